What follows belongs to an exercise in optimizing a design on an open flow for small area; a production flow would make more cautious choices.
Where RTL was checked, it was by simulation tests only, not by an equivalence proof against the original.
Order is by start time. A run may have started before the one above it ended, and the first run may already hold edits.
The series may have gaps, and a smaller design here may also do less where the tests do not look.
Function not checked in runs 1 and 2: the RTL went through the layout flow alone.
No activity file was given, so power comes from the tool's default toggle rates.

File: config.mk
export PLATFORM = sky130hd
export DESIGN_NAME = vec_alu
export DESIGN_NICKNAME = vec_alu
export VERILOG_FILES = /design/flow/design.v
export SDC_FILE = /design/flow/constraint.sdc
export NUM_CORES = 4
export LEC_CHECK = 0
export CAP_MARGIN = 20
export CORE_MARGIN = 2
export CORE_UTILIZATION = 30
export SLEW_MARGIN = 20
File: constraint.sdc
create_clock -name core_clock -period 10.0 [get_ports {clk}]
set_input_delay 2.0000 -clock core_clock [delete_from_list [all_inputs] [get_ports {clk}]]
set_output_delay 2.0000 -clock core_clock [all_outputs]
set_load 0.01 [all_outputs]
File: design.v
module register #(
        parameter BITS = 8
    )(
        input logic [BITS-1:0] in,
        input logic set,
        input logic en,
        input logic clk,
        output logic [BITS-1:0] out
    );
    logic [BITS-1:0] mem;
    always_ff @(posedge clk) begin
        if(set) mem <= in;
    end
    assign out = en ? mem : '0;
endmodule
module vector_element_alu #(
        parameter BITS = 8,
        parameter N = 64,
        parameter MULT_SHIFT = 0
    )(
        input logic [N-1:0][BITS-1:0] A,
        input logic [BITS-1:0] A_len,
        input logic [N-1:0][BITS-1:0] B,
        input logic [BITS-1:0] B_len,
        input logic [BITS-1:0] scalar,
        input logic [2:0] op_sel,
        input logic scalar_sel,
        input logic set,
        input logic en,
        input logic clk,
        output logic [N-1:0][BITS-1:0] S,
        output logic [BITS-1:0] S_len
    );
    logic [N-1:0][BITS-1:0] B_inter;
    logic [7:0] S_len_inter;
    assign S_len_inter = (scalar_sel) ? A_len : ((A_len > B_len) ? A_len : B_len);
    register #(
        .BITS(8)
    ) len (
        .in(S_len_inter),
        .set(set),
        .en(en),
        .clk(clk),
        .out(S_len)
    );
    genvar i;
    generate
        for (i=0; i<N; i++) begin
            assign B_inter[i] = scalar_sel ? scalar : B[i];
            single_element_alu #(
                .BITS(BITS),
                .MULT_SHIFT(MULT_SHIFT)
            ) alu (
                .A(A[i]),
                .B(B_inter[i]),
                .sel(op_sel),
                .set(set),
                .S(S[i]),
                .en(en),
                .clk(clk)
            );
        end
    endgenerate
endmodule
module single_element_alu #(
        parameter BITS = 8,
        parameter MULT_SHIFT = 0
    )(
        input logic [BITS-1:0] A,
        input logic [BITS-1:0] B,
        input logic [2:0] sel,
        input logic set,
        input logic en,
        input logic clk,
        output logic [BITS-1:0] S
    );
    logic [BITS-1:0] S_int;
    logic [BITS-1:0] add_sub_out;
    logic [BITS-1:0] mult_out;
    logic [BITS-1:0] cmp_out;
    always_comb begin
        if (sel[2]) begin  
            case (sel[1:0])
                2'b00: S_int = A & B;
                2'b01: S_int = A | B;
                2'b10: S_int = A ^ B;
                2'b11: S_int = ~A;
            endcase
        end else begin  
            if (sel[1]) begin  
                if (sel[0]) begin
                    S_int = cmp_out;
                end else begin
                    S_int = mult_out;
                end
            end else begin  
                S_int = add_sub_out;
            end
        end
    end
    assign cmp_out[BITS-1:1] = { (BITS-1) {add_sub_out[BITS-1]} };
    assign cmp_out[0] = |add_sub_out;
    single_add_sub #(
        .BITS(BITS)
    ) adder (
        .A(A),
        .B(B),
        .sub(sel[0]),
        .S(add_sub_out)
    );
    single_multiplier #(
        .BITS(BITS),
        .OUT_SHIFT(MULT_SHIFT)
    ) mult (
        .A(A),
        .B(B),
        .P(mult_out)
    ); 
    register #(
        .BITS(BITS)
    ) r (
        .in(S_int),
        .set(set),
        .en(en),
        .clk(clk),
        .out(S)
    );
endmodule
module single_add_sub #(
        parameter BITS = 8
    )(
        input logic [BITS-1:0] A,
        input logic [BITS-1:0] B,
        input logic sub,
        output logic [BITS-1:0] S
    );
    logic[BITS-1:0] B_int;
    assign B_int = B ^ {BITS{sub}};
    assign S = A + B_int + sub;
endmodule
module single_multiplier #(
        parameter BITS = 8,
        parameter OUT_SHIFT = 0
    )(
        input logic signed [BITS-1:0] A,
        input logic signed [BITS-1:0] B,
        output logic signed [BITS-1:0] P
    );
    logic [2*BITS-1:0] temp_P;
    assign temp_P = A * B;
    always_comb begin
        for (int i=0; i<BITS; i++) begin
            P[i] = temp_P[i+OUT_SHIFT];
        end
    end
endmodule
module vec_alu (
        input  logic         clk,
        input  logic         set,
        input  logic         en,
        input  logic [2:0]   op_sel,
        input  logic         scalar_sel,
        input  logic [7:0]   scalar,
        input  logic [511:0] A,
        input  logic [7:0]   A_len,
        input  logic [511:0] B,
        input  logic [7:0]   B_len,
        output logic [511:0] S,
        output logic [7:0]   S_len
    );
    vector_element_alu #(
        .BITS(8),
        .N(64),
        .MULT_SHIFT(0)
    ) alu (
        .A(A),
        .A_len(A_len),
        .B(B),
        .B_len(B_len),
        .scalar(scalar),
        .op_sel(op_sel),
        .scalar_sel(scalar_sel),
        .set(set),
        .en(en),
        .clk(clk),
        .S(S),
        .S_len(S_len)
    );
endmodule
File: run.sh
#!/bin/bash
# synth_recipe.tcl (not shown) runs the flow's synth.tcl, then flattens the netlist and writes it again
# the make line also repeats each setting of config.mk as NAME=value (left out here)
make -C /OpenROAD-flow-scripts/flow DESIGN_CONFIG=/design/flow/config.mk WORK_HOME=/design/flow/orfs CLKGATE_MAP_FILE= SYNTH_SCRIPT=/design/flow/synth_recipe.tcl finish
==> results of run 1 <==
cell families after synthesis:
family	after synthesis
compound gates	2546
simple gates	4036
xor+xnor	1846
buf+inv	3854
flops	520
mux	691
fa+ha+maj	3464
layer usage:
| metal | track usage, % | vias up | share of wire, % |
|---|---|---|---|
| met2 | 39.2 | 5356 | 44 |
| met5 | 0 | - | 0.094 |
| met3 | 5.08 | 1274 | 7.7 |
| met4 | 15.9 | 98 | 7.1 |
| li1 | - | 58692 | - |
| met1 | 32.0 | 63290 | 41 |
state kept, by name, indices dropped and copies added, names as in the netlist:
signal,cells
alu.len.mem,8
alu.genblk1.alu.r.mem,512
power groups by stage:
stage / Combinational [mW] / Sequential (mW) / Clock [mW]
final: 13.9 / 3.09 / 3.53
after floorplan: 9.37 / 2.96 / 0
after global routing: 15.4 / 3.12 / 3.67
after detailed placement: 13.8 / 3.14 / 0
after CTS: 13.9 / 3.10 / 3.64
after global placement: 13.6 / 3.14 / 0
worst max path at each step:
stage	start	slack, ns	to	cells after the start
floorplan	scalar_sel	2.74	alu.genblk1[23].alu.r.mem[7]	23
global placement	scalar_sel	1.77	alu.genblk1[49].alu.r.mem[7]	20
detailed placement	scalar_sel	1.79	alu.genblk1[49].alu.r.mem[7]	20
CTS	scalar_sel	2.74	alu.genblk1[49].alu.r.mem[7]	20
global route	scalar_sel	2.44	alu.genblk1[49].alu.r.mem[7]	20
finish	scalar_sel	2.69	alu.genblk1[49].alu.r.mem[7]	20
area by class of cell:
cell class / instances / area share [%]
Antenna cell: 147 / 0.214
Clock buffer: 103 / 1.36
Clock inverter: 54 / 0.387
Inverter: 3157 / 6.91
Multi-Input combinational cell: 12583 / 66.8
Sequential cell: 520 / 9.09
Tap cell: 6425 / 4.68
Timing Repair Buffer: 1821 / 10.5
layout by cell type, fill, tap and decap left out, types with 83 or more instances in the layout:
cell	instances
fa_1	832
clkdlybuf4s50_1	1561
nand2_1	787
edfxtp_1	520
a21oi_1	800
mux2i_1	156
nor2_1	2080
a2bb2oi_1	275
buf_4	213
inv_1	3116
mux4_2	441
clkbuf_16	92
nand3_1	133
and3_1	83
o21ai_0	341
ha_1	2632
and2_1	530
a21o_1	121
o21a_1	112
a21boi_0	113
xnor2_1	1243
diode_2	147
a22oi_1	117
xor2_1	566
a21oi_2	108
o211ai_1	86
through the flow:
step | utilization, % | hold WS, ns | instance area (sq um) | power, mW | setup slack, ns
2_1_floorplan | - | 2.11 | 145000 | 12.3 | 2.74
3_3_place_gp | 34.9 | 2.55 | 168000 | 16.7 | 1.77
3_5_place_dp | 34.9 | 2.56 | 168000 | 16.9 | 1.79
4_1_cts | 35.5 | 1.56 | 171000 | 20.6 | 2.74
5_1_grt | 35.6 | 1.57 | 172000 | 22.2 | 2.44
6_report | 35.6 | 1.61 | 172000 | 20.5 | 2.69
==> notes.md, run 1 <==
* Outcome: timing/DRC/antenna clean
* Clock root cell: clkbuf_16
* Initial antenna violation count at 226
* Post-route ant nets at 0
* FFs w/ async S/R, synth at 0%
* Synth Area in XOR/XNOR at 11.5%
* Top cells by count, synth: inv_1 (3117), ha_1 (2632), nor2_1 (2083)
* Largest family of logic cells by synthesized area: adder cells
* PortBufs at 1574
* Synth Area in Compound Gates at 11.9%
* Comb power frac at 67.7%
* Resized cells post-CTS at 0
* WP data required at 10.59 ns
* Area grow syn2layout at 18.2%
* Postcts setup bufs at 0
* Count leader, synth: inv_1
* GRT Util Overall at 25.2%
* Max Fclk at 137 MHz
* Post-Syn Area per Cell at 8.57 sq um
* CP Data Arrival Time at 7.90 ns
* Setup TNS at 0 ns
* GP Congestion at 0.968
* # DRC at 0
* Synth Cell Area at 0.145 sq mm
* Area of the multi-input gates at 0.115 sq mm
* Max Root-Sink Buffers at 4
* Largest cells by area after synthesis: ha_1 (23%), fa_1 (11%), edfxtp_1 (11%)
* Clock-pin slew on the worst setup and hold paths at 0.06 ns
* Critical Path Sink Type: register
* Worst path cell trace: buf_8 > and2_4 > buf_4 > a21oi_1 > inv_1 > nand2_1 > fa_1 > inv_1 > fa_1 > fa_1 > inv_1 > fa_1 > inv_1 > ha_1 > a21oi_1 > xnor2_1 > xnor2_1 > xnor3_1 > mux2i_1 > mux2_2
* Cts bufs inserted at 92
* FILL cells at 49611
* Endpoints failing hold at 0
* Seq. cell area at 0.0156 sq mm
* Worst slew pin tran at 1.10 ns
* Max VDD drop at 0.149 mV
* Power Density at 120 mW/mm^2
* Simple-Gate Fraction of Synth Area at 12.5%
* Slowest-stage cell, CP: and2_4
* GRT overflow at 0
* Clock sinks at 520
* Synth Area in Adders at 34.1%
* Synth Warn # at 3
* Cell count after synthesis at 16957
* Bufs and invs on worst path at 6
* Inst Count DP at 24506
* Synth top area share at 22.7%
* Fin crit share at 73.1%
* Hold Crit Endpoint: alu.genblk1[16].alu.r.mem[3]
* HP Start: set
* Hold Path Class: input port to register
* Leakage at 79.8 nW
* CTS tree: done
* Clock H-tree levels at 3
* Max Transition Viols Final at 0
* Initial core utilization at 30.1%
* Sequential share of power at 15.1%
* DRT iter0 DRCs at 11876
* Critical setup path kind: input port to register
* Hold-fix buffers, CTS at 0
* Vias/cell at 5.19
* Synth area leader: ha_1
* Site Rows at 255
* Post-synth cell types at 81
* Nets at 22694
* Clk pwr share at 17.2%
* Core area at 0.482 sq mm
* Power Internal at 11.1 mW
* Chip width at 700 um
* Die area at 0.490 sq mm
* Ys flop type: edfxtp_1
* Switch Pwr at 9.45 mW
* Switching share of power at 46.0%
* First-pass GRT wire length at 910000 um
* Slew HR at 26.4%
* Crit-path max FO at 23
* Vias at 128710
* Seq/Total Area, Yosys at 10.7%
* Max-cap check violation count at 0
* Synth Register Bits at 520
* Largest net degree at the start of global routing at 130
* Min Tclk post-route at 7.31 ns
* Mux cell area share after synthesis at 8.95%
* Routed wire per std cell at 25.7 um
* Final setup fails at 0
* Worst hold stages at 1
* First-pass detailed-route iteration total at 8
* Unrepaired setup endpoints after global routing: no
* Non-Filler Instances at 24810
* I/O Pins at 1575
* Number of flops mapped to enable cells by yosys at 520
* Critical path's top delay family: adder cells
* Critical path launch point type: input port
* Routed WL at 638000 um
* Die Ht at 700 um
* Share of layout cells above drive strength 1 at 6.08%
* CP peak stage delay at 0.77 ns
* Net count after synthesis at 21476
* Number of global-route vias before repair at 127616
* Final HPWL DP at 506000 um
==> run 2: changes to the inputs <==
==> design.v (replaced) <==
module register #(
        parameter BITS = 8
    )(
        input logic [BITS-1:0] r,
        input logic set,
        input logic en,
        input logic clk,
        output logic [BITS-1:0] out
    );
    logic [BITS-1:0] mem_n;
    always_ff @(posedge clk) begin
        mem_n <= ~r & (mem_n | {BITS{set}});
    end
    assign out = ~mem_n & {BITS{en}};
endmodule
module vector_element_alu #(
        parameter BITS = 8,
        parameter N = 64
    )(
        input logic [N-1:0][BITS-1:0] A,
        input logic [BITS-1:0] A_len,
        input logic [N-1:0][BITS-1:0] B,
        input logic [BITS-1:0] B_len,
        input logic [BITS-1:0] scalar,
        input logic [2:0] op_sel,
        input logic scalar_sel,
        input logic set,
        input logic en,
        input logic clk,
        output logic [N-1:0][BITS-1:0] S,
        output logic [BITS-1:0] S_len
    );
    logic is_not, is_mul, use_b, inv, cin, kill, sel_s, sel_c, sel_cmp;
    logic [BITS-1:0] b_scalar;
    assign is_not  = (op_sel == 3'd7);
    assign is_mul  = (op_sel == 3'd2);
    assign use_b   = ~scalar_sel & ~is_not;
    assign b_scalar = scalar & {BITS{scalar_sel & ~is_not}};
    assign inv     = (op_sel == 3'd1) | (op_sel == 3'd3) | is_not;
    assign cin     = (op_sel == 3'd1) | (op_sel == 3'd3);
    assign kill    = op_sel[2];
    assign sel_s   = set & (op_sel != 3'd3) & (op_sel != 3'd4);
    assign sel_c   = set & ((op_sel == 3'd4) | (op_sel == 3'd5));
    assign sel_cmp = set & (op_sel == 3'd3);
    logic a_gt;
    logic [BITS-1:0] len;
    always_comb begin
        a_gt = 1'b0;
        for (int i = 0; i < BITS; i++)
            a_gt = (A_len[i] & ~B_len[i]) | (~(A_len[i] ^ B_len[i]) & a_gt);
    end
    assign len = (scalar_sel | a_gt) ? A_len : B_len;
    register #(.BITS(BITS)) len_reg (
        .r(len & {BITS{set}}),
        .set(set),
        .en(en),
        .clk(clk),
        .out(S_len)
    );
    genvar i;
    generate
        for (i = 0; i < N; i++) begin : lane
            logic [BITS-1:0] r;
            alu_lane l (
                .a(A[i]),
                .bv(B[i]),
                .b_scalar(b_scalar),
                .use_b(use_b),
                .inv(inv),
                .m(is_mul),
                .cin(cin),
                .kill(kill),
                .sel_s(sel_s),
                .sel_c(sel_c),
                .sel_cmp(sel_cmp),
                .r(r)
            );
            register #(.BITS(BITS)) res_reg (
                .r(r),
                .set(set),
                .en(en),
                .clk(clk),
                .out(S[i])
            );
        end
    endgenerate
endmodule
module alu_lane (
        input  logic [7:0] a,
        input  logic [7:0] bv,
        input  logic [7:0] b_scalar,
        input  logic       use_b,
        input  logic       inv,
        input  logic       m,
        input  logic       cin,
        input  logic       kill,
        input  logic       sel_s,
        input  logic       sel_c,
        input  logic       sel_cmp,
        output logic [7:0] r
    );
    logic [7:0] y;
    assign y = ((bv & {8{use_b}}) | b_scalar) ^ {8{inv}};
    logic x0, y0;
    logic [7:0][7:0] ppn;
    assign x0 = a[0] | ~m;
    assign y0 = y[0] | ~m;
    always_comb begin
        ppn = '1;
        for (int k = 0; k < 8; k++) ppn[k][0] = ~(a[k] & y0);
        for (int k = 1; k < 8; k++) ppn[0][k] = ~(x0 & y[k]);
        for (int p = 1; p < 8; p++)
            for (int q = 1; p + q < 8; q++)
                ppn[p][q] = ~(a[p] & y[q] & m);
    end
    logic fc3_0, fc4_0, fc4_1, fc5_0, fc5_1, fc5_2, fc6_0, fc6_1, fc6_2, fc6_3, fs3_0, fs4_0, fs4_1, fs5_0, fs5_1, fs5_2, fs6_0, fs6_1, fs6_2, fs6_3, hc2_0, hc3_1, hc4_2, hc5_3, hc6_4, hs2_0, hs3_1, hs4_2, hs5_3, hs6_4;
    assign hs2_0 = ~(ppn[2][0] ^ ppn[1][1]);
    assign hc2_0 = ppn[2][0] | ppn[1][1];
    assign fs3_0 = ppn[3][0] ^ ppn[1][2] ^ ppn[2][1];
    assign fc3_0 = (ppn[3][0] & ppn[1][2]) | (ppn[3][0] & ppn[2][1]) | (ppn[1][2] & ppn[2][1]);
    assign hs3_1 = ~(fs3_0 ^ hc2_0);
    assign hc3_1 = fs3_0 | hc2_0;
    assign fs4_0 = ppn[4][0] ^ ppn[1][3] ^ ppn[2][2];
    assign fc4_0 = (ppn[4][0] & ppn[1][3]) | (ppn[4][0] & ppn[2][2]) | (ppn[1][3] & ppn[2][2]);
    assign fs4_1 = fs4_0 ^ ppn[3][1] ^ fc3_0;
    assign fc4_1 = (fs4_0 & ppn[3][1]) | (fs4_0 & fc3_0) | (ppn[3][1] & fc3_0);
    assign hs4_2 = ~(fs4_1 ^ hc3_1);
    assign hc4_2 = fs4_1 | hc3_1;
    assign fs5_0 = ppn[5][0] ^ ppn[1][4] ^ ppn[2][3];
    assign fc5_0 = (ppn[5][0] & ppn[1][4]) | (ppn[5][0] & ppn[2][3]) | (ppn[1][4] & ppn[2][3]);
    assign fs5_1 = fs5_0 ^ ppn[3][2] ^ ppn[4][1];
    assign fc5_1 = (fs5_0 & ppn[3][2]) | (fs5_0 & ppn[4][1]) | (ppn[3][2] & ppn[4][1]);
    assign fs5_2 = fs5_1 ^ fc4_0 ^ fc4_1;
    assign fc5_2 = (fs5_1 & fc4_0) | (fs5_1 & fc4_1) | (fc4_0 & fc4_1);
    assign hs5_3 = ~(fs5_2 ^ hc4_2);
    assign hc5_3 = fs5_2 | hc4_2;
    assign fs6_0 = ppn[6][0] ^ ppn[1][5] ^ ppn[2][4];
    assign fc6_0 = (ppn[6][0] & ppn[1][5]) | (ppn[6][0] & ppn[2][4]) | (ppn[1][5] & ppn[2][4]);
    assign fs6_1 = fs6_0 ^ ppn[3][3] ^ ppn[4][2];
    assign fc6_1 = (fs6_0 & ppn[3][3]) | (fs6_0 & ppn[4][2]) | (ppn[3][3] & ppn[4][2]);
    assign fs6_2 = fs6_1 ^ ppn[5][1] ^ fc5_0;
    assign fc6_2 = (fs6_1 & ppn[5][1]) | (fs6_1 & fc5_0) | (ppn[5][1] & fc5_0);
    assign fs6_3 = fs6_2 ^ fc5_1 ^ fc5_2;
    assign fc6_3 = (fs6_2 & fc5_1) | (fs6_2 & fc5_2) | (fc5_1 & fc5_2);
    assign hs6_4 = ~(fs6_3 ^ hc5_3);
    assign hc6_4 = fs6_3 | hc5_3;
    logic [7:0] xn, yn;
    assign xn[0] = ppn[0][0];
    assign yn[0] = ~(y[0] & ~m);
    assign xn[1] = ppn[1][0];
    assign xn[2] = hs2_0;
    assign xn[3] = hs3_1;
    assign xn[4] = hs4_2;
    assign xn[5] = hs5_3;
    assign xn[6] = hs6_4;
    assign xn[7] = ~(ppn[7][0] ^ ppn[1][6] ^ ppn[2][5] ^ ppn[3][4] ^ ppn[4][3] ^ ppn[5][2] ^ ppn[6][1] ^ fc6_0 ^ fc6_1 ^ fc6_2 ^ fc6_3 ^ hc6_4);
    always_comb for (int k = 1; k < 8; k++) yn[k] = ppn[0][k];
    logic [8:0] cn;
    logic [7:0] sn, con, s, co;
    assign cn[0] = ~cin;
    always_comb begin
        for (int k = 0; k < 8; k++) begin
            sn[k]  = xn[k] ^ yn[k] ^ cn[k];
            con[k] = (xn[k] & yn[k]) | (xn[k] & cn[k]) | (yn[k] & cn[k]);
            cn[k+1] = con[k] | kill;
        end
    end
    assign s  = ~sn;
    assign co = ~con;
    logic nz;
    assign nz = |s;
    always_comb begin
        r[0] = (s[0] & sel_s) | (co[0] & sel_c) | (nz & sel_cmp);
        for (int k = 1; k < 8; k++)
            r[k] = (s[k] & sel_s) | (co[k] & sel_c) | (s[7] & sel_cmp);
    end
endmodule
module vec_alu (
        input  logic         clk,
        input  logic         set,
        input  logic         en,
        input  logic [2:0]   op_sel,
        input  logic         scalar_sel,
        input  logic [7:0]   scalar,
        input  logic [511:0] A,
        input  logic [7:0]   A_len,
        input  logic [511:0] B,
        input  logic [7:0]   B_len,
        output logic [511:0] S,
        output logic [7:0]   S_len
    );
    vector_element_alu #(
        .BITS(8),
        .N(64)
    ) alu (
        .A(A),
        .A_len(A_len),
        .B(B),
        .B_len(B_len),
        .scalar(scalar),
        .op_sel(op_sel),
        .scalar_sel(scalar_sel),
        .set(set),
        .en(en),
        .clk(clk),
        .S(S),
        .S_len(S_len)
    );
endmodule
--- a/config.mk
+++ b/config.mk
@@ -7,5 +7,5 @@
 export LEC_CHECK = 0
 export CAP_MARGIN = 20
 export CORE_MARGIN = 2
-export CORE_UTILIZATION = 30
+export CORE_UTILIZATION = 60
 export SLEW_MARGIN = 20
==> notes.md, run 2 <==
* Outcome: did not finish (was timing/DRC/antenna clean)
* Stopped at: I/O pin placement
* Err: [ERROR PPL-0024] Number of IO pins (1575) exceeds maximum number of available positions (1402). Increase the die perimeter from 1550.50um to 2142.00um.
* Synth area leader: fa_1 (was ha_1)
* Post-Syn Area per Cell at 8.33 sq um (was 8.57 sq um)
* Count leader, synth: fa_1 (was inv_1)
* Die Ht at 388 um (was 700 um)
* Synth Warn # at 3 (unchanged)
* Chip width at 388 um (was 700 um)
* Initial core utilization at 60.5% (was 30.1%)
* Top cells by count, synth: fa_1 (1152), nor2_1 (1140), nor2b_1 (994) (was inv_1 (3117), ha_1 (2632), nor2_1 (2083))
* Largest cells by area after synthesis: fa_1 (26%), dfxtp_1 (12%), xnor2_1 (7.1%) (was ha_1 (23%), fa_1 (11%), edfxtp_1 (11%))
* Post-synth cell types at 75 (was 81)
* Seq/Total Area, Yosys at 11.9% (was 10.7%)
* Ys flop type: dfxtp_1 (was edfxtp_1)
* Cell count after synthesis at 10599 (was 16957)
* Net count after synthesis at 13133 (was 21476)
* Synth Register Bits at 520 (unchanged)
* FFs w/ async S/R, synth at 0% (unchanged)
* Synth top area share at 26.1% (was 22.7%)
* Synth Cell Area at 0.0883 sq mm (was 0.145 sq mm)
* Site Rows at 140 (was 255)
* Number of flops mapped to enable cells by yosys at 8 (was 520)
[run 2: cells by family after synthesis]
group,Yosys count,synth area share [%]
mux,302,3.73
compound gates,1977,14.6
simple gates,4334,24.7
buf+inv,1152,5.59
fa+ha+maj,1479,30.8
xor+xnor,835,8.70
flops,520,11.9
==> run 3: changes to the inputs <==
--- a/design.v
+++ b/design.v
@@ -35,7 +35,7 @@
     assign is_not  = (op_sel == 3'd7);
     assign is_mul  = (op_sel == 3'd2);
     assign use_b   = ~scalar_sel & ~is_not;
-    assign b_scalar = scalar & {BITS{scalar_sel & ~is_not}};
+    assign b_scalar = (scalar & {BITS{~is_not}}) ^ {BITS{inv}};
     assign inv     = (op_sel == 3'd1) | (op_sel == 3'd3) | is_not;
     assign cin     = (op_sel == 3'd1) | (op_sel == 3'd3);
     assign kill    = op_sel[2];
@@ -65,7 +65,8 @@
                 .a(A[i]),
                 .bv(B[i]),
                 .b_scalar(b_scalar),
-                .use_b(use_b),
+                .use_s(scalar_sel),
+                .is_not(is_not),
                 .inv(inv),
                 .m(is_mul),
                 .cin(cin),
@@ -89,7 +90,8 @@
         input  logic [7:0] a,
         input  logic [7:0] bv,
         input  logic [7:0] b_scalar,
-        input  logic       use_b,
+        input  logic       use_s,
+        input  logic       is_not,
         input  logic       inv,
         input  logic       m,
         input  logic       cin,
@@ -100,7 +102,7 @@
         output logic [7:0] r
     );
     logic [7:0] y;
-    assign y = ((bv & {8{use_b}}) | b_scalar) ^ {8{inv}};
+    assign y = use_s ? b_scalar : (bv & {8{~is_not}}) ^ {8{inv}};
     logic x0, y0;
     logic [7:0][7:0] ppn;
     assign x0 = a[0] | ~m;
==> flow/run.sh (new file) <==
#!/bin/bash
# The standard layout, with the port buffers made from the smallest buffer
# cell (sky130_fd_sc_hd__buf_1) instead of the flow's default choice.
export BUFFER_PORTS_ARGS="-buffer_cell sky130_fd_sc_hd__buf_1"
bash standard.sh > standard.log 2>&1
==> standard.sh (new file) <==
#!/bin/bash
# synth_recipe.tcl (not shown) runs the flow's synth.tcl, then flattens the netlist and writes it again
# the make line also repeats each setting of config.mk as NAME=value (left out here)
make -C /OpenROAD-flow-scripts/flow DESIGN_CONFIG=/design/flow/config.mk WORK_HOME=/design/flow/orfs CLKGATE_MAP_FILE= SYNTH_SCRIPT=/design/flow/synth_recipe.tcl "${@:-finish}"
--- a/config.mk
+++ b/config.mk
@@ -7,5 +7,5 @@
 export LEC_CHECK = 0
 export CAP_MARGIN = 20
 export CORE_MARGIN = 2
-export CORE_UTILIZATION = 60
+export CORE_UTILIZATION = 30
 export SLEW_MARGIN = 20
removed: run.sh
==> notes.md, run 3 <==
* Outcome: timing/DRC/antenna clean (was did not finish)
* Max VDD drop at 0.122 mV
* Routed WL at 480000 um
* First-pass detailed-route iteration total at 6
* Leakage at 40.8 nW
* Initial antenna violation count at 223
* Clock sinks at 520
* Worst path cell trace: clkbuf_4 > and2_4 > buf_4 > buf_4 > a21oi_2 > nand2_1 > and2_1 > fa_1 > fa_1 > fa_1 > fa_1 > ha_1 > xnor2_1 > xnor2_1 > xnor2_1 > xnor2_1 > xnor2_1 > xnor2_1 > fa_1 > nor4b_1 > a21oi_1 > a211oi_1
* Switch Pwr at 6.40 mW
* Cell count after synthesis at 10464 (was 10599)
* Post-route ant nets at 0
* Resized cells post-CTS at 0
* Sequential share of power at 24.4%
* Pwr Total at 13.8 mW
* GRT Util Overall at 31.8%
* Largest net degree at the start of global routing at 164
* Seq/Total Area, Yosys at 12.1% (was 11.9%)
* Fin crit share at 87.4%
* I/O Pins at 1575
* Initial core utilization at 30.1% (was 60.5%)
* Postcts setup bufs at 0
* Most common cell after layout, fill and taps aside: buf_1
* Endpoints failing hold at 0
* Final setup fails at 0
* Routed wire per std cell at 30.6 um
* Synth top area share at 26.5% (was 26.1%)
* Clock H-tree levels at 3
* Die area at 0.294 sq mm
* Number of flops mapped to enable cells by yosys at 8 (unchanged)
* Vias/cell at 5.65
* Net count after synthesis at 12998 (was 13133)
* Post-Syn Area per Cell at 8.30 sq um (was 8.33 sq um)
* Clk pwr share at 22.5%
* Max reg flops at 512
* CTS tree: done
* CP Data Arrival Time at 9.45 ns
* Count leader, synth: nor2_1 (was fa_1)
* Critical setup path kind: input port to register
* Post-route core utilization at 34.8%
* Slowest-stage cell, CP: and2_4
* Most frequent cells in the layout: buf_1 (1561), nor2_1 (1259), fa_1 (1152)
* DRT iter0 DRCs at 10038
* CP peak stage delay at 0.90 ns
* Switching share of power at 46.5%
* Nets at 14204
* GRT overflow at 0
* Hold-fix buffers, CTS at 0
* Chip width at 542 um (was 388 um)
* Synth Register Bits at 520 (unchanged)
* Final Cell Area at 0.100 sq mm
* Die Ht at 542 um (was 388 um)
* Comb power frac at 53.1%
* Biggest regs: alu.lane.res_reg.mem_n x512
* Synth area leader: fa_1 (unchanged)
* Slew HR at 19.0%
* Unrepaired setup endpoints after global routing: no
* Post-synth cell types at 65 (was 75)
* Number of global-route vias before repair at 86602
* Hold Path Class: register to register
* Max Transition Viols Final at 0
* Worst Skew at 0 ns
* Crit-path max FO at 24
* Critical path launch point type: input port
* # DRC at 0
* Ys flop type: dfxtp_1 (unchanged)
* Synth Warn # at 3 (unchanged)
* Max Root-Sink Buffers at 4
* Cts bufs inserted at 80
* Min Tclk post-route at 8.74 ns
* GP Congestion at 1.03
* Setup TNS at 0 ns
* Bufs and invs on worst path at 3
* Placed cell area at 0.0971 sq mm
* Area grow syn2layout at 15.3%
* First-pass GRT wire length at 669000 um
* Clock-pin slew on the worst setup and hold paths at 0.06 ns
* Clock root cell: clkbuf_16
* Core area at 0.288 sq mm
* Power Internal at 7.37 mW
* PortBufs at 1574
* Worst path most repeated cell: xnor2_1
* Clk Latency, worst-skew pair at 0.80 ns
* Critical path's top delay family: adder cells
* WP data required at 10.71 ns
* Max Fclk at 114 MHz
* FFs w/ async S/R, synth at 0% (unchanged)
* Share of layout cells above drive strength 1 at 4.83%
* Top cells by count, synth: nor2_1 (1261), fa_1 (1152), nor2b_1 (1042) (was fa_1 (1152), nor2_1 (1140), nor2b_1 (994))
* Synth Cell Area at 0.0869 sq mm (was 0.0883 sq mm)
* Worst slew pin tran at 1.22 ns
* Max-cap check violation count at 0
* Final HPWL DP at 384000 um
* Power Density at 137 mW/mm^2
* Vias at 88549
* Largest cells by area after synthesis: fa_1 (27%), dfxtp_1 (12%), nor2b_1 (7.5%) (was fa_1 (26%), dfxtp_1 (12%), xnor2_1 (7.1%))
* Critical Path Sink Type: register
* Site Rows at 197 (was 140)
* Register with the most flip-flops: alu.lane.res_reg.mem_n
-- run 3: cell count changes after synthesis, moves of 62 or more --
cell and change:
xnor2_1 -183, mux2i_1 +164, and3_1 -134, nor2_1 +121, and2_1 +114, inv_1 +92, nand2b_1 -87, nor3_1 -85
o22ai_1 -70, nand3_1 +66, or2_2 -62
-- run 3: metal layers --
| metal | global-route usage, % | wire length, um | vias up |
|---|---|---|---|
| met5 | 0 | 736 | - |
| met4 | 22.6 | 38000 | 110 |
| met3 | 11.5 | 57500 | 1208 |
| met2 | 45.6 | 200000 | 5346 |
| met1 | 39.2 | 184000 | 43890 |
| li1 | - | - | 37995 |
-- run 3: metrics by stage --
step | std cells | setup slack (ns) | hold slack, ns
after detailed placement | 15369 | 0.625 | 0.497
after CTS | 15510 | 1.50 | 0.511
after global placement | 15369 | 0.717 | 0.486
after floorplan | 10464 | 1.60 | 0.461
final | 15665 | 1.26 | 0.510
after global routing | 15621 | 1.06 | 0.527
-- run 3: power groups by stage --
stage	combinational [mW]	clock, mW	sequential (mW)
3_3_place_gp	7.16	0	3.38
5_1_grt	7.94	3.20	3.40
2_1_floorplan	4.65	0	3.02
3_5_place_dp	7.14	0	3.38
4_1_cts	7.20	3.13	3.34
6_report	7.31	3.10	3.36
-- run 3: path summary, 6_finish.rpt --
kind	from	to	slack, ns	depth (start not counted)
min	alu.lane[56].res_reg.mem_n[7]	alu.lane[56].res_reg.mem_n[7]	0.51	2
max reg2reg	alu.lane[10].res_reg.mem_n[0]	alu.lane[10].res_reg.mem_n[0]	8.90	2
min reg2reg	alu.lane[56].res_reg.mem_n[7]	alu.lane[56].res_reg.mem_n[7]	0.51	2
max	scalar_sel	alu.lane[22].res_reg.mem_n[0]	1.26	22
-- run 3: logic make-up after synthesis --
logic type,after synthesis,synth area share [%]
adders and majority gates,1479,31.3
DFF,520,12.1
and+or+nand+nor,4324,24.6
xor gates and xnor gates,629,6.90
buffers and inverters,1207,6.01
AOI/OAI and AO/OA,1865,14.0
muxes,440,5.15
-- run 3: layout make-up --
class / count / area, sq um
flip-flops and latches: 520 / 10500
clock buffers: 105 / 2260
clock inverters: 36 / 458
inverters: 461 / 1760
multi-input cells: 8737 / 71300
diodes: 155 / 388
well taps: 3781 / 4730
repair buffers: 1870 / 8860
fillers: 30931 / 188000
-- run 3: tightest hold or removal path, delay by kind of cell (launching register included) --
| kind | cells | cell delay, ns |
|---|---|---|
| AOI/OAI and AO/OA | 1 | 0.07 |
| and+or+nand+nor | 1 | 0.07 |
| DFF | 1 | 0.33 |
==> run 4: changes to the inputs <==
==> run.sh (new file) <==
#!/bin/bash
# synth_recipe.tcl (not shown) runs the flow's synth.tcl, then flattens the netlist and writes it again
# the make line also repeats each setting of config.mk as NAME=value (left out here)
make -C /OpenROAD-flow-scripts/flow DESIGN_CONFIG=/design/flow/config.mk WORK_HOME=/design/flow/orfs CLKGATE_MAP_FILE= SYNTH_SCRIPT=/design/flow/synth_recipe.tcl finish
removed: flow/run.sh
removed: standard.sh
==> notes.md, run 4 <==
* Slowest-stage cell, CP: and2_4 (unchanged)
* FILL cells at 29883 (was 30931)
* Critical setup path kind: input port to register (unchanged)
* Vias at 88109 (was 88549)
* Initial core utilization at 30.1% (unchanged)
* Worst reg-to-reg path cell count at 2 (unchanged)
* I/O Pins at 1575 (unchanged)
* Crit-path max FO at 22 (was 24)
* Most frequent cells in the layout: clkdlybuf4s50_1 (1564), nor2_1 (1259), fa_1 (1152) (was buf_1 (1561), nor2_1 (1259), fa_1 (1152))
* Post-Syn Area per Cell at 8.30 sq um (unchanged)
* Cts bufs inserted at 84 (was 80)
* Share of layout cells above drive strength 1 at 4.42% (was 4.83%)
* FFs w/ async S/R, synth at 0% (unchanged)
* Reg-to-reg slack, setup at 8.83 ns (was 8.90 ns)
* Clock root cell: clkbuf_16 (unchanged)
* Biggest regs: alu.lane.res_reg.mem_n x512 (unchanged)
* Min Tclk post-route at 8.57 ns (was 8.74 ns)
* Routed WL at 485000 um (was 480000 um)
* Number of global-route vias before repair at 87526 (was 86602)
* Unrepaired setup endpoints after global routing: no (unchanged)
* Number of flops mapped to enable cells by yosys at 8 (unchanged)
* Synth area leader: fa_1 (unchanged)
* Die Ht at 542 um (unchanged)
* Largest family of logic cells by synthesized area: adder cells (unchanged)
* Site Rows at 197 (unchanged)
* Seq. cell area at 0.0105 sq mm (unchanged)
* Final setup fails at 0 (unchanged)
* Hold-fix buffers, CTS at 0 (unchanged)
* Clock H-tree levels at 3 (unchanged)
* First-pass GRT wire length at 677000 um (was 669000 um)
* Synth Warn # at 3 (unchanged)
* Worst path most repeated cell: fa_1 (was xnor2_1)
* Chip width at 542 um (unchanged)
* Post-route core utilization at 38.0% (was 34.8%)
* Most common cell after layout, fill and taps aside: clkdlybuf4s50_1 (was buf_1)
* Synth top area share at 26.5% (unchanged)
* Hold Path Class: register to register (unchanged)
* GRT Util Overall at 32.1% (was 31.8%)
* First-pass detailed-route iteration total at 8 (was 6)
* DRT iter0 DRCs at 9847 (was 10038)
* Max VDD drop at 0.131 mV (was 0.122 mV)
* Ys flop type: dfxtp_1 (unchanged)
* Clock sinks at 520 (unchanged)
* Largest cells by area after synthesis: fa_1 (27%), dfxtp_1 (12%), nor2b_1 (7.5%) (unchanged)
* Clk Latency, worst-skew pair at 0.83 ns (was 0.80 ns)
* Max-cap check violation count at 0 (unchanged)
* CP Data Arrival Time at 9.29 ns (was 9.45 ns)
* Leakage at 44.7 nW (was 40.8 nW)
* PortBufs at 1574 (unchanged)
* GRT overflow at 0 (unchanged)
* Synth Cell Area at 0.0869 sq mm (unchanged)
* CP peak stage delay at 0.75 ns (was 0.90 ns)
* Synth Register Bits at 520 (unchanged)
* HP Start: alu.lane[31].res_reg.mem_n[7] (was alu.lane[56].res_reg.mem_n[7])
* Slew HR at 17.8% (was 19.0%)
* Post-synth cell types at 65 (unchanged)
* Top cells by count, synth: nor2_1 (1261), fa_1 (1152), nor2b_1 (1042) (unchanged)
* Count leader, synth: nor2_1 (unchanged)
* Outcome: timing/DRC/antenna clean (unchanged)
* Core area at 0.288 sq mm (unchanged)
* Register with the most flip-flops: alu.lane.res_reg.mem_n (unchanged)
* Max Root-Sink Buffers at 4 (unchanged)
* Vias/cell at 5.65 (about the same)
* Net count after synthesis at 12998 (unchanged)
* Seq/Total Area, Yosys at 12.1% (unchanged)
* Final HPWL DP at 385000 um (was 384000 um)
* WP data required at 10.72 ns (was 10.71 ns)
* Fin crit share at 85.7% (was 87.4%)
* Power Density at 133 mW/mm^2 (was 137 mW/mm^2)
* Postcts setup bufs at 0 (unchanged)
* # DRC at 0 (unchanged)
* Simple-Gate Fraction of Synth Area at 24.6% (unchanged)
* Routed wire per std cell at 31.1 um (was 30.6 um)
* Resized cells post-CTS at 0 (unchanged)
* Worst hold stages at 2 (unchanged)
* Cell count after synthesis at 10464 (unchanged)
* Max Transition Viols Final at 0 (unchanged)
* Post-route ant nets at 0 (unchanged)
* Worst path cell trace: clkbuf_8 > and2_4 > buf_12 > buf_4 > a21oi_1 > mux2i_1 > nor2_1 > fa_1 > fa_1 > fa_1 > fa_1 > ha_1 > xor2_1 > xnor2_1 > xnor2_1 > xnor2_1 > xnor2_1 > fa_1 > nor4b_1 > a21oi_1 > a211oi_1 (was clkbuf_4 > and2_4 > buf_4 > buf_4 > a21oi_2 > nand2_1 > and2_1 > fa_1 > fa_1 > fa_1 > fa_1 > ha_1 > xnor2_1 > xnor2_1 > xnor2_1 > xnor2_1 > xnor2_1 > xnor2_1 > fa_1 > nor4b_1 > a21oi_1 > a211oi_1)
* Setup TNS at 0 ns (unchanged)
* DP Worst Slack at 0.727 ns (was 0.625 ns)
* Synth Area in Adders at 31.3% (unchanged)
* CTS tree: done (unchanged)
* Synth Area in Compound Gates at 14.0% (unchanged)
* Hold Crit Endpoint: alu.lane[31].res_reg.mem_n[7] (was alu.lane[56].res_reg.mem_n[7])
* Largest net degree at the start of global routing at 152 (was 164)
* Worst r2r dst: alu.lane[15].res_reg.mem_n[1] (was alu.lane[10].res_reg.mem_n[0])
* Nets at 14156 (was 14204)
* Mux cell area share after synthesis at 5.15% (unchanged)
* Critical Path Sink Type: register (unchanged)
* GP Congestion at 1.01 (was 1.03)
* Max reg flops at 512 (unchanged)
* Worst Skew at 0 ns (unchanged)
* Worst reg2reg path startpoint: alu.lane[15].res_reg.mem_n[1] (was alu.lane[10].res_reg.mem_n[0])
* Clock-pin slew on the worst setup and hold paths at 0.06 ns (about the same)
* WHS at 0.506 ns (was 0.510 ns)
* Worst slew pin tran at 1.23 ns (was 1.22 ns)
* Synth Area in XOR/XNOR at 6.90% (unchanged)
* Initial antenna violation count at 187 (was 223)
* Endpoints failing hold at 0 (unchanged)
* Max Fclk at 117 MHz (was 114 MHz)
* Area grow syn2layout at 26.2% (was 15.3%)
* Critical path launch point type: input port (unchanged)
* Final setup margin at 1.43 ns (was 1.26 ns)
* Die area at 0.294 sq mm (unchanged)
* Area of the multi-input gates at 0.0713 sq mm (about the same)
-- run 4: kinds of logic (layout without fill, tap and decap cells) --
kind of cell / Yosys count / count (layout)
other: 0 / 121
flip-flops: 520 / 520
XOR/XNOR: 629 / 629
adder cells (fa/ha/maj): 1479 / 1479
buffers and inverters: 1207 / 2425
AND/OR/NAND/NOR: 4324 / 4324
AO/OA/AOI/OAI: 1865 / 1865
multiplexers: 440 / 440
-- run 4: power breakdown --
group	internal [mW]	total (mW)	switching, mW	leakage [nW]
sequential	2.75	3.35	0.599	4.39
combinational	3.52	8.03	4.51	38.9
clock	1.91	3.23	1.32	1.38
total	8.17	14.6	6.43	44.7
-- run 4: per-stage QoR --
step | std cells | area, sq um | total power, mW
global route | 15546 | 109000 | 15.4
finish | 15584 | 110000 | 14.6
detailed placement | 15317 | 106000 | 11.2
global placement | 15316 | 106000 | 11.2
CTS | 15463 | 109000 | 14.5
floorplan | 10464 | 86900 | 7.67
-- run 4: worst max-delay path by stage --
| stage | from | endpoint | slack (ns) | cells past startpoint |
|---|---|---|---|---|
| final | scalar_sel | alu.lane[38].res_reg.mem_n[0] | 1.43 | 21 |
| after global routing | op_sel[1] | alu.lane[28].res_reg.mem_n[0] | 1.09 | 21 |
| after CTS | scalar_sel | alu.lane[38].res_reg.mem_n[0] | 1.58 | 21 |
| after global placement | scalar_sel | alu.lane[38].res_reg.mem_n[0] | 0.82 | 21 |
| after floorplan | op_sel[0] | alu.lane[16].res_reg.mem_n[0] | 1.60 | 26 |
| after detailed placement | scalar_sel | alu.lane[38].res_reg.mem_n[0] | 0.73 | 21 |
-- run 4: metal layers --
layer,wire (um),GRT usage (%)
met1,189000,40.3
met2,206000,47.0
met5,629,0
met4,34600,21.0
met3,55200,10.2
-- run 4: final cells by class --
type	instances	share of cell area (%)
multi-input cells	8737	65.0
flip-flops and latches	520	9.57
repair buffers	1818	16.6
clock buffers	112	2.18
well taps	3781	4.32
clock inverters	34	0.411
inverters	461	1.61
diodes	121	0.276
-- run 4: critical path, delay by kind of cell --
kind	cells	cell delay [ns]
AO/OA/AOI/OAI	3	0.51
adder cells (fa/ha/maj)	6	3.00
XOR/XNOR	5	0.76
AND/OR/NAND/NOR	3	1.27
buffers and inverters	3	1.02
multiplexers	1	0.55
==> run 5: changes to the inputs <==
--- a/design.v
+++ b/design.v
@@ -31,11 +31,11 @@
         output logic [BITS-1:0] S_len
     );
     logic is_not, is_mul, use_b, inv, cin, kill, sel_s, sel_c, sel_cmp;
-    logic [BITS-1:0] b_scalar;
+    logic [BITS-1:0] b_xor;
     assign is_not  = (op_sel == 3'd7);
     assign is_mul  = (op_sel == 3'd2);
     assign use_b   = ~scalar_sel & ~is_not;
-    assign b_scalar = (scalar & {BITS{~is_not}}) ^ {BITS{inv}};
+    assign b_xor = is_not ? '1 : (scalar_sel ? scalar ^ {BITS{inv}} : {BITS{inv}});
     assign inv     = (op_sel == 3'd1) | (op_sel == 3'd3) | is_not;
     assign cin     = (op_sel == 3'd1) | (op_sel == 3'd3);
     assign kill    = op_sel[2];
@@ -43,15 +43,16 @@
     assign sel_c   = set & ((op_sel == 3'd4) | (op_sel == 3'd5));
     assign sel_cmp = set & (op_sel == 3'd3);
     logic a_gt;
-    logic [BITS-1:0] len;
     always_comb begin
         a_gt = 1'b0;
         for (int i = 0; i < BITS; i++)
             a_gt = (A_len[i] & ~B_len[i]) | (~(A_len[i] ^ B_len[i]) & a_gt);
     end
-    assign len = (scalar_sel | a_gt) ? A_len : B_len;
+    logic sel_a, sel_b;
+    assign sel_a = set & (scalar_sel | a_gt);
+    assign sel_b = set & ~(scalar_sel | a_gt);
     register #(.BITS(BITS)) len_reg (
-        .r(len & {BITS{set}}),
+        .r((A_len & {BITS{sel_a}}) | (B_len & {BITS{sel_b}})),
         .set(set),
         .en(en),
         .clk(clk),
@@ -64,9 +65,8 @@
             alu_lane l (
                 .a(A[i]),
                 .bv(B[i]),
-                .b_scalar(b_scalar),
-                .use_s(scalar_sel),
-                .is_not(is_not),
+                .b_xor(b_xor),
+                .use_b(use_b),
                 .inv(inv),
                 .m(is_mul),
                 .cin(cin),
@@ -89,9 +89,8 @@
 module alu_lane (
         input  logic [7:0] a,
         input  logic [7:0] bv,
-        input  logic [7:0] b_scalar,
-        input  logic       use_s,
-        input  logic       is_not,
+        input  logic [7:0] b_xor,
+        input  logic       use_b,
         input  logic       inv,
         input  logic       m,
         input  logic       cin,
@@ -102,7 +101,7 @@
         output logic [7:0] r
     );
     logic [7:0] y;
-    assign y = use_s ? b_scalar : (bv & {8{~is_not}}) ^ {8{inv}};
+    assign y = (bv & {8{use_b}}) ^ b_xor;
     logic x0, y0;
     logic [7:0][7:0] ppn;
     assign x0 = a[0] | ~m;
==> flow/run.sh (new file) <==
#!/bin/bash
# The standard layout with these changes:
#  - synthesis is the standard one (synth_recipe.tcl and ORFS's synth.tcl,
#    unchanged otherwise) but ABC maps with flow/area.abc, an area-oriented
#    script, instead of ORFS's delay-oriented abc_speed.script;
#  - flow/en_nor.py then rewrites the output gates that invert en inside
#    each gate to share one inverter (same function, smaller cells);
#  - the port buffers are the smallest buffer cell (sky130_fd_sc_hd__buf_1);
#  - floorplan skips its timing repair, which sizes up gates on nets that
#    are not yet buffered (REMOVE_ABC_BUFFERS=1; synthesis leaves no buffers
#    to remove); placement's repair_design buffers those nets;
#  - clock tree synthesis builds the tree from clkbuf_4 cells and adds no
#    dummy loads (the default builds it from clkbuf_16 cells).
# Every tool's output goes to the ORFS logs under orfs/logs and to
# standard.log; the netlist rewrite reports to en_nor.log.
set -euo pipefail
W=$PWD
# ORFS's synth.tcl with only the abc call's script replaced
sed 's|log_cmd abc {\*}$abc_args|log_cmd abc {*}[lreplace $abc_args 1 1 $::env(MY_ABC_SCRIPT)]|' \
    "$FLOW_HOME/scripts/synth.tcl" > "$W/synth_area.tcl"
grep -q 'MY_ABC_SCRIPT' "$W/synth_area.tcl"
# The standard flow's synthesis wrapper, sourcing that copy
sed "s|source \$::env(SCRIPTS_DIR)/synth.tcl|source $W/synth_area.tcl|" \
    "$W/synth_recipe.tcl" > "$W/synth_recipe_area.tcl"
grep -q "synth_area.tcl" "$W/synth_recipe_area.tcl"
sed "s|SYNTH_SCRIPT=[^ ]*|SYNTH_SCRIPT=$W/synth_recipe_area.tcl|" "$W/standard.sh" > "$W/standard_area.sh"
grep -q "synth_recipe_area.tcl" "$W/standard_area.sh"
WH=$(grep -o 'WORK_HOME=[^ ]*' "$W/standard.sh" | head -1 | cut -d= -f2)
RES="$WH/results/$FLOW_PLATFORM/vec_alu/base"
export MY_ABC_SCRIPT="$W/flow/area.abc"
export BUFFER_PORTS_ARGS="-buffer_cell sky130_fd_sc_hd__buf_1"
export REMOVE_ABC_BUFFERS=1
export CTS_ARGS="-sink_clustering_enable -repair_clock_nets -dont_use_dummy_load -buf_list sky130_fd_sc_hd__clkbuf_4"
bash "$W/standard_area.sh" "$RES/1_2_yosys.v" > "$W/standard_synth.log" 2>&1
python3 "$W/flow/en_nor.py" "$RES/1_2_yosys.v" > "$W/en_nor.log" 2>&1
bash "$W/standard_area.sh" > "$W/standard.log" 2>&1
==> flow/area.abc (new file) <==
strash
&get -n
&st
&synch2
&dch
&nf -R 1000 -p -F 8 -A 4
&put
==> flow/en_nor.py (new file) <==
#!/usr/bin/env python3
# Netlist clean-up after synthesis: ABC maps each output gate
# S = en & ~mem_n to nor2b(A=mem_n, B_N=en), inverting en inside every gate.
# This rewrites them as nor2(A=mem_n, B=en_n) with one shared inverter
# for en_n. The function is unchanged.
import re, sys
path = sys.argv[1]
src = open(path).read()
pat = re.compile(r'sky130_fd_sc_hd__nor2b_1(\s+\S+\s*\(\s*\.A\(([^()]*)\),\s*\.B_N\(en\),\s*\.Y\(([^()]*)\)\s*\);)')
n = 0
def rep(m):
    global n
    n += 1
    return 'sky130_fd_sc_hd__nor2_1' + m.group(1).replace('.B_N(en)', '.B(en_n_shared)')
out = pat.sub(rep, src)
if n:
    mod = re.search(r'module\s+vec_alu\s*\(.*?\);', out, re.S)
    ins = ('\n  wire en_n_shared;\n  sky130_fd_sc_hd__inv_1 en_n_shared_inv (\n    .A(en),\n    .Y(en_n_shared)\n  );\n')
    out = out[:mod.end()] + ins + out[mod.end():]
open(path, 'w').write(out)
print(f"en_nor.py: rewrote {n} nor2b gates on en")
==> standard.sh (new file) <==
#!/bin/bash
# synth_recipe.tcl (not shown) runs the flow's synth.tcl, then flattens the netlist and writes it again
# the make line also repeats each setting of config.mk as NAME=value (left out here)
make -C /OpenROAD-flow-scripts/flow DESIGN_CONFIG=/design/flow/config.mk WORK_HOME=/design/flow/orfs CLKGATE_MAP_FILE= SYNTH_SCRIPT=/design/flow/synth_recipe.tcl "${@:-finish}"
--- a/config.mk
+++ b/config.mk
@@ -6,6 +6,6 @@
 export NUM_CORES = 4
 export LEC_CHECK = 0
 export CAP_MARGIN = 20
-export CORE_MARGIN = 2
-export CORE_UTILIZATION = 30
+export CORE_AREA = 5 5 555 555
+export DIE_AREA = 0 0 560 560
 export SLEW_MARGIN = 20
removed: run.sh
==> notes.md, run 5 <==
* Outcome: timing/DRC/antenna clean (unchanged)
* Resized cells post-CTS at 0 (unchanged)
* Max reg flops at 512 (unchanged)
* DP Worst Slack at 0.429 ns (was 0.727 ns)
* Final setup fails at 0 (unchanged)
* Routed WL at 392000 um (was 485000 um)
* Clock sinks at 520 (unchanged)
* Post-Syn Area per Cell at 8.22 sq um (was 8.30 sq um)
* Hold-fix buffers, CTS at 0 (unchanged)
* Worst Skew at 0 ns (unchanged)
* Most common cell after layout, fill and taps aside: buf_1 (was clkdlybuf4s50_1)
* Biggest regs: alu.lane.res_reg.mem_n x512, alu.len_reg.mem_n x8 (was alu.lane.res_reg.mem_n x512)
* HP Start: alu.len_reg.mem_n[7] (was alu.lane[31].res_reg.mem_n[7])
* Slew HR at 22.2% (was 17.8%)
* Most frequent cells in the layout: buf_1 (1571), nor2_1 (1532), fa_1 (1152) (was clkdlybuf4s50_1 (1564), nor2_1 (1259), fa_1 (1152))
* PortBufs at 1574 (unchanged)
* Max-cap check violation count at 0 (unchanged)
* Comb power frac at 56.6% (was 55.0%)
* Routed wire per std cell at 25.3 um (was 31.1 um)
* Area grow syn2layout at 18.3% (was 26.2%)
* Power Density at 133 mW/mm^2 (about the same)
* Critical path launch point type: input port (unchanged)
* Chip width at 560 um (was 542 um)
* GRT overflow at 0 (unchanged)
* Worst r2r dst: alu.lane[47].res_reg.mem_n[4] (was alu.lane[15].res_reg.mem_n[1])
* Min Tclk post-route at 8.56 ns (was 8.57 ns)
* Clk Latency, worst-skew pair at 1.17 ns (was 0.83 ns)
* Max Fclk at 117 MHz (about the same)
* First-pass detailed-route iteration total at 7 (was 8)
* Leakage at 35.9 nW (was 44.7 nW)
* Bufs and invs on worst path at 2 (was 3)
* Cts bufs inserted at 178 (was 84)
* Clock-pin slew on the worst setup and hold paths at 0.05 ns (was 0.06 ns)
* Reg-to-reg slack, setup at 8.87 ns (was 8.83 ns)
* Site Rows at 202 (was 197)
* Power Internal at 6.24 mW (was 8.17 mW)
* Die area at 0.314 sq mm (was 0.294 sq mm)
* Endpoints failing hold at 0 (unchanged)
* I/O Pins at 1575 (unchanged)
* Cell count after synthesis at 9535 (was 10464)
* CP peak stage delay at 0.48 ns (was 0.75 ns)
* GP Congestion at 0.990 (was 1.01)
* Share of layout cells above drive strength 1 at 2.96% (was 4.42%)
* Crit-path max FO at 31 (was 22)
* Switching share of power at 49.5% (was 44.0%)
* Worst reg2reg path startpoint: alu.lane[47].res_reg.mem_n[4] (was alu.lane[15].res_reg.mem_n[1])
* GRT Util Overall at 24.0% (was 32.1%)
* Max Root-Sink Buffers at 4 (unchanged)
* Max Transition Viols Final at 0 (unchanged)
* Register with the most flip-flops: alu.lane.res_reg.mem_n (unchanged)
* Clk pwr share at 15.3% (was 22.1%)
* Worst slew pin tran at 1.16 ns (was 1.23 ns)
* Clock root cell: clkbuf_4 (was clkbuf_16)
* Final HPWL DP at 315000 um (was 385000 um)
* CTS tree: done (unchanged)
* Max VDD drop at 0.0843 mV (was 0.131 mV)
* WHS at 0.448 ns (was 0.506 ns)
* Worst hold stages at 2 (unchanged)
* Hold Crit Endpoint: alu.len_reg.mem_n[7] (was alu.lane[31].res_reg.mem_n[7])
* Critical path's top delay family: adder cells (unchanged)
* Clock H-tree levels at 4 (was 3)
* Hold Path Class: register to register (unchanged)
* Synth Warn # at 3 (unchanged)
* Pwr Total at 12.4 mW (was 14.6 mW)
* Critical Path Sink Type: register (unchanged)
* Slowest-stage cell, CP: fa_1 (was and2_4)
* CP Data Arrival Time at 9.50 ns (was 9.29 ns)
* Setup TNS at 0 ns (unchanged)
* Largest net degree at the start of global routing at 165 (was 152)
* Post-route ant nets at 0 (unchanged)
* # DRC at 0 (unchanged)
* Worst path most repeated cell: fa_1 (unchanged)
* Critical setup path kind: input port to register (unchanged)
* Final Cell Area at 0.0927 sq mm (was 0.110 sq mm)
* DRT iter0 DRCs at 8477 (was 9847)
* Initial core utilization at 26.0% (was 30.1%)
* Core area at 0.302 sq mm (was 0.288 sq mm)
* Initial antenna violation count at 127 (was 187)
* Placed cell area at 0.0912 sq mm (was 0.106 sq mm)
* Sequential share of power at 28.1% (was 22.9%)
* Die Ht at 560 um (was 542 um)
* Synth Cell Area at 0.0784 sq mm (was 0.0869 sq mm)
* Nets at 13958 (was 14156)
* WP data required at 10.94 ns (was 10.72 ns)
* First-pass GRT wire length at 564000 um (was 677000 um)
* Number of global-route vias before repair at 80886 (was 87526)
* Vias/cell at 5.21 (was 5.65)
* Postcts setup bufs at 0 (unchanged)
* Vias at 80656 (was 88109)
* Switch Pwr at 6.13 mW (was 6.43 mW)
* Unrepaired setup endpoints after global routing: no (unchanged)
* Worst reg-to-reg path cell count at 2 (unchanged)
* Final setup margin at 1.44 ns (was 1.43 ns)
* Fin crit share at 85.6% (was 85.7%)
## run 5: metal layers
metal  global-route usage, %  vias up  share of wire, %
met4                    12.8       96               6.1
li1                        -    35500                 -
met5                       0        -              0.17
met2                    37.4     4530                44
met3                    6.57      966                10
met1                    30.1    39564                39
## run 5: final cells by class
class,count,area (sq um)
Antenna cell,79,198
Tap cell,3978,4980
Timing Repair Buffer,1709,7580
Multi-Input combinational cell,8743,67200
Sequential cell,520,10400
Clock buffer,178,1340
Fill cell,32840,209000
Inverter,272,1030
## run 5: worst max-delay path by stage
stage          startpoint                             to  cells after the start
6_report        op_sel[1]   alu.lane[5].res_reg.mem_n[6]                     28
3_3_place_gp    op_sel[2]   alu.lane[2].res_reg.mem_n[5]                     29
4_1_cts         op_sel[2]   alu.lane[5].res_reg.mem_n[6]                     28
3_5_place_dp    op_sel[2]   alu.lane[2].res_reg.mem_n[2]                     29
2_1_floorplan   op_sel[0]  alu.lane[18].res_reg.mem_n[2]                     22
5_1_grt         op_sel[1]   alu.lane[2].res_reg.mem_n[2]                     29
## run 5: through the flow
step | cells | util [%]
after global placement | 15222 | 30.2
after floorplan | 9535 | -
after CTS | 15400 | 30.6
after detailed placement | 15222 | 30.2
after global routing | 15469 | 30.7
final | 15479 | 30.7
## run 5: worst reg2reg max path, stage by stage, from the launching register on
cell,delay [ns]
dfxtp_1,0.68
o21ai_0,0.19
a21oi_1,0.18
## run 5: power by group through the flow
stage,Clock [mW],Sequential [mW],Combinational [mW]
after global placement,0,3.51,6.86
after detailed placement,0,3.50,6.89
final,1.89,3.48,7.00
after global routing,2.06,3.54,7.68
after floorplan,0,3.11,4.68
after CTS,1.98,3.47,6.94
==> run 6: changes to the inputs <==
--- a/flow/run.sh
+++ b/flow/run.sh
@@ -9,7 +9,8 @@
 #  - floorplan skips its timing repair, which sizes up gates on nets that
 #    are not yet buffered (REMOVE_ABC_BUFFERS=1; synthesis leaves no buffers
 #    to remove); placement's repair_design buffers those nets;
-#  - clock tree synthesis builds the tree from clkbuf_4 cells and adds no
+#  - clock tree synthesis builds the tree from clkbuf_4 cells, in clusters
+#    of up to 14 sinks within 40 um, and adds no
 #    dummy loads (the default builds it from clkbuf_16 cells).
 # Every tool's output goes to the ORFS logs under orfs/logs and to
 # standard.log; the netlist rewrite reports to en_nor.log.
@@ -30,7 +31,7 @@
 export MY_ABC_SCRIPT="$W/flow/area.abc"
 export BUFFER_PORTS_ARGS="-buffer_cell sky130_fd_sc_hd__buf_1"
 export REMOVE_ABC_BUFFERS=1
-export CTS_ARGS="-sink_clustering_enable -repair_clock_nets -dont_use_dummy_load -buf_list sky130_fd_sc_hd__clkbuf_4"
+export CTS_ARGS="-sink_clustering_enable -repair_clock_nets -dont_use_dummy_load -buf_list sky130_fd_sc_hd__clkbuf_4 -sink_clustering_size 14 -sink_clustering_max_diameter 40"
 bash "$W/standard_area.sh" "$RES/1_2_yosys.v" > "$W/standard_synth.log" 2>&1
 python3 "$W/flow/en_nor.py" "$RES/1_2_yosys.v" > "$W/en_nor.log" 2>&1
 bash "$W/standard_area.sh" > "$W/standard.log" 2>&1
--- a/config.mk
+++ b/config.mk
@@ -5,7 +5,7 @@
 export SDC_FILE = /design/flow/constraint.sdc
 export NUM_CORES = 4
 export LEC_CHECK = 0
-export CAP_MARGIN = 20
+export CAP_MARGIN = 10
 export CORE_AREA = 5 5 555 555
 export DIE_AREA = 0 0 560 560
-export SLEW_MARGIN = 20
+export SLEW_MARGIN = 10
==> notes.md, run 6 <==
* Endpoints failing hold at 0 (unchanged)
* Nets at 13933 (was 13958)
* GRT overflow at 0 (unchanged)
* Reg-to-reg slack, setup at 8.87 ns (about the same)
* Outcome: timing/DRC/antenna clean (unchanged)
* Max Fclk at 117 MHz (about the same)
* Clk Latency, worst-skew pair at 1.17 ns (about the same)
* Slew HR at 16.8% (was 22.2%)
* Vias at 80421 (was 80656)
* Unrepaired setup endpoints after global routing: no (unchanged)
* Crit-path max FO at 31 (unchanged)
* Max Transition Viols Final at 0 (unchanged)
* Clock H-tree levels at 4 (unchanged)
* Register with the most flip-flops: alu.lane.res_reg.mem_n (unchanged)
* Hold-fix buffers, CTS at 0 (unchanged)
* Cts bufs inserted at 153 (was 178)
* Worst slew pin tran at 1.24 ns (was 1.16 ns)
* Critical setup path kind: input port to register (unchanged)
* I/O Pins at 1575 (unchanged)
* Synth Cell Area at 0.0784 sq mm (unchanged)
* GRT Util Overall at 23.9% (was 24.0%)
* Placed cell area at 0.0912 sq mm (unchanged)
* Number of global-route vias before repair at 80689 (was 80886)
* Min Tclk post-route at 8.54 ns (was 8.56 ns)
* Core area at 0.302 sq mm (unchanged)
* Final setup margin at 1.46 ns (was 1.44 ns)
* Site Rows at 202 (unchanged)
* Initial core utilization at 26.0% (unchanged)
* Max VDD drop at 0.0837 mV (was 0.0843 mV)
* Final HPWL DP at 315000 um (unchanged)
* Most common cell after layout, fill and taps aside: buf_1 (unchanged)
* Routed WL at 392000 um (about the same)
* Critical path's top delay family: adder cells (unchanged)
* Chip width at 560 um (unchanged)
* Clock sinks at 520 (unchanged)
* Clock-pin slew on the worst setup and hold paths at 0.06 ns (was 0.05 ns)
* Die area at 0.314 sq mm (unchanged)
* Setup TNS at 0 ns (unchanged)
* Vias/cell at 5.20 (was 5.21)
* Post-route core utilization at 30.6% (was 30.7%)
* Worst Skew at 0 ns (unchanged)
* Biggest regs: alu.lane.res_reg.mem_n x512, alu.len_reg.mem_n x8 (unchanged)
* CTS tree: done (unchanged)
* Hold Path Class: register to register (unchanged)
* Initial antenna violation count at 126 (was 127)
* Post-route ant nets at 0 (unchanged)
* PortBufs at 1574 (unchanged)
* Bufs and invs on worst path at 2 (unchanged)
* CP Data Arrival Time at 9.46 ns (was 9.50 ns)
* Post-Syn Area per Cell at 8.22 sq um (unchanged)
* Cell count after synthesis at 9535 (unchanged)
* Critical path launch point type: input port (unchanged)
* First-pass detailed-route iteration total at 7 (unchanged)
* Routed wire per std cell at 25.3 um (about the same)
* Max Root-Sink Buffers at 4 (unchanged)
* Fin crit share at 85.4% (was 85.6%)
* Final Cell Area at 0.0926 sq mm (was 0.0927 sq mm)
* Slowest-stage cell, CP: fa_1 (unchanged)
* Share of layout cells above drive strength 1 at 2.73% (was 2.96%)
* Most frequent cells in the layout: buf_1 (1571), nor2_1 (1534), fa_1 (1152) (was buf_1 (1571), nor2_1 (1532), fa_1 (1152))
* GP Congestion at 0.990 (unchanged)
* Area grow syn2layout at 18.0% (was 18.3%)
* Postcts setup bufs at 0 (unchanged)
* DRT iter0 DRCs at 8380 (was 8477)
* Largest net degree at the start of global routing at 165 (unchanged)
* Resized cells post-CTS at 0 (unchanged)
* Max reg flops at 512 (unchanged)
* Power Density at 132 mW/mm^2 (was 133 mW/mm^2)
* Leakage at 35.8 nW (was 35.9 nW)
* Synth Warn # at 3 (unchanged)
* CP peak stage delay at 0.47 ns (was 0.48 ns)
* WHS at 0.448 ns (about the same)
* Worst path most repeated cell: fa_1 (unchanged)
* Clock root cell: clkbuf_4 (unchanged)
* First-pass GRT wire length at 563000 um (was 564000 um)
* WP data required at 10.93 ns (was 10.94 ns)
* Final setup fails at 0 (unchanged)
* # DRC at 0 (unchanged)
* Die Ht at 560 um (unchanged)
* Critical Path Sink Type: register (unchanged)
* Max-cap check violation count at 0 (unchanged)
* DP Worst Slack at 0.429 ns (unchanged)
==> run 6: changes by cell type in the layout (fill, tap and decap cells not counted), sizes merged <==
cell,change
clkbuf,-25
diode,+8
==> run 6: final timing paths <==
path | start | to | cells after the start
worst min register to register | alu.len_reg.mem_n[1] | alu.len_reg.mem_n[1] | 2
worst min-delay path | alu.len_reg.mem_n[1] | alu.len_reg.mem_n[1] | 2
worst max register to register | alu.lane[47].res_reg.mem_n[0] | alu.lane[47].res_reg.mem_n[0] | 2
worst max-delay path | op_sel[1] | alu.lane[5].res_reg.mem_n[3] | 28
==> run 6: worst min-delay path, cell delays in order, from the launching register on <==
cell      delay, ns
dfxtp_1        0.30
clkinv_1       0.04
o21ai_0        0.05
==> run 6: stage by stage <==
stage | total power, mW | std cells
finish | 12.2 | 15462
global route | 13.1 | 15445
CTS | 12.2 | 15375
detailed placement | 10.4 | 15222
global placement | 10.4 | 15222
floorplan | 7.79 | 9535
==> run 6: where the power goes <==
part / internal (mW) / switching (mW) / total, mW
clock: 0.689 / 1.05 / 1.74
sequential: 2.82 / 0.660 / 3.48
combinational: 2.63 / 4.37 / 6.99
==> run 6: per-layer routing <==
| metal | track usage [%] | wire length, um | vias up |
|---|---|---|---|
| met1 | 30.0 | 154000 | 39432 |
| met5 | 0 | 596 | - |
| met2 | 37.3 | 173000 | 4496 |
| met3 | 6.64 | 40100 | 965 |
| met4 | 12.9 | 24100 | 86 |
| li1 | - | - | 35442 |
==> run 6: layout make-up <==
| cell class | instances | area [sq um] |
|---|---|---|
| fillers | 32878 | 209000 |
| multi-input cells | 8743 | 67200 |
| flip-flops and latches | 520 | 10400 |
| repair buffers | 1709 | 7580 |
| well taps | 3978 | 4980 |
| clock buffers | 153 | 1150 |
| inverters | 272 | 1030 |
| diodes | 87 | 218 |
==> run 7: changes to the inputs <==
--- a/flow/run.sh
+++ b/flow/run.sh
@@ -9,8 +9,9 @@
 #  - floorplan skips its timing repair, which sizes up gates on nets that
 #    are not yet buffered (REMOVE_ABC_BUFFERS=1; synthesis leaves no buffers
 #    to remove); placement's repair_design buffers those nets;
-#  - clock tree synthesis builds the tree from clkbuf_4 cells, in clusters
-#    of up to 14 sinks within 40 um, and adds no
+#  - pins may sit on adjacent routing tracks (place_pins -min_distance 1
+#    -min_distance_in_tracks), so that a smaller die holds all 1577 pins;
+#  - clock tree synthesis builds the tree from clkbuf_4 cells and adds no
 #    dummy loads (the default builds it from clkbuf_16 cells).
 # Every tool's output goes to the ORFS logs under orfs/logs and to
 # standard.log; the netlist rewrite reports to en_nor.log.
@@ -31,7 +32,8 @@
 export MY_ABC_SCRIPT="$W/flow/area.abc"
 export BUFFER_PORTS_ARGS="-buffer_cell sky130_fd_sc_hd__buf_1"
 export REMOVE_ABC_BUFFERS=1
-export CTS_ARGS="-sink_clustering_enable -repair_clock_nets -dont_use_dummy_load -buf_list sky130_fd_sc_hd__clkbuf_4 -sink_clustering_size 14 -sink_clustering_max_diameter 40"
+export PLACE_PINS_ARGS="-min_distance 1 -min_distance_in_tracks"
+export CTS_ARGS="-sink_clustering_enable -repair_clock_nets -dont_use_dummy_load -buf_list sky130_fd_sc_hd__clkbuf_4"
 bash "$W/standard_area.sh" "$RES/1_2_yosys.v" > "$W/standard_synth.log" 2>&1
 python3 "$W/flow/en_nor.py" "$RES/1_2_yosys.v" > "$W/en_nor.log" 2>&1
 bash "$W/standard_area.sh" > "$W/standard.log" 2>&1
==> config.mk (replaced) <==
export PLATFORM = sky130hd
export DESIGN_NAME = vec_alu
export DESIGN_NICKNAME = vec_alu
export VERILOG_FILES = /design/flow/design.v
export SDC_FILE = /design/flow/constraint.sdc
export NUM_CORES = 4
export LEC_CHECK = 0
export CAP_MARGIN = 20
export CORE_AREA = 5 5 415 415
export DIE_AREA = 0 0 420 420
export SLEW_MARGIN = 20
==> notes.md, run 7 <==
* First-pass GRT wire length at 515000 um (was 563000 um)
* GRT overflow at 0 (unchanged)
* Critical setup path kind: input port to register (unchanged)
* Max VDD drop at 0.113 mV (was 0.0837 mV)
* Fin crit share at 84.0% (was 85.4%)
* Share of layout cells above drive strength 1 at 2.77% (was 2.73%)
* Routed WL at 352000 um (was 392000 um)
* Chip width at 420 um (was 560 um)
* Clk Latency, worst-skew pair at 1.18 ns (was 1.17 ns)
* Vias at 80737 (was 80421)
* Max Root-Sink Buffers at 3 (was 4)
* Critical Path Sink Type: register (unchanged)
* WP data required at 10.98 ns (was 10.93 ns)
* Most frequent cells in the layout: buf_1 (1572), nor2_1 (1534), fa_1 (1152) (was buf_1 (1571), nor2_1 (1534), fa_1 (1152))
* Nets at 13939 (was 13933)
* GRT Util Overall at 38.9% (was 23.9%)
* Register with the most flip-flops: alu.lane.res_reg.mem_n (unchanged)
* Final setup fails at 0 (unchanged)
* Post-route ant nets at 0 (unchanged)
* Cell count after synthesis at 9535 (unchanged)
* CTS tree: done (unchanged)
* Die Ht at 420 um (was 560 um)
* Max Fclk at 119 MHz (was 117 MHz)
* Site Rows at 150 (was 202)
* Resized cells post-CTS at 0 (unchanged)
* Routed wire per std cell at 25.5 um (was 25.3 um)
* DP Worst Slack at 0.620 ns (was 0.429 ns)
* First-pass detailed-route iteration total at 6 (was 7)
* Max Transition Viols Final at 0 (unchanged)
* Worst slew pin tran at 1.16 ns (was 1.24 ns)
* GP Congestion at 1.04 (was 0.990)
* Worst path most repeated cell: fa_1 (unchanged)
* Min Tclk post-route at 8.40 ns (was 8.54 ns)
* Worst Skew at 0 ns (unchanged)
* Biggest regs: alu.lane.res_reg.mem_n x512, alu.len_reg.mem_n x8 (unchanged)
* Placed cell area at 0.0887 sq mm (was 0.0912 sq mm)
* Synth Warn # at 3 (unchanged)
* CP Data Arrival Time at 9.38 ns (was 9.46 ns)
* Initial antenna violation count at 178 (was 126)
* Final setup margin at 1.60 ns (was 1.46 ns)
* Largest net degree at the start of global routing at 160 (was 165)
* Clock root cell: clkbuf_4 (unchanged)
* PortBufs at 1574 (unchanged)
* Leakage at 35.7 nW (was 35.8 nW)
* Clock sinks at 520 (unchanged)
* Cts bufs inserted at 173 (was 153)
* Final Cell Area at 0.0904 sq mm (was 0.0926 sq mm)
* Clock-pin slew on the worst setup and hold paths at 0.06 ns (about the same)
* FILL cells at 16622 (was 32878)
* I/O Pins at 1575 (unchanged)
* Vias/cell at 5.87 (was 5.20)
* DRT iter0 DRCs at 8057 (was 8380)
* Setup TNS at 0 ns (unchanged)
* CP peak stage delay at 0.47 ns (about the same)
* Slowest-stage cell, CP: fa_1 (unchanged)
* Area grow syn2layout at 15.2% (was 18.0%)
* Clock H-tree levels at 4 (unchanged)
* Postcts setup bufs at 0 (unchanged)
* Unrepaired setup endpoints after global routing: no (unchanged)
* Most common cell after layout, fill and taps aside: buf_1 (unchanged)
* Die area at 0.176 sq mm (was 0.314 sq mm)
* Endpoints failing hold at 0 (unchanged)
* Synth Cell Area at 0.0784 sq mm (unchanged)
* Core area at 0.167 sq mm (was 0.302 sq mm)
* Seq. cell area at 0.0104 sq mm (unchanged)
* Hold Path Class: register to register (unchanged)
* Max reg flops at 512 (unchanged)
* Final HPWL DP at 264000 um (was 315000 um)
* Critical path launch point type: input port (unchanged)
* Initial core utilization at 46.9% (was 26.0%)
* Max-cap check violation count at 0 (unchanged)
* # DRC at 0 (unchanged)
* Area of the multi-input gates at 0.0672 sq mm (unchanged)
* Crit-path max FO at 45 (was 31)
* Number of global-route vias before repair at 81761 (was 80689)
* Slew HR at 22.9% (was 16.8%)
* Post-Syn Area per Cell at 8.22 sq um (unchanged)
* Power Density at 132 mW/mm^2 (about the same)
* Hold-fix buffers, CTS at 0 (unchanged)
* Outcome: timing/DRC/antenna clean (unchanged)
run 7: where the power goes:
part           internal (mW)  total, mW  switching, mW
combinational           2.61       6.79           4.18
clock                  0.773       1.82           1.04
sequential              2.82       3.28          0.466
run 7: worst paths after layout:
check / from / to / slack, ns / depth (start not counted)
worst max register to register: alu.lane[27].res_reg.mem_n[0] / alu.lane[27].res_reg.mem_n[0] / 9.15 / 2
worst max-delay path: op_sel[2] / alu.lane[50].res_reg.mem_n[3] / 1.60 / 29
worst min-delay path: alu.len_reg.mem_n[4] / alu.len_reg.mem_n[4] / 0.46 / 2
worst min register to register: alu.len_reg.mem_n[4] / alu.len_reg.mem_n[4] / 0.46 / 2
run 7: cell type report:
| class | count | area share [%] |
|---|---|---|
| multi-input combinational | 8743 | 74.4 |
| sequential | 520 | 11.5 |
| timing repair buffer | 1695 | 8.07 |
| tap | 2204 | 3.05 |
| clock buffer | 173 | 1.44 |
| inverter | 272 | 1.14 |
| antenna | 155 | 0.429 |
run 7: metrics by stage:
| stage | cells | hold slack, ns | utilization (%) | power (mW) |
|---|---|---|---|---|
| detailed placement | 13433 | 0.442 | 53.0 | 9.93 |
| global route | 13716 | 0.481 | 54.0 | 12.8 |
| CTS | 13606 | 0.458 | 53.8 | 11.8 |
| floorplan | 9535 | 0.427 | - | 7.79 |
| global placement | 13433 | 0.440 | 53.0 | 9.84 |
| finish | 13762 | 0.458 | 54.0 | 11.9 |
run 7: routing by layer:
layer | vias up | share of wire (%) | GRT usage (%)
li1 | 35557 | - | -
met1 | 39141 | 37 | 47.4
met2 | 4742 | 42 | 55.8
met3 | 1243 | 12 | 13.5
met4 | 54 | 9.1 | 30.2
met5 | - | 0.10 | 1.83
run 7: critical path, delay by kind of cell:
family / cells / cell delay [ns]
fa+ha+maj: 8 / 3.15
simple gates: 11 / 1.90
buf+inv: 5 / 1.39
compound gates: 4 / 0.60
xor+xnor: 1 / 0.20
==> run 8: changes to the inputs <==
--- a/flow/run.sh
+++ b/flow/run.sh
@@ -11,7 +11,8 @@
 #    to remove); placement's repair_design buffers those nets;
 #  - pins may sit on adjacent routing tracks (place_pins -min_distance 1
 #    -min_distance_in_tracks), so that a smaller die holds all 1577 pins;
-#  - clock tree synthesis builds the tree from clkbuf_4 cells and adds no
+#  - clock tree synthesis builds the tree from clkbuf_4 cells, in clusters
+#    of up to 14 sinks within 40 um, and adds no
 #    dummy loads (the default builds it from clkbuf_16 cells).
 # Every tool's output goes to the ORFS logs under orfs/logs and to
 # standard.log; the netlist rewrite reports to en_nor.log.
@@ -33,7 +34,7 @@
 export BUFFER_PORTS_ARGS="-buffer_cell sky130_fd_sc_hd__buf_1"
 export REMOVE_ABC_BUFFERS=1
 export PLACE_PINS_ARGS="-min_distance 1 -min_distance_in_tracks"
-export CTS_ARGS="-sink_clustering_enable -repair_clock_nets -dont_use_dummy_load -buf_list sky130_fd_sc_hd__clkbuf_4"
+export CTS_ARGS="-sink_clustering_enable -repair_clock_nets -dont_use_dummy_load -buf_list sky130_fd_sc_hd__clkbuf_4 -sink_clustering_size 14 -sink_clustering_max_diameter 40"
 bash "$W/standard_area.sh" "$RES/1_2_yosys.v" > "$W/standard_synth.log" 2>&1
 python3 "$W/flow/en_nor.py" "$RES/1_2_yosys.v" > "$W/en_nor.log" 2>&1
 bash "$W/standard_area.sh" > "$W/standard.log" 2>&1
==> config.mk (replaced) <==
export PLATFORM = sky130hd
export DESIGN_NAME = vec_alu
export DESIGN_NICKNAME = vec_alu
export VERILOG_FILES = /design/flow/design.v
export SDC_FILE = /design/flow/constraint.sdc
export NUM_CORES = 4
export LEC_CHECK = 0
export CAP_MARGIN = 10
export CORE_AREA = 5 5 385 385
export DIE_AREA = 0 0 390 390
export SLEW_MARGIN = 10
==> notes.md, run 8 <==
* Outcome: timing/DRC/antenna clean (unchanged)
* Hold Path Class: register to register (unchanged)
* Number of global-route vias before repair at 80540 (was 81761)
* Worst slew pin tran at 1.19 ns (was 1.16 ns)
* Worst Skew at 0 ns (unchanged)
* Resized cells post-CTS at 0 (unchanged)
* Synth Cell Area at 0.0784 sq mm (unchanged)
* Clock root cell: clkbuf_4 (unchanged)
* Critical setup path kind: input port to register (unchanged)
* Cts bufs inserted at 133 (was 173)
* Final HPWL DP at 257000 um (was 264000 um)
* Post-route ant nets at 0 (unchanged)
* Final Cell Area at 0.0897 sq mm (was 0.0904 sq mm)
* Vias/cell at 6.02 (was 5.87)
* Max Fclk at 117 MHz (was 119 MHz)
* Largest net degree at the start of global routing at 212 (was 160)
* Wire length on met3 at 50500 um (was 40600 um)
* Initial antenna violation count at 207 (was 178)
* Die Ht at 390 um (was 420 um)
* WP data required at 11.03 ns (was 10.98 ns)
* Power Density at 130 mW/mm^2 (was 132 mW/mm^2)
* Postcts setup bufs at 0 (unchanged)
* CTS tree: done (unchanged)
* Min Tclk post-route at 8.51 ns (was 8.40 ns)
* Most frequent cells in the layout: buf_1 (1572), nor2_1 (1534), fa_1 (1152) (unchanged)
* I/O Pins at 1575 (unchanged)
* Fin crit share at 85.1% (was 84.0%)
* Cell count after synthesis at 9535 (unchanged)
* Most common cell after layout, fill and taps aside: buf_1 (unchanged)
* Initial core utilization at 54.7% (was 46.9%)
* Biggest regs: alu.lane.res_reg.mem_n x512, alu.len_reg.mem_n x8 (unchanged)
* Critical path launch point type: input port (unchanged)
* Unrepaired setup endpoints after global routing: no (unchanged)
* GP Congestion at 1.05 (was 1.04)
* CP Data Arrival Time at 9.54 ns (was 9.38 ns)
* Synth Warn # at 3 (unchanged)
* Worst reg2reg path startpoint: alu.lane[42].res_reg.mem_n[0] (was alu.lane[27].res_reg.mem_n[0])
* Top routing layer in use: met5 (unchanged)
* Area grow syn2layout at 14.4% (was 15.2%)
* GRT Util Overall at 43.6% (was 38.9%)
* Worst reg-to-reg path cell count at 2 (unchanged)
* Worst setup startpoint: op_sel[2] (unchanged)
* PortBufs at 1574 (unchanged)
* Max-cap check violation count at 0 (unchanged)
* Routed WL at 340000 um (was 352000 um)
* Nets at 13896 (was 13939)
* GRT overflow at 0 (unchanged)
* Routed wire per std cell at 25.4 um (was 25.5 um)
* Site Rows at 139 (was 150)
* First-pass detailed-route iteration total at 8 (was 6)
* Share of layout cells above drive strength 1 at 2.41% (was 2.77%)
* Clock sinks at 520 (unchanged)
* DRT iter0 DRCs at 8391 (was 8057)
* Placed cell area at 0.0883 sq mm (was 0.0887 sq mm)
* Slew HR at 20.3% (was 22.9%)
* Worst hold stages at 2 (unchanged)
* FILL cells at 13595 (was 16622)
* Clock-pin slew on the worst setup and hold paths at 0.06 ns (about the same)
* Max Root-Sink Buffers at 3 (unchanged)
* Leakage at 35.5 nW (was 35.7 nW)
* Clock H-tree levels at 4 (unchanged)
* Crit-path max FO at 10 (was 45)
* Max Transition Viols Final at 0 (unchanged)
* Setup TNS at 0 ns (unchanged)
* Max VDD drop at 0.0979 mV (was 0.113 mV)
* Worst Setup EP: alu.lane[52].res_reg.mem_n[0] (was alu.lane[50].res_reg.mem_n[3])
* Final setup fails at 0 (unchanged)
* Reg-to-reg slack, setup at 9.16 ns (was 9.15 ns)
* First-pass GRT wire length at 501000 um (was 515000 um)
* Chip width at 390 um (was 420 um)
* Max reg flops at 512 (unchanged)
* Post-Syn Area per Cell at 8.22 sq um (unchanged)
* Core area at 0.143 sq mm (was 0.167 sq mm)
* Critical Path Sink Type: register (unchanged)
* Worst r2r dst: alu.lane[42].res_reg.mem_n[0] (was alu.lane[27].res_reg.mem_n[0])
* Die area at 0.152 sq mm (was 0.176 sq mm)
* Endpoints failing hold at 0 (unchanged)
* Vias at 80760 (was 80737)
* Met2 WL at 138000 um (was 147000 um)
* Clk Latency, worst-skew pair at 1.16 ns (was 1.18 ns)
* Hold-fix buffers, CTS at 0 (unchanged)
* M1 wire length at 121000 um (was 132000 um)
* # DRC at 0 (unchanged)
* Register with the most flip-flops: alu.lane.res_reg.mem_n (unchanged)
-- run 8: where the power goes --
group	total, mW	switching, mW	internal [mW]
logic	6.80	4.20	2.60
clock network	1.56	0.960	0.602
registers	3.25	0.438	2.81
-- run 8: layout make-up --
class                   count  area [sq um]  area share (%)
clock buffers             133           998            1.11
inverters                 272          1030            1.15
repair buffers           1692          7250            8.09
multi-input cells        8743         67200            74.9
well taps                1903          2380            2.66
diodes                    160           400           0.447
flip-flops and latches    520         10400            11.6
-- run 8: critical path, cell delays in order --
cell,delay [ns]
clkbuf_4,0.21
nand2b_1,0.30
and2_0,0.43
a21oi_1,0.13
a31oi_4,0.77
buf_4,0.46
buf_4,0.26
xnor2_1,0.27
nor2b_1,0.22
fa_1,0.48
fa_1,0.53
fa_1,0.46
fa_1,0.44
ha_1,0.22
xnor2_1,0.19
xnor2_1,0.18
xnor2_1,0.16
xnor2_1,0.16
xnor2_1,0.16
fa_1,0.62
nand4bb_1,0.12
nor4_1,0.34
o22ai_1,0.12
a221oi_1,0.26
-- run 8: stage by stage --
step           instances  utilization (%)  power (mW)  setup slack (ns)  hold slack (ns)
3_3_place_gp       13130             61.5        9.75             0.640            0.438
6_report           13423             62.5        11.6              1.49            0.457
3_5_place_dp       13130             61.5        9.87             0.572            0.444
5_1_grt            13361             62.4        12.4              1.32            0.476
2_1_floorplan       9535                -        7.79            -48.01            0.427
4_1_cts            13263             62.2        11.4              1.78            0.454
-- run 8: worst min-delay path by stage --
stage | from | endpoint | slack (ns)
floorplan | alu.len_reg.mem_n[0] | alu.len_reg.mem_n[0] | 0.43
global placement | alu.len_reg.mem_n[1] | alu.len_reg.mem_n[1] | 0.44
detailed placement | alu.len_reg.mem_n[4] | alu.len_reg.mem_n[4] | 0.44
CTS | alu.len_reg.mem_n[7] | alu.len_reg.mem_n[7] | 0.45
global route | alu.len_reg.mem_n[1] | alu.len_reg.mem_n[1] | 0.48
finish | alu.len_reg.mem_n[7] | alu.len_reg.mem_n[7] | 0.46
-- run 8: routing by layer --
metal	global-route usage (%)	vias up
met5	6.22	-
met4	33.3	102
met3	20.5	1255
met2	59.6	5213
met1	52.2	38747
li1	-	35443

what the ideal ports hide:
How much do the figures lean on ideal ports? The routed layouts below were timed once more, with nothing changed but the port constraints.
Step 1, drivers: a clkbuf_16 drives clk and a buf_2 each remaining input, both assumed.
Step 2 times the ports against the registers' clock, not the clock port: input delays grow and output delays shrink by t, the midpoint of the rising clock arrivals with the driver on.
a / b / c = no drivers / after step 1 / after step 2; a / b = the first two.
run	t (ns)	setup WS [ns]	worst hold slack (ns)
run 1	0.972	2.689 / 2.631 / 1.659	1.610 / 1.533 / 2.505
run 3	0.903	1.264 / 1.334 / 0.431	0.510 / 0.510 / 0.510
run 4	0.911	1.427 / 1.326 / 0.415	0.506 / 0.506 / 0.506
run 5	1.232	1.444 / 1.416 / 0.184	0.448 / 0.448 / 0.448
run 6	1.216	1.463 / 1.436 / 0.220	0.448 / 0.448 / 0.448
run 7	1.282	1.596 / 1.508 / 0.226	0.458 / 0.458 / 0.458
run 8	1.222	1.486 / 1.441 / 0.219	0.457 / 0.457 / 0.457
After both steps setup and hold are still met in every run listed. For run 7, which loses most, drivers alone change the setup slack by -0.088 ns; drivers and shift together by -1.370 ns.
